Background: an optimization exercise with open tools, aiming at small area. Do not read the settings as production practice. At most, simulation tests tie the RTL to the original design; equivalence was not proved. The runs stand in the order in which they began. Some may have run side by side, so a run need not build on the results above it, and the first need not be the original design. Not every run is shown, and edits may drop behaviour that the tests do not exercise. Function not checked in run 9: the RTL went through the layout flow alone. The clock cells of runs 9 to 11 come from the design's own scripts or RTL, not from TritonCTS. No driver is modelled on the clock port, so clock power and skew are understated where the tree is cut down; a real chip needs a root buffer or a tree. Power and IR drop assume default switching activity.

### design/flow/config.mk
export PLATFORM = sky130hd
export DESIGN_NAME = main
export DESIGN_NICKNAME = main
export VERILOG_FILES = /design/flow/design.v
export SDC_FILE = /design/flow/constraint.sdc
export NUM_CORES = 4
export LEC_CHECK = 0
export CAP_MARGIN = 20
export CORE_MARGIN = 2
export CORE_UTILIZATION = 40
export SLEW_MARGIN = 20
### design/flow/run.sh
#!/bin/bash
# synth_recipe.tcl (not shown) runs the flow's synth.tcl, then flattens the netlist and writes it again
# the make line also repeats each setting of config.mk as NAME=value (left out here)
make -C /OpenROAD-flow-scripts/flow DESIGN_CONFIG=/design/flow/config.mk WORK_HOME=/design/flow/orfs CLKGATE_MAP_FILE= SYNTH_SCRIPT=/design/flow/synth_recipe.tcl finish
### design/flow/constraint.sdc
create_clock -name core_clock -period 20.0 [get_ports {clk_in}]
set_input_delay 4.0000 -clock core_clock [delete_from_list [all_inputs] [get_ports {clk_in}]]
set_output_delay 4.0000 -clock core_clock [all_outputs]
set_load 0.01 [all_outputs]
### design/flow/design.v
module ADC128S022_DRIVER (input clk_in, start_convert, reset, ADC_SDAT,
								  output reg ADC_SCLK, ADC_CS_N, ADC_SADDR,
								  output reg [15:0] data_out
								  );
parameter divider_clk = 16;						 
parameter quantity_clk = 16;
reg [7:0] state;	
reg [7:0] next_state;
localparam IDLE 							= 8'd0;
localparam START							= 8'd1;
localparam START_GENERATE				= 8'd2;
localparam REVERSE_CLK              = 8'd3;
localparam STOP							= 8'd4;
reg process_flg;
reg [7:0] cnt;
reg [7:0] cnt_quantity_clk;
always @* 	
		case (state)
			IDLE:
				if (start_convert == 1'b0) begin
					next_state = START;
				end
				else begin
					next_state = IDLE;
				end
			START:	
				if (cnt == divider_clk) begin
					next_state = START_GENERATE;
				end
				else begin
					next_state = START;
				end
			START_GENERATE:
				if (cnt == divider_clk) begin
					next_state = REVERSE_CLK;
				end
				else begin
					next_state = START_GENERATE;
				end
			REVERSE_CLK:
				if (cnt == divider_clk && cnt_quantity_clk < quantity_clk) begin
					next_state = START_GENERATE;
				end
				else if (cnt == divider_clk && cnt_quantity_clk == quantity_clk) begin
					next_state = STOP;
				end
				else begin
					next_state = REVERSE_CLK;
				end
			STOP:
				if (state == STOP) begin
					next_state = IDLE;
				end
				else begin
					next_state = STOP;
				end
			default:
				next_state = IDLE;
		endcase
always @(posedge clk_in or negedge reset) begin
	if (!reset) begin
		ADC_SCLK <= 1'b1;
		ADC_CS_N <= 1'b1;
		ADC_SADDR <= 1'b0;
		process_flg <= 1'b0;
		cnt <= 8'd0;
	end
	else begin
	if (state == IDLE) begin
		ADC_SCLK <= 1'b1;
		ADC_CS_N <= 1'b1;
		ADC_SADDR <= 1'b0; 
		process_flg <= 1'b0;
		cnt <= 1'b0;
	end
	if (state == START) begin
		process_flg <= 1'b1;
		ADC_CS_N <= 1'b0;
		ADC_SADDR <= 1'b0;		
	end
	if (process_flg == 1'b1) begin			
		cnt <= cnt + 1'b1;
	end
	if (cnt == divider_clk) begin
		cnt <= 1'b0;
	end
	if (state == START_GENERATE) begin
		ADC_SCLK <= 1'b0;
	end
	if (state == REVERSE_CLK) begin
		ADC_SCLK <= 1'b1;
	end
	if (state == STOP) begin
		process_flg <= 1'b0;				
		ADC_CS_N <= 1'b1;	
		cnt <= 1'b0;
	end
end
end	
always @(posedge clk_in or negedge reset) begin
	if (!reset) begin
		cnt_quantity_clk <= 8'd0;
		data_out <= 16'd0;
	end
	else if (!process_flg) begin
		cnt_quantity_clk <= 1'b0;
	end
	else if (state == REVERSE_CLK && ADC_SCLK == 1'b0) begin
		cnt_quantity_clk <= cnt_quantity_clk + 1'b1;
		data_out <=  {data_out[14:0], ADC_SDAT};
	end
end
always @(posedge clk_in or negedge reset) begin 
	if(!reset) begin
		state <= IDLE;
	end
	else begin
		state <= next_state;
	end
end		
endmodule
module UART_Tx (input clk_Tx, TX_LAUNCH, reset,							 
					 input [7:0] data_in,
					 output reg	Tx_out, transmit_flg                           
					 );
parameter Fclk = 50 * 1000000;			
parameter Fuart = 9600;								 	
parameter divider	= Fclk / Fuart; 
reg [7:0] state;	
reg [7:0] next_state;
reg [7:0] state_cnt;
localparam IDLE 							= 8'd0;
localparam START_BIT						= 8'd1;
localparam SET_DATA_BIT					= 8'd2;
localparam DEC_BIT_CNT					= 8'd3;
localparam STOP_TRANSMIT				= 8'd4;
reg [24:0] cnt;
reg [7:0] bit_cnt;
always @* 	
		case (state)
			IDLE:
				if (TX_LAUNCH == 1'b0 && transmit_flg == 1'b0) begin
					next_state = START_BIT;
				end
				else begin
					next_state = IDLE;
				end
			START_BIT:	
				if (cnt == divider) begin
					next_state = SET_DATA_BIT;
				end
				else begin
					next_state = START_BIT;
				end
			SET_DATA_BIT:	
				if (cnt == divider) begin
					next_state = DEC_BIT_CNT;
				end
				else begin
					next_state = SET_DATA_BIT;
				end				
			DEC_BIT_CNT:
				if (bit_cnt == 8'd7) begin
					next_state = STOP_TRANSMIT;
				end
				else begin
					next_state = SET_DATA_BIT;
				end
			STOP_TRANSMIT:
				if (cnt == divider) begin
					next_state = IDLE;
				end
				else begin
					next_state = STOP_TRANSMIT;
				end
			default:
				next_state = IDLE;
		endcase
always @(posedge clk_Tx or negedge reset) begin
	if (!reset) begin
		transmit_flg <= 1'b0;
		cnt <= 25'd0;
		bit_cnt <= 8'd0;
		Tx_out <= 1'b1;
	end
	else begin
	if (TX_LAUNCH == 1'b0) begin
		transmit_flg <= 1'b1;
	end
	if (transmit_flg == 1'b1) begin
		cnt <= cnt + 1'b1;
	end
	if (cnt == divider) begin
		cnt <= 1'b0;
	end
	if (state == IDLE) begin
		cnt <= 1'b0;
		transmit_flg <= 1'b0;
		bit_cnt <= 1'b0;
		Tx_out <= 1'b1;
	end
	if (state == START_BIT) begin
		Tx_out <= 1'b0;
	end
	if (state == SET_DATA_BIT) begin
		Tx_out <= data_in[bit_cnt];
	end
	if (state == DEC_BIT_CNT) begin
		bit_cnt <= bit_cnt + 1'b1;
	end
	if (state == STOP_TRANSMIT) begin
		Tx_out <= 1'b1;
	end
end
end	
always @(posedge clk_Tx or negedge reset) begin 
	if(!reset) begin
		state <= IDLE;
	end
	else begin
		state <= next_state;
	end
end		
endmodule
module main (input clk_in, start_button, T_frame_switch, ADC_SDAT, reset,
				 output reg Hold_IV, Reset_IV, D_out, 
				 output ADC_SCLK, ADC_CS_N, ADC_SADDR,
				 output Tx_out, 
				 led, led_sw
				 );
assign led = start_button;
assign led_sw = T_frame_switch;
parameter divider = 8000;
parameter t_frame_1sec = 50000000;
parameter t_frame_0_1sec = 5000000;  
reg [7:0] state;	
reg [7:0] next_state;
localparam IDLE 							= 8'd0;
localparam START							= 8'd1;
localparam RESET_IV						= 8'd2;
localparam RECORDING						= 8'd3;
localparam HOLD_IV						= 8'd4;
localparam ADC								= 8'd5;
localparam WAIT_READY_CONVERTATION  = 8'd6;
localparam TRANSMITION_1_HALF			= 8'd7;
localparam RELOAD_TX						= 8'd8;
localparam TRANSMITION_2_HALF 		= 8'd9;
localparam STOP							= 8'd10;
reg process_flg;
reg [32:0] cnt;
reg [32:0] Hz;
reg ADC_start_convert;
wire [15:0] data_out;
wire [7:0] data_1_half;
wire [7:0] data_2_half;
assign data_2_half = data_out[7:0];
assign data_1_half = data_out[15:8];
reg launch_Tx;
wire transmit_flg;
reg [7:0] data_for_transmit;
always @* 	
		case (state)
			IDLE:
				if (start_button == 1'b0 && process_flg == 1'b0) begin
					next_state = START;
				end
				else begin
					next_state = IDLE;
				end
			START:	
				if (state == START) begin
					next_state = RESET_IV;
				end
				else begin
					next_state = START;
				end
			RESET_IV:	
				if (cnt == divider) begin
					next_state = RECORDING;
				end
				else begin
					next_state = RESET_IV;
				end
			RECORDING:	
				if (cnt == Hz + divider) begin
					next_state = HOLD_IV;
				end
				else begin
					next_state = RECORDING;
				end
			HOLD_IV:	
				if (cnt == Hz + divider * 2) begin
					next_state = ADC;
				end
				else begin
					next_state = HOLD_IV;
				end
			ADC:
				if (ADC_CS_N == 1'b0) begin  
					next_state = WAIT_READY_CONVERTATION;
				end
				else begin
					next_state = ADC;
				end
			WAIT_READY_CONVERTATION:
				if (ADC_CS_N == 1'b1) begin 
					next_state = TRANSMITION_1_HALF;
				end
				else begin
					next_state = WAIT_READY_CONVERTATION;
				end
			TRANSMITION_1_HALF:
				if (transmit_flg == 1'b1) begin 
					next_state = RELOAD_TX;
				end
				else begin
					next_state = TRANSMITION_1_HALF;
				end
			RELOAD_TX:
				if (transmit_flg == 1'b0) begin 
					next_state = TRANSMITION_2_HALF;
				end
				else begin
					next_state = RELOAD_TX;
				end
			TRANSMITION_2_HALF:
				if (transmit_flg == 1'b1) begin 
					next_state = STOP;
				end
				else begin
					next_state = TRANSMITION_2_HALF;
				end
			STOP:
				if (state == STOP) begin
					next_state = IDLE;
				end
				else begin
					next_state = STOP;
				end
			default:
				next_state = IDLE;
		endcase
always @(posedge clk_in or negedge reset) begin
	if (!reset) begin
		Hold_IV <= 1'b1;
		Reset_IV <= 1'b1;
		D_out <= 1'b0;
		ADC_start_convert <= 1'b1;
		launch_Tx <= 1'b1;
		process_flg <= 1'b0;
		cnt <= 33'd0;
		Hz <= t_frame_0_1sec;
		data_for_transmit <= 8'd0;
	end
	else begin
	if (T_frame_switch == 1'b0) begin
		Hz <= t_frame_0_1sec;
	end
	if (T_frame_switch == 1'b1) begin
		Hz <= t_frame_1sec;
	end
	if (start_button == 1'b0 && process_flg == 1'b0) begin
		process_flg <= 1'b1;					
		D_out <= 1'b1;
		Reset_IV <= 1'b0;
	end
	if (process_flg == 1'b1) begin
		cnt <= cnt + 1'b1;
	end
	if (state == RESET_IV) begin
	end
	if (state == RECORDING) begin
		D_out <= 1'b0;
		Reset_IV <= 1'b1;
	end
	if (state == HOLD_IV) begin
		D_out <= 1'b1;
		Hold_IV <= 1'b0;
	end
	if (state == ADC) begin
		ADC_start_convert <= 1'b0;
		Hold_IV <= 1'b1;
		Reset_IV <= 1'b1;
		D_out <= 1'b0;
	end
	if (state != ADC) begin
		ADC_start_convert <= 1'b1;
	end
	if (state == TRANSMITION_1_HALF) begin
		launch_Tx <= 1'b0;
		data_for_transmit <= data_1_half;
	end
	if (state == RELOAD_TX) begin
		launch_Tx <= 1'b1;
	end
	if (state == TRANSMITION_2_HALF) begin
		launch_Tx <= 1'b0;
		data_for_transmit <= data_2_half;
	end
	if (state != TRANSMITION_1_HALF && state != TRANSMITION_2_HALF) begin
		launch_Tx <= 1'b1;
	end
	if (state == STOP) begin
		Hold_IV <= 1'b1;
		Reset_IV <= 1'b1;
		D_out <= 1'b0;
		ADC_start_convert <= 1'b1;
		process_flg <= 1'b0;				
		cnt <= 1'b0;
		launch_Tx <= 1'b1;
	end
end
end	
always @(posedge clk_in or negedge reset) begin 
	if(!reset) begin
		state <= IDLE;
	end
	else begin
		state <= next_state;
	end
end		
ADC128S022_DRIVER ADC1 (.clk_in(clk_in), .reset(reset), .ADC_SDAT(ADC_SDAT),
						 .start_convert(ADC_start_convert), 
						 .ADC_SCLK(ADC_SCLK), .ADC_CS_N(ADC_CS_N), .ADC_SADDR(ADC_SADDR),
						 .data_out(data_out));
UART_Tx TX1 (.clk_Tx(clk_in), .TX_LAUNCH(launch_Tx), .reset(reset), .transmit_flg(transmit_flg),
			.data_in(data_for_transmit), .Tx_out(Tx_out));
endmodule
==> results of run 1 <==
final cells by class:
cell class,instances,area (µm²)
multi-input combinational,531,3330
timing repair buffer,15,144
fill,1549,8900
inverter,21,78.8
tap,220,275
sequential,129,3240
clock inverter,14,235
clock buffer,18,439
cells by family after synthesis:
logic type      synth area share
compound gates            0.0947
xor+xnor                  0.0796
fa+ha+maj                 0.0257
buf+inv                   0.0394
flops                      0.475
mux                       0.0374
other cells             0.000550
simple gates               0.248
sequential cells by signal (all words and copies together), names as in the netlist, 4 cells and up:
name                   count
cnt                       33
TX1.cnt                   25
ADC1.data_out             16
ADC1.cnt                   8
ADC1.cnt_quantity_clk      8
TX1.bit_cnt                8
data_for_transmit          8
state                      4
cell usage in the layout (no fill, tap or decap), drive strengths merged, types with 11 or more instances in the layout:
cell | synthesis | routed
clkbuf | 26 | 18
xnor2 | 27 | 27
and2 | 14 | 14
or3 | 12 | 12
o21ai | 37 | 37
ha | 14 | 14
nand3 | 35 | 35
a21oi | 25 | 25
inv | 21 | 22
nor2 | 89 | 89
xor2 | 35 | 35
nand2 | 67 | 67
mux2 | 16 | 16
and3 | 15 | 15
clkdlybuf4s50 | 0 | 11
nor3 | 13 | 13
nand2b | 18 | 18
nand4 | 25 | 25
dfrtp | 121 | 121
power by group through the flow:
| stage | sequential, mW | clock (mW) | combinational (mW) |
|---|---|---|---|
| floorplan | 0.267 | 0 | 0.00363 |
| global placement | 0.267 | 0 | 0.00989 |
| detailed placement | 0.267 | 0 | 0.0102 |
| CTS | 0.262 | 0.361 | 0.0102 |
| global route | 0.262 | 0.374 | 0.0115 |
| finish | 0.263 | 0.354 | 0.00974 |
worst max path at each step:
| stage | start | slack [ns] | cells after the start | endpoint |
|---|---|---|---|---|
| final | start_button | 10.85 | 2 | led |
| after global routing | start_button | 10.82 | 2 | led |
| after CTS | start_button | 10.85 | 2 | led |
| after detailed placement | start_button | 10.86 | 2 | led |
| after global placement | start_button | 10.87 | 2 | led |
| after floorplan | start_button | 11.88 | 1 | led |
routing by layer:
metal	vias to the layer above	wire (µm)
met5	-	0
met4	0	174
met3	13	447
met2	80	6350
met1	2451	6810
li1	2498	-
tightest hold or removal path: cells and delay by family (launching register included):
kind          cells  cell delay [ns]
flops             1             0.36
simple gates      2             0.11
metrics by stage:
step | util | area [µm²] | power [mW] | hold WS [ns]
after global routing | 0.465 | 7740 | 0.648 | 0.484
after CTS | 0.464 | 7720 | 0.633 | 0.471
final | 0.465 | 7740 | 0.627 | 0.472
after detailed placement | 0.424 | 7050 | 0.277 | 0.461
after global placement | 0.424 | 7050 | 0.277 | 0.452
after floorplan | - | 6820 | 0.270 | 0.441
==> flow_summary.ini, run 1 <==
[synth]
postSynthCellCount = 721
synth-edff-count = 0
syn-num-nets = 740
synth-async-reset-ratio = 1.00
synth_most_common_cell = dfrtp_1
synth_top_area_share = 0.444
synth-seq-cells = 129
avgSynthCellArea_um2 = 9.46
synth.distinct_cells = 63
yosysWarnings = 3
yosysSeqAreaShare = 0.475
ys.flop_type = dfrtp_1
synth_top_cell_by_area = dfrtp_1
yosys-top-cells-count = 121 x dfrtp_1, 89 x nor2_1, 67 x nand2_1, 37 x o21ai_0
synth.area.top_cells = dfrtp_1 44%, nor2_1 4.9%, xor2_1 4.5%, nand2_1 3.7%, xnor2_1 3.5%
syn-cell-area_um2 = 6820

[critical_path]
r2r-end = state[1]
critPathSlowestCell = clkdlybuf4s50_1
cpPeakStageDelay_ns = 0.58
cp-start-kind = input port
critical_path.top_delay_family = buffers and inverters
arrival_ns = 5.15
required_ns = 16.00
rr_worst_depth = 8
r2r_start = Hz[18]
worst_setup_path_end_kind = primary output
worst-setup-path-type = in -> out
crit_chain = clkdlybuf4s50_1 -> clkdlybuf4s50_1
critPathBufInv = 2
r2r_setup_slack_ns = 17.04
crit_fanout = 5
crit_top_cell = clkdlybuf4s50_1

[floorplanning]
start_util = 0.410
die_x_um = 135
core_um2 = 16600
dieHeight_um = 135
dieArea_um2 = 18100
num_rows = 47
ioPinCount = 14

[worst_hold_path]
hold_depth = 2
min_to = Hold_IV
hp-class = reg -> reg
holdCritStartpoint = Hold_IV

[cts]
cts-root-buf = clkbuf_16
clk_latency_ns = 0.42
clock-sinks = 129
htree_levels = 4
cts_tree = done
cts_made_buffers = 17
cts_hold_buffers = 0
clk_path_buf_depth = 2
clk_pin_slew_ns = 0.05
cts_setup_buffers = 0
cts_resized = 0

[placement]
place_ws_ns = 10.86
place_inst = 916
gp_congestion = 0.845
hpwl_mm = 9.34
io_buffers = 12

[final_layout]
final_layout_size_suffix_gt1_frac = 0.100
area_growth_pct = 13.4
final_cells = 948
num_antenna_cells = 0
nets = 734

[global_routing]
grt_use_met3 = 0.0379
track_usage = 0.166
grt-ovfl-total = 0
grt_max_degree = 82
gr-usage-met1 = 0.230
grt-busiest-layer = met2
grt_pass1_wl_mm = 24.1
grt_pass1_vias = 5021
use_met2 = 0.253
antenna_found_initial = 0

[drt]
vias = 5042
vias_per_cell = 5.32
detail_route.wl_per_cell_um = 14.5
initialDrtViolationCount = 330
routed_wirelength_mm = 13.8
antenna_left = 0
drc = 0
drtPass1Iterations = 4

[sta]
worst_pin_slew_ns = 0.804
period_minus_slack_ns = 9.15
max_clock_freq_ghz = 0.109
finalCritPeriodShare = 0.458
setup_viol = 0
final_hold_viol_count = 0
slew_headroom = 0.463
tns_ns = 0
grt_setup_unrepaired = false
finClkSkew_ns = 0.00951
drv_slew = 0
worst_slack_ns = 10.85

[pwr]
p_sw_frac = 0.201
pwr-share-comb = 0.016
p_int_mw = 0.501
leakage_nw = 3.34
powerDensity_nw_per_um2 = 81.0
p_sw_mw = 0.126
max-vdd-ir-drop_v = 0.0000543
clock_power_share = 0.566
seq_power_share = 0.419

[run]
cap_violations = 0

[run_status]
status = finished clean
==> inputs of run 2 (changes only) <==
==> design/flow/design.v (replaced) <==
module main (input clk_in, start_button, T_frame_switch, ADC_SDAT, reset,
             output Hold_IV, Reset_IV, D_out,
             output ADC_SCLK, ADC_CS_N, ADC_SADDR,
             output Tx_out,
             output led, led_sw);
assign led = start_button;
assign led_sw = T_frame_switch;
assign ADC_SADDR = 1'b0;
reg p_rst, p_rec, p_hold, p_seq;
wire idle = ~(p_rst | p_rec | p_hold | p_seq);
reg [25:0] M;
wire m_rst_end  = &M[12:8] & M[6] & M[0];                      
wire m_hold_end = &M[12:8] & &M[5:0];                     
wire m_rec_end  = T_frame_switch ? ((M & 26'd49999999) == 26'd49999999)
                                 : ((M & 26'd4999999)  == 26'd4999999);
wire start   = idle & ~start_button;
wire go_rec  = p_rst  & m_rst_end;
wire go_hold = p_rec  & m_rec_end;
wire go_seq  = p_hold & m_hold_end;
reg [5:0]  K;
reg [12:0] U;
reg [15:0] data;
wire run = (K != 6'd18);
wire uA  = U[12] & U[10] & U[6] & U[4] & U[3];            
reg  term;
always @* begin
    if (K >= 6'd30 && K <= 6'd61) term = U[4];              
    else case (K)
        6'd28: term = U[0];                                  
        6'd29: term = U[4] & U[0];                           
        6'd62: term = U[1] & U[0];                           
        6'd63, 6'd0, 6'd9, 6'd10: term = uA & U[0];          
        6'd8:  term = uA & U[1] & U[0];                      
        default: term = uA;                                  
    endcase
end
wire end_seq = p_seq & (K == 6'd9) & U[0];
wire in_adc = (K >= 6'd30 && K <= 6'd61);
wire sample = run & term & in_adc & ~K[0];
always @(posedge clk_in or negedge reset) begin
    if (!reset) begin
        p_rst <= 1'b0; p_rec <= 1'b0; p_hold <= 1'b0; p_seq <= 1'b0;
        K <= 6'd18;
    end else begin
        p_rst  <= start   | (p_rst  & ~m_rst_end);
        p_rec  <= go_rec  | (p_rec  & ~m_rec_end);
        p_hold <= go_hold | (p_hold & ~m_hold_end);
        p_seq  <= go_seq  | (p_seq  & ~end_seq);
        if (go_seq) K <= 6'd28;
        else if (run & term) K <= K + 6'd1;
    end
end
always @(posedge clk_in) begin
    if (idle | go_rec | go_hold | go_seq) M <= 26'd0;
    else M <= M + 26'd1;
    if (go_seq | term | ~run) U <= 13'd0;
    else U <= U + 13'd1;
    if (sample) data <= {data[14:0], ADC_SDAT};
end
assign Reset_IV = ~p_rst;
assign Hold_IV  = ~p_hold;
assign D_out    = p_rst | p_hold;
assign ADC_CS_N = ~(K >= 6'd29 && K <= 6'd61);
assign ADC_SCLK = ~(in_adc & ~K[0]);
wire [3:0] sel = {K[3] | K[4], K[2:0]};
reg dbit;
always @* begin
    case (sel)
        4'd0: dbit = data[8];  4'd1: dbit = data[9];  4'd2: dbit = data[10]; 4'd3: dbit = data[11];
        4'd4: dbit = data[12]; 4'd5: dbit = data[13]; 4'd6: dbit = data[14]; 4'd7: dbit = data[15];
        4'd8: dbit = data[6];  4'd9: dbit = data[7];  4'd10: dbit = data[0]; 4'd11: dbit = data[1];
        4'd12: dbit = data[2]; 4'd13: dbit = data[3]; 4'd14: dbit = data[4]; default: dbit = data[5];
    endcase
end
wire is_data  = (K <= 6'd7) || (K >= 6'd10 && K <= 6'd17);
wire is_start = (K == 6'd63) || (K == 6'd9);
assign Tx_out = is_start ? 1'b0 : is_data ? dbit : 1'b1;
endmodule
==> run 2 against run 1 <==
  * Still clean
  * Sequential share of layout area down 0.61 points
  * Final area decreased by 53%
  * Final cell count decreased by 51%
  * Routed wire length down 53%
  * Sequential cell count decreased by 64
  * Clock-buffer cell count shrank 7
==> flow_summary.ini, run 2 <==
[run_status]
status = finished clean

[sta]
drv_slew = 0
slew_headroom = 0.505
period_minus_slack_ns = 9.05
finalCritPeriodShare = 0.453
final_hold_viol_count = 0
finClkSkew_ns = 0.0123
worst_pin_slew_ns = 0.737
max_clock_freq_ghz = 0.110
setup_viol = 0
grt_setup_unrepaired = false
tns_ns = 0

[synth]
synth_most_common_cell = nor2_1
synth.area.top_cells = dfxtp_1 24%, edfxtp_1 15%, xor2_1 6.1%, dfrtp_1 6.1%, nor2_1 5.6%
synth_top_area_share = 0.237
yosysWarnings = 1
avgSynthCellArea_um2 = 9.41
syn-num-nets = 362
postSynthCellCount = 350
syn-cell-area_um2 = 3290
synth-async-reset-ratio = 0.154
synth-seq-cells = 65
yosys-top-cells-count = 49 x nor2_1, 39 x dfxtp_1, 31 x nand2_1, 29 x nand3_1, 23 x xor2_1
synth_top_cell_by_area = dfxtp_1
ys.flop_type = dfxtp_1
yosysSeqAreaShare = 0.460
synth-edff-count = 16
synth.distinct_cells = 57

[floorplanning]
dieHeight_um = 94.8
die_x_um = 94.8
start_util = 0.407
core_um2 = 8090
ioPinCount = 14
dieArea_um2 = 8980
num_rows = 33

[cts]
htree_levels = 3
clk_latency_ns = 0.34
clk_path_buf_depth = 2
cts_resized = 0
cts_tree = done
clock-sinks = 65
clk_pin_slew_ns = 0.08
cts_setup_buffers = 0
cts_made_buffers = 9
cts-root-buf = clkbuf_8
cts_hold_buffers = 0

[drt]
detail_route.wl_per_cell_um = 13.8
routed_wirelength_mm = 6.42
vias = 2449
drc = 0
drtPass1Iterations = 4
vias_per_cell = 5.26
antenna_left = 0
initialDrtViolationCount = 89

[final_layout]
nets = 368
largest_register = M
top_regs = M: 26 flops, data: 16 flops, U: 13 flops
num_antenna_cells = 0
area_growth_pct = 11.4
largest_register_ffs = 26
final_layout_size_suffix_gt1_frac = 0.116
final_cell_mix = 49 x nor2_1, 39 x dfxtp_1, 31 x nand2_1
fillers = 818
layout_commonest_cell = nor2_1

[global_routing]
grt_max_degree = 27
grt-ovfl-total = 0
track_usage = 0.157
grt_pass1_vias = 2380
antenna_found_initial = 0
grt_pass1_wl_mm = 11.1

[critical_path]
r2r_setup_slack_ns = 16.65
crit_chain = clkdlybuf4s50_1 -> clkdlybuf4s50_1
critical_path.top_delay_family = buffers and inverters
worst_setup_path_end_kind = primary output
arrival_ns = 5.05
cpPeakStageDelay_ns = 0.55
worst-setup-path-type = in -> out
required_ns = 16.00
crit_top_cell = clkdlybuf4s50_1
critPathBufInv = 2
crit_fanout = 3
critPathSlowestCell = clkdlybuf4s50_1
cp-start-kind = input port

[run]
cap_violations = 0

[placement]
hpwl_mm = 4.45
io_buffers = 12
gp_congestion = 0.810

[worst_hold_path]
hp-class = reg -> reg
==> run 2: cell count changes in the layout (fill, tap and decap cells not counted), sizes merged, moves of 11 or more <==
cell and delta:
edfxtp +16, nand2b -17, inv -11, dfxtp +39
nand4 -15, a21oi -19, nor2 -30, xor2 -12
o21ai -24, xnor2 -16, nand2 -36, dfrtp -113
and2 -13, mux2 -15
==> run 2: area by class of cell <==
cell class | instances | area (µm²) | area share
Tap cell | 105 | 131 | 0.0358
Clock inverter | 5 | 60.1 | 0.0164
Inverter | 10 | 37.5 | 0.0102
Timing Repair Buffer | 14 | 135 | 0.0368
Multi-Input combinational cell | 256 | 1630 | 0.444
Sequential cell | 65 | 1510 | 0.412
Clock buffer | 11 | 163 | 0.0443
==> run 2: worst paths after layout <==
check / depth (start not counted) / startpoint / to
worst min-delay path: 0 / data[9] / data[10]
min in group asynchronous: 1 / reset / p_hold
worst max-delay path: 2 / T_frame_switch / led_sw
worst min register to register: 0 / data[9] / data[10]
worst max register to register: 10 / K[1] / data[8]
max in group asynchronous: 1 / reset / K[1]
==> run 2: metrics by stage <==
stage | std cells | utilization | area (µm²) | hold WS [ns] | worst slack (ns)
6_report | 466 | 0.454 | 3670 | 0.455 | 10.95
5_1_grt | 466 | 0.454 | 3670 | 0.470 | 10.90
3_5_place_dp | 450 | 0.426 | 3450 | 0.438 | 10.95
3_3_place_gp | 450 | 0.426 | 3450 | 0.435 | 10.96
2_1_floorplan | 350 | - | 3290 | 0.420 | 11.88
4_1_cts | 466 | 0.454 | 3670 | 0.454 | 10.94
==> run 2: cells by family (layout without fill, tap and decap cells) <==
kind of cell	after synthesis	count (layout)	synth area share
other	1	1	0.00114
buffers and inverters	29	40	0.0456
AO/OA/AOI/OAI	47	47	0.112
adder cells (fa/ha/maj)	7	7	0.0266
flip-flops	65	65	0.460
XOR/XNOR	34	34	0.0904
AND/OR/NAND/NOR	164	164	0.256
multiplexers	3	3	0.00949
==> run 2: routing by layer <==
layer | wire [µm] | part of all wire | global-route usage
met1 | 3070 | 0.48 | 0.205
met2 | 3070 | 0.48 | 0.252
met3 | 217 | 0.034 | 0.0487
met4 | 68 | 0.011 | 0.0435
met5 | 0 | 0 | 0
Power of run 2 is not shown: the default activity estimate is doubtful for this run.
==> inputs of run 3 (changes only) <==
==> design/flow/design.v (replaced) <==
module main (input clk_in, start_button, T_frame_switch, ADC_SDAT, reset,
             output Hold_IV, Reset_IV, D_out,
             output ADC_SCLK, ADC_CS_N, ADC_SADDR,
             output Tx_out,
             output led, led_sw);
assign led = start_button;
assign led_sw = T_frame_switch;
assign ADC_SADDR = 1'b0;
reg p_rst, p_rec, p_hold, p_seq;
wire idle = ~(p_rst | p_rec | p_hold | p_seq);
reg  [17:0] Mo;
reg  [15:0] S;                        
wire [25:0] M = {S[15:8], Mo};
wire m_fb       = ~(M[25] ^ M[5] ^ M[1] ^ M[0]);
wire m_rst_end  = (M & 26'h089216e) == 26'h0090106;     
wire m_hold_end = (M & 26'h148750a) == 26'h0005000;     
wire m_rec_end  = T_frame_switch ? ((M & 26'h3fdff7e) == 26'h370b00e)    
                                 : ((M & 26'h167feef) == 26'h1655e8b);   
wire start   = idle & ~start_button;
wire go_rec  = p_rst  & m_rst_end;
wire go_hold = p_rec  & m_rec_end;
wire go_seq  = p_hold & m_hold_end;
wire m_clr   = idle | go_rec | go_hold | go_seq;
reg [5:0]  K;
reg [12:0] U;
wire run = (K != 6'd19);
wire u_fb  = ~(U[12] ^ U[3] ^ U[2] ^ U[0]);
wire u1    = (U & 13'h0001) == 13'h0001;    
wire u3    = (U & 13'h0401) == 13'h0400;    
wire u16   = (U & 13'h0601) == 13'h0200;    
wire u17   = (U & 13'h0441) == 13'h0040;    
wire u5208 = (U & 13'h1ff9) == 13'h14a1;    
wire u5209 = (U & 13'h1efb) == 13'h16b9;    
wire in_adc = (K >= 6'd30 && K <= 6'd61);
reg  term;
always @* begin
    if (in_adc) term = u16;
    else case (K)
        6'd28, 6'd9: term = u1;
        6'd29: term = u17;
        6'd62: term = u3;
        6'd63, 6'd0, 6'd8, 6'd10, 6'd11: term = u5209;
        default: term = u5208;
    endcase
end
wire end_seq = p_seq & (K == 6'd10) & u1;
wire sample  = run & term & in_adc & ~K[0];
always @(posedge clk_in or negedge reset) begin
    if (!reset) begin
        p_rst <= 1'b0; p_rec <= 1'b0; p_hold <= 1'b0; p_seq <= 1'b0;
        K <= 6'd19;
    end else begin
        p_rst  <= start   | (p_rst  & ~m_rst_end);
        p_rec  <= go_rec  | (p_rec  & ~m_rec_end);
        p_hold <= go_hold | (p_hold & ~m_hold_end);
        p_seq  <= go_seq  | (p_seq  & ~end_seq);
        if (go_seq) K <= 6'd28;
        else if (run & term) K <= K + 6'd1;
    end
end
always @(posedge clk_in) begin
    if (m_clr) Mo <= 18'd0;
    else Mo <= {~Mo[16:0], m_fb};
    if (go_seq | term | ~run) U <= 13'd0;
    else U <= {~U[11:0], u_fb};
    if (sample) S[7:0] <= {S[6:0], ADC_SDAT};
    if (~p_seq | sample) S[15:8] <= ~({S[14:8], p_seq ? S[7] : Mo[17]} | {8{m_clr}});
end
assign Reset_IV = ~p_rst;
assign Hold_IV  = ~p_hold;
assign D_out    = p_rst | p_hold;
assign ADC_CS_N = ~(K >= 6'd29 && K <= 6'd61);
assign ADC_SCLK = ~(in_adc & ~K[0]);
wire [3:0] sel = {K[3] | K[4], K[2:0]};
reg dbit;
always @* begin
    case (sel)
        4'd0: dbit = ~S[8];  4'd1: dbit = S[9];  4'd2: dbit = ~S[10]; 4'd3: dbit = S[11];
        4'd4: dbit = ~S[12]; 4'd5: dbit = S[13]; 4'd6: dbit = ~S[14]; 4'd7: dbit = S[15];
        4'd8: dbit = S[5];   4'd9: dbit = S[6];  4'd10: dbit = S[7];  4'd11: dbit = S[0];
        4'd12: dbit = S[1];  4'd13: dbit = S[2]; 4'd14: dbit = S[3];  default: dbit = S[4];
    endcase
end
wire is_data  = (K <= 6'd7) || (K >= 6'd11 && K <= 6'd18);
wire is_start = (K == 6'd63) || (K == 6'd10);
assign Tx_out = is_start ? 1'b0 : is_data ? dbit : 1'b1;
endmodule
--- a/design/flow/config.mk
+++ b/design/flow/config.mk
@@ -7,5 +7,8 @@
 export LEC_CHECK = 0
 export CAP_MARGIN = 20
 export CORE_MARGIN = 2
-export CORE_UTILIZATION = 40
+export CORE_UTILIZATION = 60
+export CTS_BUF_LIST = sky130_fd_sc_hd__clkbuf_4
+export CTS_CLUSTER_DIAMETER = 200
+export CTS_CLUSTER_SIZE = 40
 export SLEW_MARGIN = 20
==> run 3 against run 2 <==
  * Area after synthesis fell by 19%
  * Sequential share of layout area up 5.1 points
  * Non-clock buffer count stayed put
  * Clock skew is 0.0060 ns higher
  * Highest routed layer unchanged
  * Routed wire length fell by 13%
  * Fmax about the same
  * Worst hold slack worse by 0.037 ns
  * First-iteration DRC count is 110% higher
  * Critical path depth is the same
  * Still clean on timing, DRC and antenna
  * Final cell count down 27%
  * Global-route usage increased by 8.5 points
==> flow_summary.ini, run 3 <==
[floorplanning]
dieArea_um2 = 5000
start_util = 0.617
core_um2 = 4320
dieHeight_um = 70.7
ioPinCount = 14
num_rows = 24
die_x_um = 70.7

[critical_path]
cpPeakStageDelay_ns = 0.54
critical_path.top_delay_family = buffers and inverters
crit_chain = clkdlybuf4s50_1 -> clkdlybuf4s50_1
crit_top_cell = clkdlybuf4s50_1
cp-start-kind = input port
arrival_ns = 5.04
worst_setup_path_end_kind = primary output
critPathSlowestCell = clkdlybuf4s50_1
critPathBufInv = 2
worst-setup-path-type = in -> out
required_ns = 16.00
crit_fanout = 3

[cts]
cts-root-buf = clkbuf_4
htree_levels = 3
clk_pin_slew_ns = 0.11
cts_made_buffers = 9
clock-sinks = 57
cts_tree = done
clk_latency_ns = 0.42
clk_path_buf_depth = 2
cts_resized = 0
cts_hold_buffers = 0
cts_setup_buffers = 0

[placement]
hpwl_mm = 3.97
place_inst = 323
gp_congestion = 0.849
io_buffers = 12
place_ws_ns = 10.94

[worst_hold_path]
hp-class = reg -> reg

[sta]
worst_pin_slew_ns = 0.593
worst_slack_ns = 10.96
slew_headroom = 0.603
setup_viol = 0
period_minus_slack_ns = 9.04
drv_slew = 0
finalCritPeriodShare = 0.452
grt_setup_unrepaired = false
final_hold_viol_count = 0
finClkSkew_ns = 0.0184
max_clock_freq_ghz = 0.111
tns_ns = 0

[final_layout]
final_cells = 340
final_cell_mix = 40 x nor2_1, 31 x dfxtp_1, 24 x nand2_1
top_regs = Mo: 18 flops, S: 16 flops, U: 13 flops
nets = 293
largest_register_ffs = 18
final_layout_size_suffix_gt1_frac = 0.0903
num_antenna_cells = 0
area_growth_pct = 9.47
regArea_um2 = 1360
fillers = 355
largest_register = Mo
layout_commonest_cell = nor2_1
multi_input_area_um2 = 1190

[global_routing]
grt-busiest-layer = met2
gr-usage-met1 = 0.340
grt-ovfl-total = 0
grt_pass1_vias = 1892
track_usage = 0.242
grt_pass1_wl_mm = 9.29
grt_max_degree = 27
antenna_found_initial = 0
use_met2 = 0.344
grt_use_met3 = 0.0741

[synth]
synth_top_cell_by_area = dfxtp_1
synth-edff-count = 16
synth.area.top_cells = dfxtp_1 23%, edfxtp_1 18%, dfrtp_1 6.6%, nor2_1 5.6%, nand2_1 3.4%
yosys-top-cells-count = 40 x nor2_1, 31 x dfxtp_1, 24 x nand2_1, 17 x nor3_1, 16 x edfxtp_1
synth.distinct_cells = 61
synth-async-reset-ratio = 0.175
synth-seq-cells = 57
postSynthCellCount = 274
avgSynthCellArea_um2 = 9.74
yosysSeqAreaShare = 0.508
syn-cell-area_um2 = 2670
synth_top_area_share = 0.233
yosysWarnings = 1
syn-num-nets = 284
synth_most_common_cell = nor2_1
ys.flop_type = dfxtp_1

[drt]
detail_route.wl_per_cell_um = 16.4
vias_per_cell = 6.00
drtPass1Iterations = 4
vias = 2039
initialDrtViolationCount = 185
drc = 0
antenna_left = 0
routed_wirelength_mm = 5.58

[run_status]
status = finished clean

[run]
cap_violations = 0
[run 3: routing by layer]
layer / vias to the layer above / wire length [µm]
met5: - / 0
li1: 1008 / -
met4: 0 / 97
met1: 945 / 2670
met2: 74 / 2470
met3: 12 / 331
[run 3: final cells by class]
type | count | share of cell area
flip-flops and latches | 57 | 0.464
multi-input cells | 192 | 0.409
repair buffers | 14 | 0.0475
clock buffers | 10 | 0.0257
well taps | 52 | 0.0223
clock inverters | 6 | 0.0201
inverters | 9 | 0.0116
[run 3: kinds of logic (layout without fill, tap and decap cells)]
kind of cell / Yosys count / after routing / synth area share
flops: 57 / 57 / 0.508
compound gates: 41 / 41 / 0.103
xor+xnor: 6 / 6 / 0.0197
mux: 9 / 9 / 0.0394
fa+ha+maj: 5 / 5 / 0.0234
other cells: 1 / 1 / 0.00141
buf+inv: 25 / 39 / 0.0445
simple gates: 130 / 130 / 0.261
[run 3: per-stage QoR]
stage,util,cell area [µm²],hold slack [ns]
4_1_cts,0.673,2910,0.423
5_1_grt,0.676,2920,0.429
6_report,0.676,2920,0.417
3_5_place_dp,0.642,2780,0.407
3_3_place_gp,0.642,2780,0.402
2_1_floorplan,-,2670,0.383
[run 3: final timing paths]
| path | start | end | slack, ns | cells after the start |
|---|---|---|---|---|
| worst max-delay path | T_frame_switch | led_sw | 10.96 | 2 |
| worst min-delay path | U[1] | U[2] | 0.42 | 1 |
| worst max register to register | K[1] | S[15] | 17.24 | 7 |
| worst min register to register | U[1] | U[2] | 0.42 | 1 |
| max in group asynchronous | reset | K[4] | 15.75 | 1 |
| min in group asynchronous | reset | p_seq | 3.89 | 1 |
Power of run 3 is not shown: the default activity estimate is doubtful for this run.
==> inputs of run 4 (changes only) <==
--- a/design/flow/design.v
+++ b/design/flow/design.v
@@ -11,26 +11,25 @@
 reg  [17:0] Mo;
 reg  [15:0] S;                        
 wire [25:0] M = {S[15:8], Mo};
-wire m_fb       = ~(M[25] ^ M[5] ^ M[1] ^ M[0]);
-wire m_rst_end  = (M & 26'h089216e) == 26'h0090106;     
-wire m_hold_end = (M & 26'h148750a) == 26'h0005000;     
-wire m_rec_end  = T_frame_switch ? ((M & 26'h3fdff7e) == 26'h370b00e)    
-                                 : ((M & 26'h167feef) == 26'h1655e8b);   
+wire m_fb       = ~(M[25] ^ M[20]);
+wire m_8001     = (M & 26'h00de151) == 26'h0018150;     
+wire m_rec_end  = T_frame_switch ? ((M & 26'h3ef7fff) == 26'h1ed1172)    
+                                 : ((M & 26'h3fdb19f) == 26'h1a8211d);   
 wire start   = idle & ~start_button;
-wire go_rec  = p_rst  & m_rst_end;
+wire go_rec  = p_rst  & m_8001;
 wire go_hold = p_rec  & m_rec_end;
-wire go_seq  = p_hold & m_hold_end;
-wire m_clr   = idle | go_rec | go_hold | go_seq;
+wire go_seq  = p_hold & m_8001;
+wire m_clr   = idle | go_hold;
 reg [5:0]  K;
 reg [12:0] U;
 wire run = (K != 6'd19);
-wire u_fb  = ~(U[12] ^ U[3] ^ U[2] ^ U[0]);
-wire u1    = (U & 13'h0001) == 13'h0001;    
-wire u3    = (U & 13'h0401) == 13'h0400;    
-wire u16   = (U & 13'h0601) == 13'h0200;    
-wire u17   = (U & 13'h0441) == 13'h0040;    
-wire u5208 = (U & 13'h1ff9) == 13'h14a1;    
-wire u5209 = (U & 13'h1efb) == 13'h16b9;    
+wire u_fb  = ~(U[12] ^ U[9]);
+wire u1    = (U & 13'h0004) == 13'h0004;    
+wire u3    = (U & 13'h0010) == 13'h0010;    
+wire u16   = (U & 13'h0030) == 13'h0010;    
+wire u17   = (U & 13'h0108) == 13'h0100;    
+wire u5208 = (U & 13'h173e) == 13'h1638;    
+wire u5209 = (U & 13'h0e7d) == 13'h020d;    
 wire in_adc = (K >= 6'd30 && K <= 6'd61);
 reg  term;
 always @* begin
@@ -50,18 +49,18 @@
         p_rst <= 1'b0; p_rec <= 1'b0; p_hold <= 1'b0; p_seq <= 1'b0;
         K <= 6'd19;
     end else begin
-        p_rst  <= start   | (p_rst  & ~m_rst_end);
+        p_rst  <= start   | (p_rst  & ~m_8001);
         p_rec  <= go_rec  | (p_rec  & ~m_rec_end);
-        p_hold <= go_hold | (p_hold & ~m_hold_end);
+        p_hold <= go_hold | (p_hold & ~m_8001);
         p_seq  <= go_seq  | (p_seq  & ~end_seq);
         if (go_seq) K <= 6'd28;
         else if (run & term) K <= K + 6'd1;
     end
 end
 always @(posedge clk_in) begin
-    if (m_clr) Mo <= 18'd0;
+    if (m_clr) Mo <= {17'd0, go_hold};
     else Mo <= {~Mo[16:0], m_fb};
-    if (go_seq | term | ~run) U <= 13'd0;
+    if (go_seq | term | ~run) U <= 13'h1aa8;
     else U <= {~U[11:0], u_fb};
     if (sample) S[7:0] <= {S[6:0], ADC_SDAT};
     if (~p_seq | sample) S[15:8] <= ~({S[14:8], p_seq ? S[7] : Mo[17]} | {8{m_clr}});
==> design/flow/flow/run.sh (new file) <==
#!/bin/bash
# Own layout flow: the standard flow, with
#  - the standard synthesis's combinational logic re-mapped by ABC for area
#    (every flip-flop instance, its name and its cell are kept as synthesized),
#  - port buffers of the smallest buffer cell,
#  - a clock tree without dummy loads.
# Each tool's output goes to a log file in this folder.
set -euo pipefail
HERE=$(pwd)
FL=$HERE/flow
LIB=$FLOW_HOME/platforms/$FLOW_PLATFORM/lib/sky130_fd_sc_hd__tt_025C_1v80.lib
RES=$HERE/orfs/results/$FLOW_PLATFORM/main/base
export BUFFER_PORTS_ARGS="-buffer_cell sky130_fd_sc_hd__buf_1"
export CTS_ARGS="-sink_clustering_enable -repair_clock_nets -dont_use_dummy_load -buf_list sky130_fd_sc_hd__clkbuf_4 -sink_clustering_size 40 -sink_clustering_max_diameter 200"

# 1. standard synthesis
bash standard.sh synth > synth.log 2>&1

# 2. re-map the combinational logic for area
python3 $FL/splitlib.py $LIB comb.lib seq.lib > splitlib.log 2>&1
DONT=$(awk '/DONT_USE_CELLS/{f=1} f{print} f&&!/\\$/{f=0}' $FLOW_HOME/platforms/$FLOW_PLATFORM/config.mk | grep -o 'sky130_fd_sc_hd__[A-Za-z0-9_]*' | sort -u)
DU=$(echo "$DONT" | sed 's/^/-dont_use /' | tr '\n' ' ')
cp $RES/1_2_yosys.v 1_2_yosys.standard.v
cat > remap.ys <<EOF
read_liberty -ignore_miss_func comb.lib
read_liberty -lib seq.lib
read_verilog 1_2_yosys.standard.v
hierarchy -top $FLOW_TOP
flatten
opt_clean
abc -liberty $LIB $DU -script $FL/remap.abc
opt_clean -purge
hilomap -singleton -hicell sky130_fd_sc_hd__conb_1 HI -locell sky130_fd_sc_hd__conb_1 LO
insbuf -buf sky130_fd_sc_hd__buf_1 A X
tee -o remap_stat.txt stat -liberty $LIB
write_verilog -noattr -noexpr 1_2_yosys.remapped.v
EOF
yosys -s remap.ys > remap.log 2>&1
grep -o 'sky130_fd_sc_hd__[a-z]*df[a-z]*_[0-9]* [^ ]*' 1_2_yosys.standard.v | sort > flops.standard.txt
grep -o 'sky130_fd_sc_hd__[a-z]*df[a-z]*_[0-9]* [^ ]*' 1_2_yosys.remapped.v | sort > flops.remapped.txt
echo "$DONT" > dont_use.txt
if cmp -s flops.standard.txt flops.remapped.txt && ! grep -q -w -F -f dont_use.txt 1_2_yosys.remapped.v; then
  cp 1_2_yosys.remapped.v $RES/1_2_yosys.v
  rm -f $RES/1_synth.odb $RES/1_synth.sdc
  bash standard.sh synth > synth_odb.log 2>&1
else
  echo "flip-flops changed; keeping the standard netlist" > remap_skipped.log
fi

# 3. the rest of the standard flow
bash standard.sh > layout.log 2>&1
==> design/flow/flow/remap.abc (new file) <==
strash
dch
map -a
topo
==> design/flow/flow/splitlib.py (new file) <==
# Split the platform liberty into combinational and sequential cells, so the
# remap step can expand the combinational cells into logic and keep every
# flip-flop instance as it is.
import re, sys
t = open(sys.argv[1]).read()
i = t.index('cell (')
head, cells, pos = t[:i], [], i
while True:
    j = t.find('cell (', pos)
    if j < 0:
        break
    p = t.index('{', j) + 1
    depth = 1
    while depth:
        c = t[p]
        depth += (c == '{') - (c == '}')
        p += 1
    cells.append(t[j:p])
    pos = p
tail = t[pos:]
seq = [c for c in cells if re.search(r'\n\s*(ff|latch|statetable)\s*\(', c)]
comb = [c for c in cells if c not in seq]
open(sys.argv[2], 'w').write(head + '\n'.join(comb) + tail)
open(sys.argv[3], 'w').write(head + '\n'.join(seq) + tail)
==> design/flow/standard.sh (new file) <==
#!/bin/bash
# synth_recipe.tcl (not shown) runs the flow's synth.tcl, then flattens the netlist and writes it again
# the make line also repeats each setting of config.mk as NAME=value (left out here)
make -C /OpenROAD-flow-scripts/flow DESIGN_CONFIG=/design/flow/config.mk WORK_HOME=/design/flow/orfs CLKGATE_MAP_FILE= SYNTH_SCRIPT=/design/flow/synth_recipe.tcl "${@:-finish}"
removed: design/flow/run.sh
==> run 4 against run 3 <==
  * Still clean
  * Final area shrank 16%
  * Largest cell class unchanged
  * Area after synthesis is 14% lower
  * Clock-buffer cell count down 1
==> flow_summary.ini, run 4 <==
[drt]
vias = 1852
vias_per_cell = 5.66
drtPass1Iterations = 4
routed_wirelength_mm = 4.64
initialDrtViolationCount = 147
detail_route.wl_per_cell_um = 14.2
antenna_left = 0
drc = 0

[floorplanning]
ioPinCount = 14
dieArea_um2 = 4330
dieHeight_um = 65.8
start_util = 0.625
die_x_um = 65.8
num_rows = 22
core_um2 = 3660

[synth]
postSynthCellCount = 261
syn-num-nets = 266
avgSynthCellArea_um2 = 8.77
syn-cell-area_um2 = 2290
yosysWarnings = 1

[final_layout]
multi_input_area_um2 = 777
top_regs = Mo: 18 flops, S: 16 flops, U: 13 flops
largest_register_ffs = 18
num_antenna_cells = 0
final_layout_size_suffix_gt1_frac = 0.0609
nets = 286
largest_register = Mo
regArea_um2 = 1360
final_cell_mix = 54 x nor2_1, 39 x clkinv_1, 33 x nand2_1
fillers = 305
layout_commonest_cell = nor2_1
area_growth_pct = 7.05

[critical_path]
critical_path.top_delay_family = buffers and inverters
worst-setup-path-type = in -> out
cpPeakStageDelay_ns = 0.16
worst_setup_path_end_kind = primary output
crit_top_cell = buf_1
cp-start-kind = input port
crit_chain = buf_1 -> buf_1
required_ns = 16.00
crit_fanout = 3
critPathBufInv = 2
critPathSlowestCell = buf_1
r2r_setup_slack_ns = 15.85
arrival_ns = 4.28

[global_routing]
antenna_found_initial = 0
track_usage = 0.246
grt_pass1_wl_mm = 7.61
grt-ovfl-total = 0
grt_max_degree = 26
grt_pass1_vias = 1702

[sta]
finClkSkew_ns = 0.0217
tns_ns = 0
grt_setup_unrepaired = false
worst_pin_slew_ns = 1.11
drv_slew = 0
max_clock_freq_ghz = 0.121
finalCritPeriodShare = 0.414
final_hold_viol_count = 0
slew_headroom = 0.250
period_minus_slack_ns = 8.28
setup_viol = 0

[cts]
clock-sinks = 57
clk_latency_ns = 0.39
htree_levels = 3
cts_hold_buffers = 0
cts_resized = 0
clk_path_buf_depth = 2
cts_made_buffers = 9
clk_pin_slew_ns = 0.09
cts_setup_buffers = 0
cts_tree = done
cts-root-buf = clkbuf_4

[placement]
gp_congestion = 0.873
io_buffers = 12
hpwl_mm = 3.39

[run]
cap_violations = 0

[run_status]
status = finished clean

[worst_hold_path]
hp-class = reg -> reg
## run 4: per-stage QoR
stage	hold slack (ns)	setup WS, ns	cell area, µm²	std cells	utilization
2_1_floorplan	0.366	11.88	2290	261	-
3_3_place_gp	0.370	11.73	2380	318	0.651
3_5_place_dp	0.371	11.71	2380	318	0.651
4_1_cts	0.375	11.72	2450	327	0.670
5_1_grt	0.390	11.67	2450	327	0.670
6_report	0.369	11.72	2450	327	0.670
## run 4: path summary, 6_finish.rpt
| kind | startpoint | to | cells past startpoint |
|---|---|---|---|
| max in group asynchronous | reset | K[1] | 1 |
| worst max register to register | K[0] | S[14] | 12 |
| worst min-delay path | U[7] | U[8] | 1 |
| min in group asynchronous | reset | K[2] | 1 |
| worst min register to register | U[7] | U[8] | 1 |
| worst max-delay path | T_frame_switch | led_sw | 2 |
## run 4: final cells by class
| class | count | area share |
|---|---|---|
| well taps | 48 | 0.0245 |
| multi-input cells | 162 | 0.317 |
| repair buffers | 12 | 0.0184 |
| flip-flops and latches | 57 | 0.553 |
| inverters | 39 | 0.0597 |
| clock buffers | 9 | 0.0276 |
## run 4: routing by layer
metal / wire length, µm / global-route usage / up-vias
met4: 117 / 0.141 / 0
met3: 280 / 0.0784 / 12
met1: 2140 / 0.317 / 869
met2: 2100 / 0.362 / 61
met5: 0 / 0 / -
li1: - / - / 910
Power of run 4 is not shown: the default activity estimate is doubtful for this run.
==> inputs of run 5 (changes only) <==
--- a/design/flow/flow/run.sh
+++ b/design/flow/flow/run.sh
@@ -11,7 +11,7 @@
 LIB=$FLOW_HOME/platforms/$FLOW_PLATFORM/lib/sky130_fd_sc_hd__tt_025C_1v80.lib
 RES=$HERE/orfs/results/$FLOW_PLATFORM/main/base
 export BUFFER_PORTS_ARGS="-buffer_cell sky130_fd_sc_hd__buf_1"
-export CTS_ARGS="-sink_clustering_enable -repair_clock_nets -dont_use_dummy_load -buf_list sky130_fd_sc_hd__clkbuf_4 -sink_clustering_size 40 -sink_clustering_max_diameter 200"
+export CTS_ARGS="-sink_clustering_enable -repair_clock_nets -dont_use_dummy_load -buf_list sky130_fd_sc_hd__clkbuf_16 -sink_clustering_size 64 -sink_clustering_max_diameter 500"
 
 # 1. standard synthesis
 bash standard.sh synth > synth.log 2>&1
==> run 5 against run 4 <==
  * Routed wire length rose by 1.8%
  * Fmax barely moved
  * Worst hold slack better by 0.0078 ns
  * Critical path type unchanged
  * Sequential cell count unchanged
  * Non-clock buffer count is the same
  * Highest routed layer unchanged
  * Critical endpoint unchanged
  * Clock skew down 0.013 ns
  * Largest cell class unchanged
  * Setup slack hardly changed
  * Register-to-register slack better by 0.03 ns
  * Final area is 6.4% higher
  * Synthesized cell count did not move
==> flow_summary.ini, run 5 <==
[critical_path]
r2r_start = K[0]
arrival_ns = 4.28
crit_chain = buf_1 -> buf_1
cpPeakStageDelay_ns = 0.16
critical_path.top_delay_family = buffers and inverters
cp-start-kind = input port
cp-startpoint = T_frame_switch
worst-setup-path-type = in -> out
crit_top_cell = buf_1
crit_fanout = 3
worst_setup_path_end_kind = primary output
critPathBufInv = 2
critPathSlowestCell = buf_1
required_ns = 16.00

[cts]
cts-root-buf = clkbuf_16
clk_pin_slew_ns = 0.05
clock-sinks = 57
clk_path_buf_depth = 2
cts_setup_buffers = 0
cts_tree = done
htree_levels = 3
clk_latency_ns = 0.32
cts_resized = 0
cts_hold_buffers = 0
cts_made_buffers = 9

[global_routing]
track_usage = 0.251
grt_pass1_wl_mm = 7.86
antenna_found_initial = 0
grt_use_met3 = 0.0750
grt-ovfl-total = 0
use_met2 = 0.379
grt_max_degree = 26
gr-usage-met1 = 0.331
grt_pass1_vias = 1722
grt-busiest-layer = met2

[sta]
grt_setup_unrepaired = false
slew_headroom = 0.296
drv_slew = 0
worst_pin_slew_ns = 1.04
tns_ns = 0
final_hold_viol_count = 0
period_minus_slack_ns = 8.28
fin_hold_ws_ns = 0.376
finClkSkew_ns = 0.00880
setup_viol = 0
finalCritPeriodShare = 0.414
max_clock_freq_ghz = 0.121

[floorplanning]
start_util = 0.625
core_um2 = 3660
num_rows = 22
dieHeight_um = 65.8
ioPinCount = 14
die_x_um = 65.8
dieArea_um2 = 4330

[synth]
avgSynthCellArea_um2 = 8.77
postSynthCellCount = 261
syn-num-nets = 266
syn-cell-area_um2 = 2290
yosysWarnings = 1

[drt]
initialDrtViolationCount = 171
detail_route.wl_per_cell_um = 14.4
vias = 1823
drtPass1Iterations = 5
antenna_left = 0
drc = 0
routed_wirelength_mm = 4.72
vias_per_cell = 5.57

[run]
cap_violations = 0

[worst_hold_path]
hp-class = reg -> reg
holdCritStartpoint = U[7]

[final_layout]
largest_register = Mo
num_antenna_cells = 0
largest_register_ffs = 18
nets = 286
area_growth_pct = 13.9
layout_commonest_cell = nor2_1
finish.utilization = 0.713
top_regs = Mo: 18 flops, S: 16 flops, U: 13 flops
final_layout_size_suffix_gt1_frac = 0.0609
final_cell_mix = 54 x nor2_1, 39 x clkinv_1, 33 x nand2_1

[placement]
hpwl_mm = 3.39
io_buffers = 12
gp_congestion = 0.873

[run_status]
status = finished clean
==> run 5: routing by layer <==
| layer | part of all wire | up-vias |
|---|---|---|
| li1 | - | 909 |
| met2 | 0.46 | 48 |
| met1 | 0.46 | 855 |
| met3 | 0.060 | 11 |
| met4 | 0.019 | 0 |
| met5 | 0 | - |
==> run 5: area by class of cell <==
class                      count  area (µm²)
sequential                    57        1360
tap                           48        60.1
inverter                      39         146
timing repair buffer          12        45.0
fill                         285        1050
clock buffer                   9         225
multi-input combinational    162         777
==> run 5: metrics by stage <==
step / area [µm²] / worst slack [ns] / cells
CTS: 2610 / 11.72 / 327
global placement: 2380 / 11.73 / 318
detailed placement: 2380 / 11.71 / 318
finish: 2610 / 11.72 / 327
global route: 2610 / 11.67 / 327
floorplan: 2290 / 11.88 / 261
==> run 5: worst paths after layout <==
check | endpoint | slack (ns) | depth (start not counted)
setup / recovery | led_sw | 11.72 | 2
hold / removal | U[8] | 0.38 | 1
setup reg to reg | S[14] | 15.88 | 12
hold reg to reg | U[8] | 0.38 | 1
max in group asynchronous | K[1] | 16.00 | 1
min in group asynchronous | K[2] | 3.63 | 1
Power of run 5 is not shown: the default activity estimate is doubtful for this run.
==> inputs of run 6 (changes only) <==
--- a/design/flow/flow/run.sh
+++ b/design/flow/flow/run.sh
@@ -11,7 +11,7 @@
 LIB=$FLOW_HOME/platforms/$FLOW_PLATFORM/lib/sky130_fd_sc_hd__tt_025C_1v80.lib
 RES=$HERE/orfs/results/$FLOW_PLATFORM/main/base
 export BUFFER_PORTS_ARGS="-buffer_cell sky130_fd_sc_hd__buf_1"
-export CTS_ARGS="-sink_clustering_enable -repair_clock_nets -dont_use_dummy_load -buf_list sky130_fd_sc_hd__clkbuf_16 -sink_clustering_size 64 -sink_clustering_max_diameter 500"
+export CTS_ARGS="-sink_clustering_enable -repair_clock_nets -dont_use_dummy_load -buf_list sky130_fd_sc_hd__clkbuf_2 sky130_fd_sc_hd__clkbuf_4 -sink_clustering_size 12 -sink_clustering_max_diameter 60"
 
 # 1. standard synthesis
 bash standard.sh synth > synth.log 2>&1
==> design/flow/flow/remap.abc (replaced) <==
strash
dc2
dc2
dc2
dch
amap
topo
==> run 6 against run 5 <==
  * The flow now stops in clock tree synthesis (4_1_cts)
  * Synthesized cell count decreased by 11%
  * Area after synthesis decreased by 4.0%
==> flow_summary.ini, run 6 <==
[floorplanning]
start_util = 0.644
num_rows = 21
ioPinCount = 14
die_x_um = 64.5
dieHeight_um = 64.5

[placement]
place_inst = 287
io_buffers = 12
place_ws_ns = 11.73
gp_congestion = 0.967
hpwl_mm = 3.33

[synth]
syn-num-nets = 236
yosysWarnings = 1
postSynthCellCount = 231
syn-cell-area_um2 = 2200
avgSynthCellArea_um2 = 9.52

[run_status]
status = did not finish
error_line = [ERROR STA-0564] clock_tree_synthesis positional arguments not supported.
flow.stopped_at = clock tree synthesis (4_1_cts)
==> run 6: worst min-delay path by stage <==
stage             to  slack, ns  cells past startpoint
3_3_place_gp   U[12]       0.37                      1
3_5_place_dp   U[12]       0.37                      1
2_1_floorplan  U[12]       0.36                      1
==> run 6: power groups by stage <==
stage | Clock [mW] | Sequential [mW] | Combinational, mW
detailed placement | 0 | 0.121 | 0.00108
floorplan | 0 | 0.121 | 0.000420
global placement | 0 | 0.121 | 0.00104
==> run 6: metrics by stage <==
step | area [µm²] | util | hold slack, ns | power [mW]
after global placement | 2300 | 0.673 | 0.369 | 0.122
after detailed placement | 2300 | 0.673 | 0.373 | 0.122
after floorplan | 2200 | - | 0.358 | 0.121
==> inputs of run 7 (changes only) <==
--- a/design/flow/design.v
+++ b/design/flow/design.v
@@ -7,22 +7,27 @@
 assign led_sw = T_frame_switch;
 assign ADC_SADDR = 1'b0;
 reg p_rst, p_rec, p_hold, p_seq;
+reg [5:0] K;                          
+wire run = (K != 6'd19);              
 wire idle = ~(p_rst | p_rec | p_hold | p_seq);
-reg  [17:0] Mo;
+reg  [9:0]  Mo;
 reg  [15:0] S;                        
-wire [25:0] M = {S[15:8], Mo};
-wire m_fb       = ~(M[25] ^ M[20]);
-wire m_8001     = (M & 26'h00de151) == 26'h0018150;     
-wire m_rec_end  = T_frame_switch ? ((M & 26'h3ef7fff) == 26'h1ed1172)    
-                                 : ((M & 26'h3fdb19f) == 26'h1a8211d);   
+wire [17:0] P = {S[15:8], Mo};
+wire [7:0]  Q = S[7:0];
+wire p_fb    = ~(P[17] ^ P[16]);
+wire p_8001  = (P & 18'h1f145) == 18'h03045;            
+wire p_wrap  = (P & 18'h1ffff) == 18'h09d83;            
+wire m_rec_end = T_frame_switch ? (~P[0] & ((Q & 8'd235) == 8'd235))             
+                                : (((P & 18'h3944d) == 18'h39041) & ((Q & 8'd130) == 8'd2));  
 wire start   = idle & ~start_button;
-wire go_rec  = p_rst  & m_8001;
-wire go_hold = p_rec  & m_rec_end;
-wire go_seq  = p_hold & m_8001;
-wire m_clr   = idle | go_hold;
-reg [5:0]  K;
+wire go_rec  = p_rst  & p_8001;
+wire rec_end = m_rec_end & ~run;      
+wire go_hold = p_rec  & rec_end;
+wire go_seq  = p_hold & p_8001;
+wire tick    = p_rec  & p_wrap;
+wire [17:0] P_next = (idle | tick) ? 18'h15555 : go_hold ? 18'h15556
+                   : {~S[14:8], ~(p_seq ? S[7] : Mo[9]), ~Mo[8:0], p_fb};
 reg [12:0] U;
-wire run = (K != 6'd19);
 wire u_fb  = ~(U[12] ^ U[9]);
 wire u1    = (U & 13'h0004) == 13'h0004;    
 wire u3    = (U & 13'h0010) == 13'h0010;    
@@ -44,26 +49,27 @@
 end
 wire end_seq = p_seq & (K == 6'd10) & u1;
 wire sample  = run & term & in_adc & ~K[0];
+wire q_load  = (run & term & (K == 6'd18)) | (~run & idle);
+wire q_fb    = ~(S[7] ^ S[2]);
 always @(posedge clk_in or negedge reset) begin
     if (!reset) begin
         p_rst <= 1'b0; p_rec <= 1'b0; p_hold <= 1'b0; p_seq <= 1'b0;
         K <= 6'd19;
     end else begin
-        p_rst  <= start   | (p_rst  & ~m_8001);
-        p_rec  <= go_rec  | (p_rec  & ~m_rec_end);
-        p_hold <= go_hold | (p_hold & ~m_8001);
+        p_rst  <= start   | (p_rst  & ~p_8001);
+        p_rec  <= go_rec  | (p_rec  & ~rec_end);
+        p_hold <= go_hold | (p_hold & ~p_8001);
         p_seq  <= go_seq  | (p_seq  & ~end_seq);
         if (go_seq) K <= 6'd28;
         else if (run & term) K <= K + 6'd1;
     end
 end
 always @(posedge clk_in) begin
-    if (m_clr) Mo <= {17'd0, go_hold};
-    else Mo <= {~Mo[16:0], m_fb};
+    Mo <= P_next[9:0];
     if (go_seq | term | ~run) U <= 13'h1aa8;
     else U <= {~U[11:0], u_fb};
-    if (sample) S[7:0] <= {S[6:0], ADC_SDAT};
-    if (~p_seq | sample) S[15:8] <= ~({S[14:8], p_seq ? S[7] : Mo[17]} | {8{m_clr}});
+    if (sample | q_load | tick) S[7:0] <= q_load ? 8'd246 : {S[6:0], p_seq ? ADC_SDAT : q_fb};
+    if (~p_seq | sample) S[15:8] <= P_next[17:10];
 end
 assign Reset_IV = ~p_rst;
 assign Hold_IV  = ~p_hold;
--- a/design/flow/flow/run.sh
+++ b/design/flow/flow/run.sh
@@ -11,7 +11,7 @@
 LIB=$FLOW_HOME/platforms/$FLOW_PLATFORM/lib/sky130_fd_sc_hd__tt_025C_1v80.lib
 RES=$HERE/orfs/results/$FLOW_PLATFORM/main/base
 export BUFFER_PORTS_ARGS="-buffer_cell sky130_fd_sc_hd__buf_1"
-export CTS_ARGS="-sink_clustering_enable -repair_clock_nets -dont_use_dummy_load -buf_list sky130_fd_sc_hd__clkbuf_2 sky130_fd_sc_hd__clkbuf_4 -sink_clustering_size 12 -sink_clustering_max_diameter 60"
+export CTS_ARGS="-sink_clustering_enable -repair_clock_nets -dont_use_dummy_load -buf_list sky130_fd_sc_hd__clkbuf_8 -sink_clustering_levels 1 -sink_clustering_size 30 -sink_clustering_max_diameter 300"
 
 # 1. standard synthesis
 bash standard.sh synth > synth.log 2>&1
==> run 7 against run 6 <==
  * Area after synthesis decreased by 4.0%
  * The run now finishes clean
  * Synthesized cell count increased by 1.7%
==> flow_summary.ini, run 7 <==
[sta]
finClkSkew_ns = 0.0216
drv_slew = 0
tns_ns = 0
setup_viol = 0
max_clock_freq_ghz = 0.121
final_hold_viol_count = 0
slew_headroom = 0.409
fin_hold_ws_ns = 0.389
period_minus_slack_ns = 8.29
grt_setup_unrepaired = false
worst_pin_slew_ns = 0.883
finalCritPeriodShare = 0.414

[final_layout]
largest_register = S
final_layout_size_suffix_gt1_frac = 0.0321
final_cell_mix = 41 x nor2_1, 35 x clkinv_1, 28 x nand2_1
top_regs = S: 16 flops, U: 13 flops, Mo: 10 flops
layout_commonest_cell = nor2_1
nets = 256
num_antenna_cells = 0
area_growth_pct = 7.59
fillers = 303
largest_register_ffs = 16

[cts]
clk_latency_ns = 0.31
cts-root-buf = clkbuf_8
clock-sinks = 49
cts_resized = 0
cts_setup_buffers = 0
cts_made_buffers = 5
cts_tree = done
clk_path_buf_depth = 2
htree_levels = 2
clk_pin_slew_ns = 0.07
cts_hold_buffers = 0

[worst_hold_path]
holdCritStartpoint = U[11]
hp-class = reg -> reg

[run]
cap_violations = 0

[global_routing]
track_usage = 0.243
grt_pass1_vias = 1639
grt_pass1_wl_mm = 7.53
grt_max_degree = 15
grt-ovfl-total = 0
antenna_found_initial = 0

[floorplanning]
dieArea_um2 = 4010
ioPinCount = 14
dieHeight_um = 63.3
start_util = 0.628
die_x_um = 63.3
core_um2 = 3360
num_rows = 21

[critical_path]
required_ns = 16.00
critPathBufInv = 2
crit_top_cell = buf_1
r2r_start = K[0]
cpPeakStageDelay_ns = 0.16
arrival_ns = 4.29
critPathSlowestCell = buf_1
worst_setup_path_end_kind = primary output
worst-setup-path-type = in -> out
crit_chain = buf_1 -> buf_1
cp-start-kind = input port
critical_path.top_delay_family = buffers and inverters
cp-startpoint = T_frame_switch
crit_fanout = 3

[placement]
gp_congestion = 1.07
hpwl_mm = 3.45
io_buffers = 12

[synth]
avgSynthCellArea_um2 = 8.98
syn-num-nets = 240
yosysWarnings = 1
syn-cell-area_um2 = 2110
postSynthCellCount = 235

[drt]
antenna_left = 0
initialDrtViolationCount = 188
drc = 0
vias = 1741
drtPass1Iterations = 4
detail_route.wl_per_cell_um = 15.2
vias_per_cell = 5.90
routed_wirelength_mm = 4.49

[run_status]
status = finished clean
run 7: per-layer routing:
layer	vias to the layer above	global-route usage	part of all wire	routed length (µm)
met4	0	0.103	0.020	91
met1	817	0.331	0.46	2050
met3	10	0.0625	0.054	243
li1	855	-	-	-
met5	-	0	0	0
met2	59	0.371	0.47	2100
run 7: worst paths after layout:
path                                to  slack [ns]  cells after the start
worst max-delay path            led_sw       11.71                      2
worst min register to register   U[12]        0.39                      1
max in group asynchronous         K[0]       15.99                      1
worst min-delay path             U[12]        0.39                      1
min in group asynchronous         K[3]        3.65                      1
worst max register to register    S[4]       15.67                     11
run 7: area by class of cell:
cell class	instances	area, µm²	area share
well taps	46	57.6	0.0253
flip-flops and latches	49	1190	0.526
multi-input cells	148	773	0.340
inverters	35	131	0.0579
clock buffers	5	68.8	0.0303
repair buffers	12	45.0	0.0198
run 7: metrics by stage:
step	setup slack (ns)	cell area [µm²]	util	cells
detailed placement	11.71	2200	0.655	290
finish	11.71	2270	0.675	295
global placement	11.73	2200	0.655	290
CTS	11.71	2270	0.675	295
floorplan	11.88	2110	-	235
global route	11.70	2270	0.675	295
Power of run 7 is not shown: the default activity estimate is doubtful for this run.
==> inputs of run 8 (changes only) <==
--- a/design/flow/flow/run.sh
+++ b/design/flow/flow/run.sh
@@ -21,30 +21,44 @@
 DONT=$(awk '/DONT_USE_CELLS/{f=1} f{print} f&&!/\\$/{f=0}' $FLOW_HOME/platforms/$FLOW_PLATFORM/config.mk | grep -o 'sky130_fd_sc_hd__[A-Za-z0-9_]*' | sort -u)
 DU=$(echo "$DONT" | sed 's/^/-dont_use /' | tr '\n' ' ')
 cp $RES/1_2_yosys.v 1_2_yosys.standard.v
-cat > remap.ys <<EOF
+echo "$DONT" > dont_use.txt
+grep -o 'sky130_fd_sc_hd__[a-z]*df[a-z]*_[0-9]* [^ ]*' 1_2_yosys.standard.v | sort > flops.standard.txt
+# try several ABC scripts and keep the smallest netlist that keeps every
+# flip-flop and uses no don't-use cell
+best=""; best_area=""
+for abc in $FL/remap*.abc; do
+  n=$(basename $abc .abc)
+  cat > $n.ys <<EOF
 read_liberty -ignore_miss_func comb.lib
 read_liberty -lib seq.lib
 read_verilog 1_2_yosys.standard.v
 hierarchy -top $FLOW_TOP
 flatten
 opt_clean
-abc -liberty $LIB $DU -script $FL/remap.abc
+abc -liberty $LIB $DU -script $abc
 opt_clean -purge
 hilomap -singleton -hicell sky130_fd_sc_hd__conb_1 HI -locell sky130_fd_sc_hd__conb_1 LO
 insbuf -buf sky130_fd_sc_hd__buf_1 A X
-tee -o remap_stat.txt stat -liberty $LIB
-write_verilog -noattr -noexpr 1_2_yosys.remapped.v
+tee -o $n.stat stat -liberty $LIB
+write_verilog -noattr -noexpr $n.v
 EOF
-yosys -s remap.ys > remap.log 2>&1
-grep -o 'sky130_fd_sc_hd__[a-z]*df[a-z]*_[0-9]* [^ ]*' 1_2_yosys.standard.v | sort > flops.standard.txt
-grep -o 'sky130_fd_sc_hd__[a-z]*df[a-z]*_[0-9]* [^ ]*' 1_2_yosys.remapped.v | sort > flops.remapped.txt
-echo "$DONT" > dont_use.txt
-if cmp -s flops.standard.txt flops.remapped.txt && ! grep -q -w -F -f dont_use.txt 1_2_yosys.remapped.v; then
+  yosys -s $n.ys > $n.log 2>&1 || continue
+  grep -o 'sky130_fd_sc_hd__[a-z]*df[a-z]*_[0-9]* [^ ]*' $n.v | sort > $n.flops.txt
+  cmp -s flops.standard.txt $n.flops.txt || continue
+  grep -q -w -F -f dont_use.txt $n.v && continue
+  area=$(sed -n 's/.*Chip area for module.*: *\([0-9.]*\).*/\1/p' $n.stat | head -1)
+  [ -n "$area" ] || continue
+  echo "$n $area" >> remap_areas.log
+  if [ -z "$best" ] || awk -v a="$area" -v b="$best_area" 'BEGIN{exit !(a<b)}'; then best=$n; best_area=$area; fi
+done
+if [ -n "$best" ]; then
+  echo "using $best ($best_area)" >> remap_areas.log
+  cp $best.v 1_2_yosys.remapped.v
   cp 1_2_yosys.remapped.v $RES/1_2_yosys.v
   rm -f $RES/1_synth.odb $RES/1_synth.sdc
   bash standard.sh synth > synth_odb.log 2>&1
 else
-  echo "flip-flops changed; keeping the standard netlist" > remap_skipped.log
+  echo "no remapped netlist kept; using the standard one" >> remap_areas.log
 fi
 
 # 3. the rest of the standard flow
==> design/flow/flow/remap1.abc (new file) <==
strash
dc2
dc2
dc2
dch
amap
topo
==> design/flow/flow/remap2.abc (new file) <==
strash
dc2
dc2
dc2
dch -f
amap
topo
==> design/flow/flow/remap3.abc (new file) <==
strash
dc2
dc2
dch
amap
topo
==> design/flow/flow/remap4.abc (new file) <==
strash
rewrite
refactor
balance
dc2
dc2
dch
amap
topo
==> design/flow/flow/remap5.abc (new file) <==
strash
dc2
dc2
dc2
dc2
dch -f
amap
topo
==> design/flow/flow/remap6.abc (new file) <==
strash
dch
map -a
topo
removed: design/flow/flow/remap.abc
==> run 8 against run 7 <==
  * Clock-buffer cell count unchanged
  * Core utilization decreased by 0.26 points
  * Critical path depth did not move
  * Final area down 0.39%
  * Critical endpoint unchanged
  * Largest cell class unchanged
==> flow_summary.ini, run 8 <==
[run_status]
status = finished clean

[cts]
clk_latency_ns = 0.30
cts_resized = 0
cts_tree = done
clock-sinks = 49
htree_levels = 2
clk_path_buf_depth = 2
cts_hold_buffers = 0
cts_made_buffers = 5
cts_setup_buffers = 0
clk_pin_slew_ns = 0.08
cts-root-buf = clkbuf_8

[floorplanning]
dieHeight_um = 63.2
ioPinCount = 14
start_util = 0.625
num_rows = 21
die_x_um = 63.2
dieArea_um2 = 3990
core_um2 = 3360

[sta]
worst_pin_slew_ns = 0.819
finalCritPeriodShare = 0.414
final_hold_viol_count = 0
finClkSkew_ns = 0.0166
grt_setup_unrepaired = false
period_minus_slack_ns = 8.29
max_clock_freq_ghz = 0.121
slew_headroom = 0.450
drv_slew = 0
tns_ns = 0
setup_viol = 0

[final_layout]
largest_register_ffs = 16
area_growth_pct = 7.62
num_antenna_cells = 0
top_regs = S: 16 flops, U: 13 flops, Mo: 10 flops
final_layout_size_suffix_gt1_frac = 0.0321
regArea_um2 = 1190
final_cell_mix = 39 x clkinv_1, 37 x nor2_1, 34 x nand2_1
layout_commonest_cell = clkinv_1
largest_register = S
nets = 256
fillers = 302
multi_input_area_um2 = 749

[worst_hold_path]
holdCritStartpoint = Mo[5]
hold_depth = 1
hp-class = reg -> reg
min_to = Mo[6]

[drt]
vias_per_cell = 6.13
detail_route.wl_per_cell_um = 15.8
routed_wirelength_mm = 4.67
drc = 0
initialDrtViolationCount = 246
antenna_left = 0
drtPass1Iterations = 5
vias = 1807

[critical_path]
arrival_ns = 4.29
r2r_start = K[0]
critical_path.top_delay_family = buffers and inverters
required_ns = 16.00
critPathSlowestCell = buf_1
crit_fanout = 3
crit_chain = buf_1 -> buf_1
cpPeakStageDelay_ns = 0.16
r2r_setup_slack_ns = 15.86
rr_worst_depth = 11
worst-setup-path-type = in -> out
crit_top_cell = buf_1
cp-start-kind = input port
critPathBufInv = 2
r2r-end = S[6]
worst_setup_path_end_kind = primary output

[global_routing]
grt-busiest-layer = met2
gr-usage-met1 = 0.338
antenna_found_initial = 0
use_met2 = 0.415
grt_pass1_wl_mm = 7.98
grt_max_degree = 16
grt_pass1_vias = 1709
track_usage = 0.256
grt-ovfl-total = 0
grt_use_met3 = 0.0571

[synth]
syn-num-nets = 240
yosysWarnings = 1
avgSynthCellArea_um2 = 8.94
syn-cell-area_um2 = 2100
postSynthCellCount = 235

[run]
cap_violations = 0

[placement]
io_buffers = 12
hpwl_mm = 3.61
gp_congestion = 1.02
-- run 8: area by class of cell --
class / instances / share of cell area
tap: 46 / 0.0254
sequential: 49 / 0.528
clock buffer: 5 / 0.0304
timing repair buffer: 12 / 0.0199
multi-input combinational: 144 / 0.331
inverter: 39 / 0.0647
-- run 8: worst max-delay path by stage --
stage                        start     end  slack (ns)  cells past startpoint
floorplan             start_button     led       11.88                      1
global placement    T_frame_switch  led_sw       11.71                      2
detailed placement  T_frame_switch  led_sw       11.70                      2
CTS                 T_frame_switch  led_sw       11.70                      2
global route        T_frame_switch  led_sw       11.67                      2
finish              T_frame_switch  led_sw       11.71                      2
-- run 8: routing by layer --
| metal | wire length, µm | part of all wire | up-vias |
|---|---|---|---|
| met5 | 0 | 0 | - |
| met4 | 114 | 0.024 | 0 |
| met3 | 325 | 0.070 | 15 |
| met2 | 2240 | 0.48 | 94 |
| met1 | 1990 | 0.43 | 846 |
| li1 | - | - | 852 |
-- run 8: stage by stage --
stage / area (µm²) / hold WS, ns / utilization / std cells / setup WS, ns
floorplan: 2100 / 0.354 / - / 235 / 11.88
global placement: 2190 / 0.366 / 0.652 / 290 / 11.71
global route: 2260 / 0.408 / 0.673 / 295 / 11.67
finish: 2260 / 0.389 / 0.673 / 295 / 11.71
CTS: 2260 / 0.389 / 0.673 / 295 / 11.70
detailed placement: 2190 / 0.363 / 0.652 / 290 / 11.70
Power of run 8 is not shown: the default activity estimate is doubtful for this run.
==> inputs of run 9 (changes only) <==
--- a/design/flow/design.v
+++ b/design/flow/design.v
@@ -16,9 +16,9 @@
 wire [7:0]  Q = S[7:0];
 wire p_fb    = ~(P[17] ^ P[16]);
 wire p_8001  = (P & 18'h1f145) == 18'h03045;            
-wire p_wrap  = (P & 18'h1ffff) == 18'h09d83;            
-wire m_rec_end = T_frame_switch ? (~P[0] & ((Q & 8'd235) == 8'd235))             
-                                : (((P & 18'h3944d) == 18'h39041) & ((Q & 8'd130) == 8'd2));  
+wire p_wrap  = P == 18'h35f1a;                          
+wire m_rec_end = p_8001 & (T_frame_switch ? ((Q & 8'd235) == 8'd235)     
+                                          : ((Q & 8'd130) == 8'd2));     
 wire start   = idle & ~start_button;
 wire go_rec  = p_rst  & p_8001;
 wire rec_end = m_rec_end & ~run;      
--- a/design/flow/flow/run.sh
+++ b/design/flow/flow/run.sh
@@ -3,7 +3,7 @@
 #  - the standard synthesis's combinational logic re-mapped by ABC for area
 #    (every flip-flop instance, its name and its cell are kept as synthesized),
 #  - port buffers of the smallest buffer cell,
-#  - a clock tree without dummy loads.
+#  - a clock tree of a few buffers driven by the clock port (cts_post.tcl).
 # Each tool's output goes to a log file in this folder.
 set -euo pipefail
 HERE=$(pwd)
@@ -11,6 +11,7 @@
 LIB=$FLOW_HOME/platforms/$FLOW_PLATFORM/lib/sky130_fd_sc_hd__tt_025C_1v80.lib
 RES=$HERE/orfs/results/$FLOW_PLATFORM/main/base
 export BUFFER_PORTS_ARGS="-buffer_cell sky130_fd_sc_hd__buf_1"
+export POST_CTS_TCL=$FL/cts_post.tcl
 export CTS_ARGS="-sink_clustering_enable -repair_clock_nets -dont_use_dummy_load -buf_list sky130_fd_sc_hd__clkbuf_8 -sink_clustering_levels 1 -sink_clustering_size 30 -sink_clustering_max_diameter 300"
 
 # 1. standard synthesis
==> design/flow/flow/cts_post.tcl (new file) <==
set cts_buf_master sky130_fd_sc_hd__clkbuf_8
set nbuf 3
set block [ord::get_db_block]
set db [ord::get_db]
set clk_port_net [$block findNet clk_in]
set sinks {}
set tree_insts {}
set tree_nets {}
set todo [list $clk_port_net]
while {[llength $todo] > 0} {
  set net [lindex $todo 0]
  set todo [lrange $todo 1 end]
  foreach it [$net getITerms] {
    if {[$it getIoType] ne "INPUT"} { continue }
    set inst [$it getInst]
    set mname [[$inst getMaster] getName]
    if {[string match "sky130_fd_sc_hd__clkbuf_*" $mname] || [string match "sky130_fd_sc_hd__clkinv_*" $mname] || [string match "sky130_fd_sc_hd__buf_*" $mname]} {
      lappend tree_insts $inst
      foreach o [$inst getITerms] {
        if {[$o getIoType] eq "OUTPUT" && [$o getNet] ne "NULL"} { lappend tree_nets [$o getNet]; lappend todo [$o getNet] }
      }
    } else {
      set bb [[$it getInst] getBBox]
      lappend sinks [list [expr {([$bb xMin] + [$bb xMax]) / 2}] [expr {([$bb yMin] + [$bb yMax]) / 2}] $it]
    }
  }
}
puts "clock: [llength $sinks] sinks, [llength $tree_insts] tree cells replaced by $nbuf $cts_buf_master"
foreach s $sinks { [lindex $s 2] disconnect }
foreach inst $tree_insts { odb::dbInst_destroy $inst }
foreach net $tree_nets { odb::dbNet_destroy $net }
set sinks [lsort -integer -index 0 $sinks]
set n [llength $sinks]
for {set k 0} {$k < $nbuf} {incr k} {
  set lo [expr {($k * $n) / $nbuf}]
  set hi [expr {(($k + 1) * $n) / $nbuf - 1}]
  set net [odb::dbNet_create $block clknet_leaf_$k]
  $net setSigType CLOCK
  set buf [odb::dbInst_create $block [$db findMaster $cts_buf_master] clkbuf_leaf_$k]
  [$buf findITerm A] connect $clk_port_net
  [$buf findITerm X] connect $net
  set xs 0; set ys 0
  foreach s [lrange $sinks $lo $hi] {
    [lindex $s 2] connect $net
    set xs [expr {$xs + [lindex $s 0]}]
    set ys [expr {$ys + [lindex $s 1]}]
  }
  set m [expr {$hi - $lo + 1}]
  $buf setLocation [expr {$xs / $m}] [expr {$ys / $m}]
  $buf setPlacementStatus PLACED
}
detailed_placement
check_placement -verbose
estimate_parasitics -placement
report_check_types -max_slew -max_capacitance -violators
==> design/flow/flow/remap01.abc (new file) <==
strash
dc2
dc2
dc2
dch
amap
topo
==> design/flow/flow/remap02.abc (new file) <==
strash
dc2
dc2
dc2
dch -f
amap
topo
==> design/flow/flow/remap03.abc (new file) <==
strash
dc2
dc2
dch
amap
topo
==> design/flow/flow/remap04.abc (new file) <==
strash
rewrite
refactor
balance
dc2
dc2
dch
amap
topo
==> design/flow/flow/remap05.abc (new file) <==
strash
dc2
dc2
dc2
dc2
dch -f
amap
topo
==> design/flow/flow/remap06.abc (new file) <==
strash
rewrite
refactor
balance
dc2
dch -f
amap
topo
==> design/flow/flow/remap07.abc (new file) <==
strash
balance
dc2
dc2
dc2
dch -f
amap
topo
==> design/flow/flow/remap08.abc (new file) <==
strash
rewrite
refactor
balance
rewrite
dc2
dch
amap
topo
==> design/flow/flow/remap09.abc (new file) <==
strash
rewrite
refactor
balance
dc2
dc2
dch -f
amap
topo
==> design/flow/flow/remap10.abc (new file) <==
strash
resub -K 8
rewrite
refactor
dc2
dch
amap
topo
removed: design/flow/flow/remap1.abc
removed: design/flow/flow/remap2.abc
removed: design/flow/flow/remap3.abc
removed: design/flow/flow/remap4.abc
removed: design/flow/flow/remap5.abc
removed: design/flow/flow/remap6.abc
==> run 9 against run 8 <==
  * Still clean on timing, DRC and antenna
  * First-iteration DRC count down 17%
  * Routed wire length grew 0.69%
  * Critical path depth unchanged
  * Setup slack better by 0.00050 ns
  * Sequential cell count stayed put
  * Fmax hardly changed
  * Final cell count stayed put
  * Sequential share of layout area is 0.23 points lower
  * Register-to-register slack improved by 0.07 ns
  * Worst hold slack gained 0.0034 ns
  * Critical endpoint unchanged
==> flow_summary.ini, run 9 <==
[critical_path]
worst-setup-path-type = in -> out
required_ns = 16.00
cp-start-kind = input port
critPathBufInv = 2
critical_path.top_delay_family = buffers and inverters
arrival_ns = 4.29
crit_fanout = 3
rr_worst_depth = 11
worst_setup_path_end_kind = primary output
cpPeakStageDelay_ns = 0.16
path_depth = 2
crit_chain = buf_1 -> buf_1
crit_top_cell = buf_1
critPathSlowestCell = buf_1

[sta]
grt_setup_unrepaired = false
worst_pin_slew_ns = 0.884
max_clock_freq_ghz = 0.121
fin_hold_ws_ns = 0.392
period_minus_slack_ns = 8.29
tns_ns = 0
setup_viol = 0
finalCritPeriodShare = 0.414
slew_headroom = 0.395
finClkSkew_ns = 0.0147
drv_slew = 0
final_hold_viol_count = 0

[drt]
antenna_left = 0
drc = 0
initialDrtViolationCount = 203
route.met3.wl_um = 268
routed_wirelength_mm = 4.70
top_layer_used = met4
drtPass1Iterations = 5
detail_route.wl_per_cell_um = 15.9
vias_per_cell = 5.99
wl_met2_mm = 2.22
vias = 1767
wl_met1_mm = 2.06

[placement]
hpwl_mm = 3.59
gp_congestion = 0.966
io_buffers = 12

[run_status]
status = finished clean

[floorplanning]
dieHeight_um = 63.7
num_rows = 21
ioPinCount = 14
start_util = 0.631
die_x_um = 63.7
dieArea_um2 = 4060
core_um2 = 3390

[final_layout]
final_cell_mix = 39 x nor2_1, 37 x clkinv_1, 23 x dfxtp_1
final_layout_size_suffix_gt1_frac = 0.0241
largest_register_ffs = 16
largest_register = S
area_growth_pct = 6.20
nets = 256
num_antenna_cells = 0
top_regs = S: 16 flops, U: 13 flops, Mo: 10 flops
layout_commonest_cell = nor2_1

[cts]
clk_pin_slew_ns = 0.10
clk_latency_ns = 0.16
clock-sinks = 49

[global_routing]
track_usage = 0.256
antenna_found_initial = 0
grt_pass1_vias = 1723
grt-ovfl-total = 0
grt_max_degree = 18
grt_pass1_wl_mm = 8.02

[worst_hold_path]
hold_depth = 1
hp-class = reg -> reg

[synth]
yosysWarnings = 1
syn-num-nets = 242
syn-cell-area_um2 = 2140
postSynthCellCount = 237
avgSynthCellArea_um2 = 9.03

[run]
cap_violations = 0
## run 9: path summary, 6_finish.rpt
kind,from,slack (ns),endpoint
worst max-delay path,T_frame_switch,11.72,led_sw
worst min-delay path,U[11],0.39,U[12]
worst max register to register,K[0],15.93,S[8]
worst min register to register,U[11],0.39,U[12]
max in group asynchronous,reset,15.88,K[1]
min in group asynchronous,reset,3.76,p_rec
## run 9: per-stage QoR
stage | std cells | setup WS [ns] | cell area [µm²] | utilization
3_5_place_dp | 292 | 11.72 | 2230 | 0.658
5_1_grt | 295 | 11.68 | 2270 | 0.670
6_report | 295 | 11.72 | 2270 | 0.670
2_1_floorplan | 237 | 11.88 | 2140 | -
3_3_place_gp | 292 | 11.73 | 2230 | 0.658
## run 9: area by class of cell
| type | instances | area (µm²) |
|---|---|---|
| Sequential cell | 49 | 1190 |
| Buffer | 3 | 41.3 |
| Timing Repair Buffer | 12 | 45.0 |
| Fill cell | 297 | 1120 |
| Multi-Input combinational cell | 148 | 795 |
| Inverter | 37 | 139 |
| Tap cell | 46 | 57.6 |
## run 9: layer usage
layer / up-vias / GRT usage
li1: 848 / -
met1: 829 / 0.341
met2: 74 / 0.414
met3: 16 / 0.0446
met4: 0 / 0.101
met5: - / 0
Power of run 9 is not shown: the default activity estimate is doubtful for this run.
==> inputs of run 10 (changes only) <==
--- a/design/flow/design.v
+++ b/design/flow/design.v
@@ -16,9 +16,9 @@
 wire [7:0]  Q = S[7:0];
 wire p_fb    = ~(P[17] ^ P[16]);
 wire p_8001  = (P & 18'h1f145) == 18'h03045;            
-wire p_wrap  = P == 18'h35f1a;                          
-wire m_rec_end = p_8001 & (T_frame_switch ? ((Q & 8'd235) == 8'd235)     
-                                          : ((Q & 8'd130) == 8'd2));     
+wire p_wrap  = (P & 18'h1ffff) == 18'h09d83;            
+wire m_rec_end = T_frame_switch ? (~P[0] & ((Q & 8'd235) == 8'd235))             
+                                : (((P & 18'h3944d) == 18'h39041) & ((Q & 8'd130) == 8'd2));  
 wire start   = idle & ~start_button;
 wire go_rec  = p_rst  & p_8001;
 wire rec_end = m_rec_end & ~run;      
==> run 10 against run 9 <==
  * Final cell count is 0.68% lower
  * Setup slack worse by 0.0021 ns
  * Die area is 1.6% lower
  * Core utilization is 0.59 points lower
  * Via count is 1.1% higher
  * First-iteration DRC count is 1.5% higher
  * Critical path type unchanged
==> flow_summary.ini, run 10 <==
[run_status]
status = finished clean

[sta]
finClkSkew_ns = 0.00826
finalCritPeriodShare = 0.414
worst_pin_slew_ns = 0.821
period_minus_slack_ns = 8.29
final_hold_viol_count = 0
grt_setup_unrepaired = false
max_clock_freq_ghz = 0.121
slew_headroom = 0.448
drv_slew = 0
tns_ns = 0
setup_viol = 0

[synth]
postSynthCellCount = 235
syn-num-nets = 240
avgSynthCellArea_um2 = 8.94
yosysWarnings = 1
syn-cell-area_um2 = 2100

[final_layout]
top_regs = S: 16 flops, U: 13 flops, Mo: 10 flops
layout_commonest_cell = clkinv_1
num_antenna_cells = 0
nets = 254
fillers = 308
area_growth_pct = 6.31
regArea_um2 = 1190
multi_input_area_um2 = 749
largest_register = S
final_layout_size_suffix_gt1_frac = 0.0243
final_cell_mix = 39 x clkinv_1, 37 x nor2_1, 34 x nand2_1
largest_register_ffs = 16

[critical_path]
worst-setup-path-type = in -> out
worst_setup_path_end_kind = primary output
required_ns = 16.00
crit_top_cell = buf_1
cp-start-kind = input port
arrival_ns = 4.29
cpPeakStageDelay_ns = 0.16
critPathSlowestCell = buf_1
crit_chain = buf_1 -> buf_1
critical_path.top_delay_family = buffers and inverters
critPathBufInv = 2
crit_fanout = 3

[floorplanning]
start_util = 0.625
dieArea_um2 = 3990
num_rows = 21
core_um2 = 3360
dieHeight_um = 63.2
die_x_um = 63.2
ioPinCount = 14

[drt]
routed_wirelength_mm = 4.74
initialDrtViolationCount = 206
vias_per_cell = 6.10
vias = 1787
drtPass1Iterations = 4
detail_route.wl_per_cell_um = 16.2
drc = 0
antenna_left = 0

[global_routing]
track_usage = 0.253
antenna_found_initial = 0
grt_pass1_wl_mm = 8.02
grt-ovfl-total = 0
grt_pass1_vias = 1699
grt_max_degree = 18

[cts]
clock-sinks = 49
clk_latency_ns = 0.16
clk_pin_slew_ns = 0.10

[placement]
hpwl_mm = 3.61
io_buffers = 12
gp_congestion = 1.02

[run]
cap_violations = 0

[worst_hold_path]
hp-class = reg -> reg
-- run 10: cell type report --
type                    instances  area share
flip-flops and latches         49       0.535
multi-input cells             144       0.335
inverters                      39      0.0655
well taps                      46      0.0258
repair buffers                 12      0.0202
plain buffers                   3      0.0185
-- run 10: worst paths after layout --
check | from | to | slack [ns] | depth (start not counted)
min reg2reg | U[11] | U[12] | 0.39 | 1
max | T_frame_switch | led_sw | 11.71 | 2
max in group asynchronous | reset | K[1] | 15.86 | 1
min | U[11] | U[12] | 0.39 | 1
max reg2reg | K[0] | S[12] | 15.82 | 12
min in group asynchronous | reset | p_rec | 3.77 | 1
-- run 10: layer usage --
layer	up-vias	global-route usage	share of wire
met2	70	0.436	0.49
met4	0	0.0489	0.019
met1	855	0.333	0.44
li1	847	-	-
met5	-	0	0
met3	15	0.0554	0.053
-- run 10: per-stage QoR --
stage | hold WS (ns) | instance area (µm²) | setup slack [ns] | cells | util
3_5_place_dp | 0.363 | 2190 | 11.70 | 290 | 0.652
3_3_place_gp | 0.366 | 2190 | 11.71 | 290 | 0.652
5_1_grt | 0.412 | 2230 | 11.67 | 293 | 0.664
6_report | 0.391 | 2230 | 11.71 | 293 | 0.664
2_1_floorplan | 0.354 | 2100 | 11.88 | 235 | -
Power of run 10 is not shown: the default activity estimate is doubtful for this run.
==> inputs of run 11 (changes only) <==
==> design/flow/config.mk (replaced) <==
export PLATFORM = sky130hd
export DESIGN_NAME = main
export DESIGN_NICKNAME = main
export VERILOG_FILES = /design/flow/design.v
export SDC_FILE = /design/flow/constraint.sdc
export NUM_CORES = 4
export LEC_CHECK = 0
export CAP_MARGIN = 20
export CORE_MARGIN = 2
export CORE_UTILIZATION = 75
export PLACE_DENSITY = 0.85
export SLEW_MARGIN = 20
==> run 11 against run 10 <==
  * Still clean on timing, DRC and antenna
  * Via count rose by 6.7%
  * Routed wire length rose by 9.5%
  * Global-route usage rose by 9.5 points
  * Core utilization rose by 15 points
  * Clock skew rose by 0.0026 ns
  * Fmax fell by 0.11%
  * Register-to-register slack barely moved
  * Sequential share of layout area rose by 0.45 points
  * Area after synthesis did not move
  * Die area fell by 19%
  * Final cell count fell by 5.1%
  * First-iteration DRC count rose by 18%
  * Largest cell class unchanged
  * Highest routed layer unchanged
==> flow_summary.ini, run 11 <==
[run_status]
status = finished clean

[synth]
yosysWarnings = 1
avgSynthCellArea_um2 = 8.94
syn-cell-area_um2 = 2100
postSynthCellCount = 235
syn-num-nets = 240

[floorplanning]
start_util = 0.776
die_x_um = 56.9
dieHeight_um = 56.9
num_rows = 19
ioPinCount = 14
core_um2 = 2710
dieArea_um2 = 3240

[global_routing]
track_usage = 0.348
grt_pass1_vias = 1859
grt_max_degree = 18
antenna_found_initial = 0
gr-usage-met1 = 0.447
grt_use_met3 = 0.0726
grt-busiest-layer = met2
grt_pass1_wl_mm = 8.66
grt-ovfl-total = 0
use_met2 = 0.565

[final_layout]
area_growth_pct = 5.42
nets = 254
final_cell_mix = 39 x clkinv_1, 37 x nor2_1, 34 x nand2_1
final_layout_size_suffix_gt1_frac = 0.0243
largest_register = S
top_regs = S: 16 flops, U: 13 flops, Mo: 10 flops
num_antenna_cells = 0
largest_register_ffs = 16
layout_commonest_cell = clkinv_1

[sta]
worst_pin_slew_ns = 0.810
slew_headroom = 0.456
finClkSkew_ns = 0.0108
period_minus_slack_ns = 8.30
finalCritPeriodShare = 0.415
drv_slew = 0
final_hold_viol_count = 0
tns_ns = 0
max_clock_freq_ghz = 0.121
setup_viol = 0
grt_setup_unrepaired = false

[cts]
clock-sinks = 49
clk_pin_slew_ns = 0.09
clk_latency_ns = 0.16

[critical_path]
critPathSlowestCell = buf_1
critical_path.top_delay_family = buffers and inverters
crit_top_cell = buf_1
cpPeakStageDelay_ns = 0.17
worst_setup_path_end_kind = primary output
crit_fanout = 3
required_ns = 16.00
worst-setup-path-type = in -> out
cp-start-kind = input port
arrival_ns = 4.30
critPathBufInv = 2
crit_chain = buf_1 -> buf_1

[drt]
vias_per_cell = 6.86
drtPass1Iterations = 6
detail_route.wl_per_cell_um = 18.7
antenna_left = 0
routed_wirelength_mm = 5.19
initialDrtViolationCount = 243
drc = 0
vias = 1906

[worst_hold_path]
hp-class = reg -> reg

[placement]
hpwl_mm = 3.77
gp_congestion = 0.967
io_buffers = 12

[run]
cap_violations = 0
[run 11: layout make-up]
class                           count  area (µm²)
Sequential cell                    49        1190
Multi-Input combinational cell    144         749
Fill cell                         179         494
Inverter                           39         146
Timing Repair Buffer               12        45.0
Buffer                              3        41.3
Tap cell                           31        38.8
[run 11: per-stage QoR]
step / area (µm²) / cells / util / worst slack (ns) / hold slack (ns)
final: 2220 / 278 / 0.818 / 11.70 / 0.391
after detailed placement: 2170 / 275 / 0.802 / 11.70 / 0.373
after floorplan: 2100 / 235 / - / 11.88 / 0.354
after global placement: 2170 / 275 / 0.802 / 11.71 / 0.364
after global routing: 2220 / 278 / 0.818 / 11.67 / 0.399
[run 11: routing by layer]
layer  part of all wire  vias up
met5                  0        -
li1                   -      840
met2               0.49      143
met1               0.37      888
met3              0.092       35
met4              0.054        0
[run 11: final timing paths]
kind	from	depth (start not counted)	slack (ns)	to
min in group asynchronous	reset	1	3.77	p_rec
worst max-delay path	T_frame_switch	2	11.70	led_sw
max in group asynchronous	reset	1	15.86	K[4]
worst min-delay path	U[7]	1	0.39	U[8]
worst max register to register	K[0]	11	15.81	S[3]
worst min register to register	U[7]	1	0.39	U[8]
Power of run 11 is not shown: the default activity estimate is doubtful for this run.

==> port drivers added, routing unchanged <==
How much do the figures lean on ideal ports? The routed layouts below were timed once more, with nothing changed but the port constraints. Step 1, drivers: a clkbuf_16 drives clk_in and a buf_2 each remaining input, both assumed. Step 2 also shifts input and output timing later by t, the mid clock arrival at the registers, as if the neighbouring blocks saw the same clock. Slacks: no drivers / after step 1 / after step 2; pairs: no drivers / after step 1.
run	t (ns)	setup slack, ns	slew at the worst register clock pin (ns)
run 1	0.457	10.846 / 10.825 / 10.825	0.06 / 0.06
run 2	0.362	10.949 / 10.927 / 10.927	0.08 / 0.08
run 3	0.436	10.956 / 10.935 / 10.935	0.11 / 0.11
run 4	0.408	11.723 / 11.700 / 11.700	0.09 / 0.09
run 5	0.345	11.723 / 11.700 / 11.700	0.05 / 0.05
run 7	0.323	11.713 / 11.690 / 11.690	0.09 / 0.09
run 8	0.322	11.715 / 11.693 / 11.693	0.09 / 0.09
run 9	0.200	11.715 / 11.693 / 11.693	0.10 / 0.10
run 10	0.197	11.713 / 11.692 / 11.692	0.10 / 0.10
run 11	0.200	11.704 / 11.679 / 11.679	0.10 / 0.10
After both steps every run listed still meets setup and hold. For run 11, which loses most, drivers alone change the setup slack by -0.025 ns; drivers and shift together by -0.025 ns.
